Background: an optimization exercise with open tools, aiming at small area and a short achievable clock period. Do not read the settings as production practice. Only simulation tests tie the RTL to the original design; equivalence was not proved. Runs are listed by start time; runs that overlapped did not see each other's results, and the first one shown may already differ from the original design. Some runs may be left out. An edit can pass the tests and still lose a function that they never use.

## design/flow/run.sh

```bash
#!/bin/bash
# synth_recipe.tcl (not shown) runs the flow's synth.tcl, then flattens the netlist and writes it again
# the make line also repeats each setting of config.mk as NAME=value (left out here)
make -C /OpenROAD-flow-scripts/flow DESIGN_CONFIG=/design/flow/config.mk WORK_HOME=/design/flow/orfs CLKGATE_MAP_FILE= SYNTH_SCRIPT=/design/flow/synth_recipe.tcl finish
```

## design/flow/config.mk

```make
export PLATFORM = sky130hd
export DESIGN_NAME = processor_arm
export DESIGN_NICKNAME = processor_arm
export VERILOG_FILES = /design/flow/design.v
export SDC_FILE = /design/flow/constraint.sdc
export NUM_CORES = 4
export LEC_CHECK = 0
export CAP_MARGIN = 20
export CORE_MARGIN = 2
export CORE_UTILIZATION = 45
export PLACE_DENSITY = 0.6
export SLEW_MARGIN = 20
```

## design/flow/constraint.sdc

```tcl
create_clock -name core_clock -period 9.0 [get_ports {CLOCK_50}]
set_input_delay 1.8000 -clock core_clock [delete_from_list [all_inputs] [get_ports {CLOCK_50}]]
set_output_delay 1.8000 -clock core_clock [all_outputs]
set_load 0.01 [all_outputs]
```

## design/flow/design.v

```verilog
module flopr #(parameter N = 64)
              (input logic clk, reset,
		input logic [N-1:0] d,
		output logic [N-1:0] q);
	always_ff @(posedge clk, posedge reset)
		if (reset) q <= 'b0;
		else q <= d;
endmodule
module mux2 #(parameter N = 64)
				(input logic [N-1:0] d0, d1,
				input logic s,
				output logic [N-1:0] y);
	assign y = s ? d1 : d0;
endmodule
module adder #(parameter N = 64)
					(input logic [N-1:0] a, b,
					output logic [N-1:0] y);
	assign y = a + b;
endmodule
module sl2 #(parameter N = 64)
				(input logic [N-1:0] a,					
				output logic [N-1:0] y);
	assign y[0] = 1'b0;
	assign y[1] = 1'b0;
	assign y[63:2] = a[61:0];
endmodule
module signext (input logic [31:0] a,
					 output logic [63:0] y);
	always_comb
		casez(a[31:21])
		    11'b111_1100_00?0: y = {{55{a[20]}}, a[20:12]};
		    11'b101_1010_0???: y = {{45{a[23]}}, a[23:5]};
		    11'b110_1001_01??: y = {48'b0, a[20:5]};
		    default : y = '0;
		endcase
endmodule 
module alu (input logic [63:0] a, b,
			input logic [3:0] ALUControl,
			input logic [1:0] LSL,
			output logic [63:0] result,
			output logic zero);
	always_comb
		begin
			casez(ALUControl)
				4'b0000: result = a & b;
				4'b0001: result = a | b;
				4'b0010: result = a + b;
				4'b0110: result = a - b;
				4'b0111: result = b;
				4'b0100: result = b << (LSL * 16);
				default: result = '1;
			endcase
			zero = (result == '0) ? '1 : '0;
		end
endmodule
module regfile #(parameter N=64)
					(input logic clk, we3,
					 input logic [4:0] ra1, ra2, wa3,
					 input logic [N-1:0] wd3,
					 output logic [N-1:0] rd1, rd2);
		logic [N-1:0] registers [0:31];
		always_ff @(posedge clk)
			begin
				if(we3) begin
					registers[wa3] <= wd3;
				end
			end
	always_comb begin
		rd1 = (ra1 == 5'b11111) ? 64'b0 : ((we3 && (ra1 == wa3)) ? wd3 : registers[ra1]);
		rd2 = (ra2 == 5'b11111) ? 64'b0 : ((we3 && (ra2 == wa3)) ? wd3 : registers[ra2]);
	end
endmodule
module maindec (input logic [10:0] Op,
					 output logic Reg2Loc, ALUSrc, MemtoReg, RegWrite, MemRead, MemWrite, Branch,
					 output logic  [1:0] ALUOp);
		logic [0:8] results;
		always_comb
		casez(Op)
			11'b111_1100_0010 : results = 9'b011110000;
			11'b111_1100_0000 : results = 9'b110001000;
			11'b101_1010_0??? : results = 9'b100000101;
			11'b100_0101_1000 : results = 9'b000100010;
			11'b110_0101_1000 : results = 9'b000100010;
			11'b100_0101_0000 : results = 9'b000100010;
			11'b101_0101_0000 : results = 9'b000100010;
			11'b110_1001_01?? : results = 9'b010100011;  
			default : results = 9'b000000000;
		endcase 
		assign Reg2Loc = results[0];
		assign ALUSrc = results[1];
		assign MemtoReg = results[2];
		assign RegWrite = results[3];
		assign MemRead = results[4];
		assign MemWrite = results[5];
		assign Branch = results[6];
		assign ALUOp = results[7:8];
endmodule 
module aludec (input  logic [10:0] funct,  
					input  logic [1:0]  aluop,  
					output logic [3:0] alucontrol);  				
	always_comb
		if (aluop == 2'b00) alucontrol = 4'b0010;										 
		else if (aluop == 2'b01) alucontrol = 4'b0111; 									 
		else if((aluop == 2'b10)  & (funct == 11'b10001011000)) alucontrol = 4'b0010;	 
		else if((aluop == 2'b10)  & (funct == 11'b11001011000)) alucontrol = 4'b0110;	 
		else if((aluop == 2'b10)  & (funct == 11'b10001010000)) alucontrol = 4'b0000;	 
		else if((aluop == 2'b10)  & (funct == 11'b10101010000)) alucontrol = 4'b0001;	 
		else if(aluop == 2'b11)  alucontrol = 4'b0100; 									 
		else alucontrol = 4'b0000;
endmodule
module controller(input logic [10:0] instr,
						output logic [3:0] AluControl,						
						output logic reg2loc, regWrite, AluSrc, Branch,
											memtoReg, memRead, memWrite);
	logic [1:0] AluOp_s;
	maindec 	decPpal 	(.Op(instr), 
							.Reg2Loc(reg2loc), 
							.ALUSrc(AluSrc), 
							.MemtoReg(memtoReg), 
							.RegWrite(regWrite), 
							.MemRead(memRead), 
							.MemWrite(memWrite), 
							.Branch(Branch), 
							.ALUOp(AluOp_s));	
	aludec 	decAlu 	(.funct(instr), 
							.aluop(AluOp_s), 
							.alucontrol(AluControl));
endmodule
module fetch #(parameter N=64)
				 (input logic PCSrc_F, clk, reset,
				  input logic [N-1:0] PCBranch_F,
				  output logic [N-1:0] imem_addr_F);
		logic [N-1:0] adder_output, mux_output;
		mux2 Mux (adder_output, PCBranch_F, PCSrc_F, mux_output);
		flopr PC (clk, reset, mux_output, imem_addr_F);
		adder Add (imem_addr_F, 64'd4, adder_output);
endmodule 
module decode #(parameter N = 64)
					(input logic regWrite_D, reg2loc_D, clk,
					input logic [N-1:0] writeData3_D,
					input logic [31:0] instr_D,
					output logic [N-1:0] signImm_D, readData1_D, readData2_D, 
					input logic [4:0] wa3_D);  
	logic [4:0] ra2;			
	mux2 	#(5) 	ra2mux	(.d0(instr_D[20:16]), .d1(instr_D[4:0]), .s(reg2loc_D), .y(ra2));
	regfile 		registers(.clk(clk), .we3(regWrite_D), .ra1(instr_D[9:5]), .ra2(ra2), .wa3(wa3_D), 
								 .wd3(writeData3_D), .rd1(readData1_D), .rd2(readData2_D));
	signext 		ext		(.a(instr_D), .y(signImm_D));	
endmodule
module execute #(parameter N = 64)
					(input logic AluSrc,
					 input logic [3:0] AluControl,
					 input logic [1:0] LSL,
					 input logic [N-1:0] PC_E, signImm_E, readData1_E, readData2_E,
					 output logic [N-1:0] PCBranch_E, aluResult_E, writeData_E, 
					 output logic zero_E);
		logic [N-1:0] sl2_output, mux_output;
		sl2 SL2 (signImm_E, sl2_output);
		mux2 Mux (readData2_E, signImm_E, AluSrc, mux_output);
		alu ALU (readData1_E,  mux_output, AluControl, LSL, aluResult_E, zero_E);
		adder Add (PC_E, sl2_output, PCBranch_E);
		assign writeData_E = readData2_E;
endmodule 
module memory 	(input logic Branch_M, zero_M,					
					output logic PCSrc_M);
	assign PCSrc_M = Branch_M & zero_M;
endmodule
module writeback #(parameter N = 64)
					(input logic [N-1:0] aluResult_W, DM_readData_W,
					input logic memtoReg,
					output logic [N-1:0] writeData3_W);					
	mux2 #(64) MtoRmux (.d0(aluResult_W), .d1(DM_readData_W), .s(memtoReg), .y(writeData3_W));
endmodule
module datapath #(parameter N = 64)
					(input logic reset, clk,
					input logic reg2loc,									
					input logic AluSrc,
					input logic [3:0] AluControl,
					input logic	Branch,
					input logic memRead,
					input logic memWrite,
					input logic regWrite,	
					input logic memtoReg,									
					input logic [31:0] IM_readData,
					input logic [N-1:0] DM_readData,
					output logic [N-1:0] IM_addr, DM_addr, DM_writeData,
					output logic DM_writeEnable, DM_readEnable );					
	logic PCSrc;
	logic [N-1:0] PCBranch_E, aluResult_E, writeData_E, writeData3; 
	logic [N-1:0] signImm_D, readData1_D, readData2_D;
	logic zero_E;
	logic [95:0] qIF_ID;
	logic [270:0] qID_EX;
	logic [202:0] qEX_MEM;
	logic [134:0] qMEM_WB;
	fetch 	#(64) 	FETCH 	(.PCSrc_F(PCSrc),
										.clk(clk),
										.reset(reset),
										.PCBranch_F(qEX_MEM[197:134]),
										.imem_addr_F(IM_addr));								
	flopr 	#(96)		IF_ID 	(.clk(clk),
										.reset(reset), 
										.d({IM_addr, IM_readData}),
										.q(qIF_ID));
	decode 	#(64) 	DECODE 	(.regWrite_D(qMEM_WB[134]),
										.reg2loc_D(reg2loc), 
										.clk(clk),
										.writeData3_D(writeData3),
										.instr_D(qIF_ID[31:0]), 
										.signImm_D(signImm_D), 
										.readData1_D(readData1_D),
										.readData2_D(readData2_D),
										.wa3_D(qMEM_WB[4:0]));				
	flopr 	#(271)	ID_EX 	(.clk(clk),
										.reset(reset), 
										.d({AluSrc, AluControl, Branch, memRead, memWrite, regWrite, memtoReg,	
											qIF_ID[95:32], signImm_D, readData1_D, readData2_D, qIF_ID[4:0]}),
										.q(qID_EX));
	logic [1:0] LSL_reg;
	always_ff @(posedge clk) begin
			LSL_reg <= qIF_ID[22:21];
		end
	execute 	#(64) 	EXECUTE 	(.AluSrc(qID_EX[270]),
										.AluControl(qID_EX[269:266]),
										.LSL(LSL_reg),
										.PC_E(qID_EX[260:197]), 
										.signImm_E(qID_EX[196:133]), 
										.readData1_E(qID_EX[132:69]), 
										.readData2_E(qID_EX[68:5]), 
										.PCBranch_E(PCBranch_E), 
										.aluResult_E(aluResult_E), 
										.writeData_E(writeData_E), 
										.zero_E(zero_E));											
	flopr 	#(203)	EX_MEM 	(.clk(clk),
										.reset(reset), 
										.d({qID_EX[265:261], PCBranch_E, zero_E, aluResult_E, writeData_E, qID_EX[4:0]}),
										.q(qEX_MEM));	
	memory				MEMORY	(.Branch_M(qEX_MEM[202]), 
										.zero_M(qEX_MEM[133]), 
										.PCSrc_M(PCSrc));
	assign DM_writeData = qEX_MEM[68:5];
	assign DM_addr = qEX_MEM[132:69];
	assign DM_writeEnable = qEX_MEM[200];
	assign DM_readEnable = qEX_MEM[201];
	flopr 	#(135)	MEM_WB 	(.clk(clk),
										.reset(reset), 
										.d({qEX_MEM[199:198], qEX_MEM[132:69],	DM_readData, qEX_MEM[4:0]}),
										.q(qMEM_WB));
	writeback #(64) 	WRITEBACK (.aluResult_W(qMEM_WB[132:69]), 
										.DM_readData_W(qMEM_WB[68:5]), 
										.memtoReg(qMEM_WB[133]), 
										.writeData3_W(writeData3));		
endmodule
module processor_arm #(parameter N = 64)
							(input logic CLOCK_50, reset,
							output logic [N-1:0] IM_addr,
							input  logic [31:0] IM_readData,
							output logic [N-1:0] DM_writeData, DM_addr,
							output logic DM_writeEnable, DM_readEnable,
							input  logic [N-1:0] DM_readData);
	logic [3:0] AluControl;
	logic reg2loc, regWrite, AluSrc, Branch, memtoReg, memRead, memWrite;
	logic [10:0] instr;
	controller 		c 			(.instr(instr), 
									.AluControl(AluControl), 
									.reg2loc(reg2loc), 
									.regWrite(regWrite), 
									.AluSrc(AluSrc), 
									.Branch(Branch),
									.memtoReg(memtoReg), 
									.memRead(memRead), 
									.memWrite(memWrite));
	datapath #(64) dp 		(.reset(reset), 
									.clk(CLOCK_50), 
									.reg2loc(reg2loc), 
									.AluSrc(AluSrc), 
									.AluControl(AluControl), 
									.Branch(Branch), 
									.memRead(memRead),
									.memWrite(memWrite), 
									.regWrite(regWrite), 
									.memtoReg(memtoReg), 
									.IM_readData(IM_readData), 
									.DM_readData(DM_readData), 
									.IM_addr(IM_addr), 
									.DM_addr(DM_addr), 
									.DM_writeData(DM_writeData), 
									.DM_writeEnable(DM_writeEnable), 
									.DM_readEnable(DM_readEnable));				
	flopr #(11)		IF_ID_TOP(.clk(CLOCK_50),
									.reset(reset), 
									.d(IM_readData[31:21]), 
									.q(instr));
endmodule
```

==> flow_summary.json, run 1 <==
{
  "status": "no timing/DRC/antenna violations",
  "setup_viol": 0,
  "hold_viol": 0,
  "fin_skew_ns": 0.0406,
  "synth_fp_nets": 10800,
  "reg_top3": "dp.DECODE.registers.registers: 2048 flops, dp.ID_EX.q: 224 flops, dp.EX_MEM.q: 202 flops",
  "die-area_sq_mm": 0.300,
  "yosys.area_share.simple_pct": 12.8,
  "area_growth_pct": 12.1,
  "min_to": "dp.ID_EX.q[246]",
  "grt_pass1_vias": 92900,
  "placed_area_sq_mm": 0.140,
  "min_path_cells": 0,
  "cts_tree": "yes",
  "synth_compound_area_share_pct": 9.01,
  "clockBufferDepth": 4,
  "track_usage_pct": 31.7,
  "drcViolationCount": 0,
  "grt_pass1_wl_microns": 688000,
  "core_sq_mm": 0.294,
  "die_w_microns": 548,
  "final_cell_mix": "nand2_1 (2333), edfxtp_1 (2048), dfrtp_1 (712), mux4_2 (644), nand3_1 (609)",
  "cpMaxStageDelayCell": "nor4_1",
  "synth-edff-count": 2048,
  "synth_fa_ha_area_share_pct": 1.23,
  "drive_above_1_share_pct": 14.0,
  "num-nets-final": 10700,
  "synth_seq_area_share_pct": 59.7,
  "place_congestion": 1.02,
  "crit_fanout": 16,
  "ios": 292,
  "antenna_found_initial": 27,
  "wl_microns": 487000,
  "htree_levels": 5,
  "synthDistinctLibCells": 104,
  "syn_area_sq_mm": 0.133,
  "period_minus_slack_ns": 8.57,
  "via_per_inst": 6.54,
  "ys_warn_count": 12,
  "rrSetupSlack_ns": 0.43,
  "die_h_microns": 548,
  "largest_reg_flops": 2048,
  "fill_cells": 24800,
  "synth_area_leaders": "edfxtp_1 (46%), dfrtp_1 (14%), mux4_2 (11%)",
  "insertion_delay_ns": 0.95,
  "rsz0062_at_grt": "false",
  "slew-limit-headroom_pct": 15.0,
  "tns_ns": 0,
  "ant_nets": 0,
  "postCtsSetupRepairBufs": 0,
  "maxSlewViolCount": 0,
  "finalInstanceArea_sq_mm": 0.149,
  "synth_ff_type": "edfxtp_1",
  "vias": 96000,
  "wire_per_inst_microns": 33.2,
  "cts.clk_slew.worst_paths_ns": 0.06,
  "cts_sinks": 2771,
  "dp.cells": 14100,
  "maxCapViolCount": 0,
  "cts_made_buffers": 298,
  "grt_max_degree": 168,
  "endpoint_kind": "register",
  "synth-seq-cells": 2771,
  "yosysTopAreaCellShare_pct": 46.2,
  "critical_path_class": "register to register",
  "worst_slew_pin_slew_ns": 1.27,
  "async_flop_share_pct": 26.0,
  "drt-initial-drc-count": 13800,
  "cp-start-kind": "register",
  "fin_cells": 14700,
  "synth_xor_area_share_pct": 1.54,
  "hold_buffers": 0,
  "rows": 199,
  "worstReg2RegStart": "dp.ID_EX.q[270]",
  "final_common_cell": "nand2_1",
  "initial_core_util_pct": 45.3,
  "critical_path_required_ns": 9.82,
  "drt-pass1-iter-count": 9,
  "min_from": "dp.IF_ID.q[81]",
  "hpwlAfterDp_microns": 301000,
  "cts_root_buf": "clkbuf_16",
  "finalCritPeriodShare_pct": 95.2,
  "gr-total-overflow": 0,
  "worstPathArrival_ns": 9.39,
  "ff2ff_path_depth": 23,
  "top_register": "dp.DECODE.registers.registers",
  "cts_resized": 0,
  "synth_top_family_by_area": "simple AND/OR/NAND/NOR gates",
  "crit_chain": "mux2i_1, ha_1, o211ai_1, nor3_1, nand3_1, or3b_2, or3_1, o21ai_2, nand2_1, xor2_1, ha_1, nand4_1, nor4_1, nand3_1, o211ai_1, nor3_2, a31oi_1, xor2_1, a211o_1, or4b_1, or4_1, or4_1, nor4_2",
  "fmax_mhz": 117,
  "reg2reg_to": "dp.EX_MEM.q[133]",
  "port-buffer-count": 291,
  "hp-class": "register to register",
  "whs_ns": 0.339,
  "synth_largest_area_cell": "edfxtp_1",
  "synthMuxAreaShare_pct": 12.3,
  "cpPeakStageDelay_ns": 0.62,
  "syn_area_per_cell_sq_um": 12.5,
  "postSynthCellCount": 10600
}
layer usage:
metal	global-route usage, %	up-vias	routed length, microns
met4	11.6	8	19900
met2	48.9	6117	221000
met5	0	-	56
met1	43.7	49000	191000
met3	7.84	1054	55400
li1	-	39800	-
worst max path at each step:
stage | startpoint | endpoint | slack (ns) | cells past startpoint
global route | dp.ID_EX.q[270] | dp.EX_MEM.q[133] | 0.02 | 25
finish | dp.ID_EX.q[270] | dp.EX_MEM.q[133] | 0.43 | 23
CTS | dp.ID_EX.q[270] | dp.EX_MEM.q[133] | 0.35 | 23
detailed placement | dp.ID_EX.q[270] | dp.EX_MEM.q[133] | 0.39 | 23
floorplan | reset | IF_ID_TOP.q[0] | -2.68 | 1
global placement | dp.ID_EX.q[270] | dp.EX_MEM.q[133] | 0.38 | 23
critical path: cells and delay by family, from the launching register on:
kind | cells | cell delay, ns
simple gates | 13 | 4.93
xor+xnor | 2 | 0.30
mux | 1 | 0.46
flops | 1 | 0.60
compound gates | 5 | 1.35
fa+ha+maj | 2 | 0.81
cell families (layout without fill, tap and decap cells):
group           count (synthesis)  in the layout
compound gates               1745           1745
xor+xnor                      234            234
fa+ha+maj                     130            130
buf+inv                      1028           1156
flops                        2771           2771
mux                           815            815
other cells                     0              8
simple gates                 3897           3897
metrics by stage:
stage / worst slack, ns / util (%)
after global placement: 0.376 / 47.4
after global routing: 0.0183 / 50.8
after CTS: 0.352 / 50.7
final: 0.433 / 50.8
after detailed placement: 0.392 / 47.4
after floorplan: -2.68 / -
layout make-up:
type / instances / area [sq um] / share of cell area [%]
Clock inverter: 154 / 1560 / 1.04
Antenna cell: 8 / 20.0 / 0.0134
Sequential cell: 2771 / 79600 / 53.3
Tap cell: 3919 / 4900 / 3.28
Clock buffer: 390 / 8170 / 5.47
Multi-Input combinational cell: 6821 / 49600 / 33.2
Inverter: 101 / 385 / 0.258
Timing Repair Buffer: 511 / 5160 / 3.46
synth_stat cells (13+ instances only):
cell      count
o21ai_1      22
buf_2        95
and3_1      274
and2_1       16
buf_1        78
nand2b_1     33
a311oi_1    363
mux4_2      644
xor2_1      110
mux2_2       70
o21bai_1     26
nor4_1       38
a21oi_1     367
or3b_2       13
dfrtp_1     721
nor3_1       76
o22ai_1      64
edfxtp_1   2048
o211ai_1     32
o221ai_1     39
clkbuf_1    609
buf_4       135
o31ai_1      16
nor2b_1      35
or3_1        16
nor2_1      325
o21a_1       21
a31oi_1     153
nand4_1      45
inv_1       100
a211oi_1    150
a221oi_1     14
nand2_1    2333
or4_1        15
nand3_1     610
a21o_1       83
o21ai_0     258
xnor2_1     124
ha_1        128
mux2i_1      98
Power of run 1 is not shown: the default activity estimate is doubtful for this run.
==> run 2: changes to the inputs <==
==> design/flow/design.v (replaced) <==
module regfile #(parameter N=64)
					(input  logic clk, we,
					 input  logic [4:0] wa,
					 input  logic [N-1:0] wd,
					 input  logic [4:0] ra1, ra2,
					 input  logic byp1, byp2,
					 output logic [N-1:0] rd1, rd2);
	logic [N-1:0] registers [0:30];
	genvar k;
	generate
		for (k = 0; k < 31; k++) begin : g_reg
			always_ff @(posedge clk)
				if (we && wa == k) registers[k] <= wd;
		end
	endgenerate
	always_comb begin
		rd1 = {N{byp1}} & wd;
		rd2 = {N{byp2}} & wd;
		for (int i = 0; i < 31; i++) begin
			rd1 = rd1 | ({N{ra1 == i}} & registers[i]);
			rd2 = rd2 | ({N{ra2 == i}} & registers[i]);
		end
	end
endmodule
module processor_arm #(parameter N = 64)
							(input logic CLOCK_50, reset,
							output logic [N-1:0] IM_addr,
							input  logic [31:0] IM_readData,
							output logic [N-1:0] DM_writeData, DM_addr,
							output logic DM_writeEnable, DM_readEnable,
							input  logic [N-1:0] DM_readData);
	logic clk;
	assign clk = CLOCK_50;
	logic [63:0] pc_q;
	logic        d_ldur, d_stur, d_cbz, d_add, d_sub, d_and, d_orr, d_movz;
	logic [4:0]  d_ra1, d_ra2;
	logic        d_byp1, d_byp2;
	logic [23:0] d_ins;       
	logic [63:0] d_pc;
	logic        e_memRead, e_memWrite, e_branch, e_regWrite, e_memtoReg;
	logic        e_and, e_orr, e_cin;
	logic [63:0] e_a, e_b, e_s;
	logic [4:0]  e_rd;
	logic        m_memRead, m_memWrite, m_branch, m_regWrite, m_memtoReg;
	logic        m_zero;
	logic [63:0] m_res, m_s;
	logic [4:0]  m_rd;
	logic        w_regWrite;
	logic [4:0]  w_rd;
	logic [63:0] w_wd;
	logic        pcsrc;
	logic [63:0] pc_next;
	assign pcsrc   = m_branch & m_zero;
	assign pc_next = pcsrc ? m_res : pc_q + 64'd4;
	always_ff @(posedge clk, posedge reset)
		if (reset) pc_q <= '0;
		else       pc_q <= pc_next;
	assign IM_addr = pc_q;
	logic [10:0] op;
	logic f_ldur, f_stur, f_cbz, f_add, f_sub, f_and, f_orr, f_movz;
	assign op     = IM_readData[31:21];
	assign f_ldur = (op == 11'b111_1100_0010);
	assign f_stur = (op == 11'b111_1100_0000);
	assign f_cbz  = (op[10:3] == 8'b101_1010_0);
	assign f_add  = (op == 11'b100_0101_1000);
	assign f_sub  = (op == 11'b110_0101_1000);
	assign f_and  = (op == 11'b100_0101_0000);
	assign f_orr  = (op == 11'b101_0101_0000);
	assign f_movz = (op[10:2] == 9'b110_1001_01);
	logic [4:0] f_rn, f_rm2;
	logic       f_hit1, f_hit2, f_noa;
	assign f_rn   = IM_readData[9:5];
	assign f_rm2  = IM_readData[28] ? IM_readData[4:0] : IM_readData[20:16];
	assign f_hit1 = m_regWrite & (f_rn  == m_rd) & (f_rn  != 5'd31);
	assign f_hit2 = m_regWrite & (f_rm2 == m_rd) & (f_rm2 != 5'd31);
	assign f_noa  = f_cbz | f_movz;
	always_ff @(posedge clk, posedge reset)
		if (reset) begin
			d_ldur <= 1'b0; d_stur <= 1'b0; d_cbz <= 1'b0; d_add <= 1'b0;
			d_sub  <= 1'b0; d_and  <= 1'b0; d_orr <= 1'b0; d_movz <= 1'b0;
		end else begin
			d_ldur <= f_ldur; d_stur <= f_stur; d_cbz <= f_cbz; d_add <= f_add;
			d_sub  <= f_sub;  d_and  <= f_and;  d_orr <= f_orr; d_movz <= f_movz;
		end
	always_ff @(posedge clk) begin
		d_ra1  <= (f_noa | f_hit1) ? 5'd31 : f_rn;
		d_byp1 <= f_hit1 & ~f_noa;
		d_ra2  <= f_hit2 ? 5'd31 : f_rm2;
		d_byp2 <= f_hit2;
		d_ins  <= IM_readData[23:0];
		d_pc   <= pc_q;
	end
	logic [63:0] rd1, rd2;
	logic [63:0] target;
	logic        d_we;
	regfile RF (.clk(clk), .we(w_regWrite), .wa(w_rd), .wd(w_wd),
	            .ra1(d_ra1), .byp1(d_byp1), .ra2(d_ra2), .byp2(d_byp2),
	            .rd1(rd1), .rd2(rd2));
	assign target = d_pc + {{43{d_ins[23]}}, d_ins[23:5], 2'b00};
	logic [63:0] imm9, immz, a_d, b_d;
	assign imm9 = {{55{d_ins[20]}}, d_ins[20:12]};
	assign immz = {48'b0, d_ins[20:5]} << {d_ins[22:21], 4'b0000};
	assign a_d = rd1 | ({64{d_cbz}} & target);
	assign b_d = ({64{d_add | d_and | d_orr}} & rd2) |
	             ({64{d_sub}} & ~rd2) |
	             ({64{d_ldur | d_stur}} & imm9) |
	             ({64{d_movz}} & immz);
	assign d_we = d_ldur | d_add | d_sub | d_and | d_orr | d_movz;
	always_ff @(posedge clk, posedge reset)
		if (reset) begin
			e_memRead <= 1'b0; e_memWrite <= 1'b0; e_branch <= 1'b0;
			e_regWrite <= 1'b0; e_memtoReg <= 1'b0;
		end else begin
			e_memRead <= d_ldur; e_memWrite <= d_stur; e_branch <= d_cbz;
			e_regWrite <= d_we; e_memtoReg <= d_ldur;
		end
	always_ff @(posedge clk) begin
		e_and <= d_and;
		e_orr <= d_orr;
		e_cin <= d_sub;
		e_a   <= a_d;
		e_b   <= b_d;
		e_s   <= rd2;
		e_rd  <= d_ins[4:0];
	end
	logic [64:0] sum;
	logic [63:0] res;
	assign sum = {e_a, 1'b1} + {e_b, e_cin};
	always_comb
		if (e_and)      res = e_a & e_b;
		else if (e_orr) res = e_a | e_b;
		else            res = sum[64:1];
	always_ff @(posedge clk, posedge reset)
		if (reset) begin
			m_memRead <= 1'b0; m_memWrite <= 1'b0; m_branch <= 1'b0;
			m_regWrite <= 1'b0; m_memtoReg <= 1'b0;
		end else begin
			m_memRead <= e_memRead; m_memWrite <= e_memWrite; m_branch <= e_branch;
			m_regWrite <= e_regWrite; m_memtoReg <= e_memtoReg;
		end
	always_ff @(posedge clk) begin
		m_zero <= (e_s == 64'd0);
		m_res  <= res;
		m_s    <= e_s;
		m_rd   <= e_rd;
	end
	assign DM_addr        = m_res;
	assign DM_writeData   = m_s;
	assign DM_writeEnable = m_memWrite;
	assign DM_readEnable  = m_memRead;
	always_ff @(posedge clk, posedge reset)
		if (reset) w_regWrite <= 1'b0;
		else       w_regWrite <= m_regWrite;
	always_ff @(posedge clk) begin
		w_rd <= m_rd;
		w_wd <= m_memtoReg ? DM_readData : m_res;
	end
endmodule
==> run 2 against run 1 <==
Effect of this change:
- die area shrank 19%
- area after synthesis shrank 19%
- largest cell class unchanged
- count of clock-buffer cells in the layout shrank 31
- critical endpoint is now e_a[62]
- register-to-register slack improved by 3.7 ns
- via count shrank 5.4%
- setup slack improved by 3.7 ns
- still clean
==> flow_summary.json, run 2 <==
{
  "crit_fanout": 5,
  "tns_ns": 0,
  "place_congestion": 0.998,
  "num-nets-final": 8622,
  "ios": 292,
  "fin_skew_ns": 0.0579,
  "postCtsSetupRepairBufs": 0,
  "top_register": "RF.registers",
  "port-buffer-count": 291,
  "rsz0062_at_grt": "false",
  "vias": 90800,
  "grt_max_degree": 75,
  "synth_area_leaders": "edfxtp_1 (55%), dfxtp_1 (9.3%), a22oi_1 (7.4%)",
  "hpwlAfterDp_microns": 303000,
  "hold_buffers": 0,
  "wl_microns": 543000,
  "insertion_delay_ns": 0.99,
  "syn_area_sq_mm": 0.108,
  "slew-limit-headroom_pct": 7.47,
  "async_flop_share_pct": 3.15,
  "cts_root_buf": "clkbuf_16",
  "htree_levels": 5,
  "status": "no timing/DRC/antenna violations",
  "setup_viol": 0,
  "ant_nets": 0,
  "final_common_cell": "edfxtp_1",
  "grt_pass1_vias": 83900,
  "drt-initial-drc-count": 18800,
  "drt-pass1-iter-count": 10,
  "via_per_inst": 7.70,
  "synth_fa_ha_area_share_pct": 2.23,
  "synth_fp_nets": 8329,
  "synthDistinctLibCells": 81,
  "clockBufferDepth": 4,
  "worst_slew_pin_slew_ns": 1.39,
  "cts_sinks": 2568,
  "core_sq_mm": 0.240,
  "yosys.area_share.simple_pct": 7.01,
  "synth_xor_area_share_pct": 1.40,
  "critical_path_class": "register to register",
  "cts_resized": 0,
  "gr-total-overflow": 0,
  "grt_pass1_wl_microns": 719000,
  "wire_per_inst_microns": 46.0,
  "synth-seq-cells": 2568,
  "initial_core_util_pct": 45.1,
  "die-area_sq_mm": 0.245,
  "drive_above_1_share_pct": 10.6,
  "cp-start-kind": "register",
  "synthMuxAreaShare_pct": 1.45,
  "rows": 180,
  "endpoint_kind": "register",
  "antenna_found_initial": 54,
  "postSynthCellCount": 8039,
  "track_usage_pct": 43.0,
  "synth-edff-count": 1984,
  "area_growth_pct": 16.0,
  "hold_viol": 0,
  "cts.clk_slew.worst_paths_ns": 0.06,
  "cts_made_buffers": 279,
  "maxSlewViolCount": 0,
  "synth_top_family_by_area": "compound AO/OA/AOI/OAI gates",
  "synthTopCellsByCount": "edfxtp_1 (1984), a22oi_1 (1061), dfxtp_1 (503), a221oi_1 (500), a22o_1 (494)",
  "cts_tree": "yes",
  "synth_compound_area_share_pct": 19.2,
  "yosysTopAreaCellShare_pct": 55.0,
  "worstPathArrival_ns": 5.66,
  "largest_reg_flops": 1984,
  "maxCapViolCount": 0,
  "whs_ns": 0.326,
  "final_cell_mix": "edfxtp_1 (1984), a22oi_1 (1061), a221oi_1 (500), dfxtp_1 (496), a22o_1 (494)",
  "syn_area_per_cell_sq_um": 13.5,
  "yosysMostFrequentCell": "edfxtp_1",
  "synth_ff_type": "edfxtp_1",
  "synth_largest_area_cell": "edfxtp_1",
  "critical_path_required_ns": 9.77,
  "die_h_microns": 495,
  "finalCritPeriodShare_pct": 54.2,
  "period_minus_slack_ns": 4.88,
  "synth_seq_area_share_pct": 66.2,
  "hp-class": "register to register",
  "fmax_mhz": 205,
  "drcViolationCount": 0,
  "fill_cells": 19800,
  "ys_warn_count": 3,
  "die_w_microns": 495
}
## run 2: cell count changes in the layout (fill, tap and decap cells not counted), sizes merged, moves of 141 or more
| cell | delta |
|---|---|
| nand4 | +141 |
| and3 | -247 |
| dfrtp | -640 |
| nand2 | -2008 |
| nand3 | -142 |
| dfxtp | +501 |
| a221oi | +486 |
| a22o | +484 |
| mux4 | -644 |
| a22oi | +1052 |
| a21oi | -192 |
| a311oi | -358 |
## run 2: layer usage
metal | GRT usage, % | wire length [microns]
met5 | 1.14 | 396
met4 | 29.0 | 50100
met3 | 23.8 | 105000
met2 | 59.2 | 212000
met1 | 50.9 | 175000
## run 2: final cells by class
class                      count  area (sq um)  area share, %
multi-input combinational   4761         34800           27.7
timing repair buffer         546          5180           4.12
inverter                     176           664          0.529
tap                         3185          3990           3.17
sequential                  2568         71700           57.1
antenna                       78           195          0.155
clock inverter               122          1420           1.13
clock buffer                 359          7690           6.12
## run 2: cells by family after synthesis
family / count (synthesis)
simple gates: 1517
mux: 147
flops: 2568
fa+ha+maj: 192
compound gates: 2732
xor+xnor: 173
buf+inv: 710
## run 2: stage by stage
stage	worst slack, ns	utilization [%]	instance area (sq um)	instances
after floorplan	5.04	-	108000	8039
after global placement	4.10	48.4	116000	11200
after detailed placement	4.23	48.5	116000	11200
after CTS	4.21	52.3	125000	11700
after global routing	4.01	52.3	125000	11700
final	4.12	52.4	126000	11800
## run 2: final timing paths
path                                  to     start  cells past startpoint  slack [ns]
worst max-delay path             e_a[62]  d_ins[5]                     12        4.12
worst min-delay path             m_rd[1]   e_rd[1]                      0        0.33
worst max register to register   e_a[62]  d_ins[5]                     12        4.12
worst min register to register   m_rd[1]   e_rd[1]                      0        0.33
max in group asynchronous       pc_q[52]     reset                      3        6.66
min in group asynchronous       pc_q[10]     reset                      2        1.20
## run 2: critical path, cell delays in order, from the launching register on
cell and delay, ns:
dfxtp_1 0.34, ha_1 0.25, fa_1 0.43, a211oi_1 0.40, o21ai_0 0.29, a211oi_1 0.65
o211ai_1 0.38, o2111ai_1 0.63, a31oi_1 0.27, a31oi_1 0.51, o21bai_1 0.21, a31oi_1 0.19
o21ai_0 0.11
Power of run 2 is not shown: the default activity estimate is doubtful for this run.
==> run 3: changes to the inputs <==
--- a/design/flow/design.v
+++ b/design/flow/design.v
@@ -4,3 +4,3 @@
 					 input  logic [N-1:0] wd,
-					 input  logic [4:0] ra1, ra2,
+					 input  logic [30:0] sel1, sel2,
 					 input  logic byp1, byp2,
@@ -19,4 +19,4 @@
 		for (int i = 0; i < 31; i++) begin
-			rd1 = rd1 | ({N{ra1 == i}} & registers[i]);
-			rd2 = rd2 | ({N{ra2 == i}} & registers[i]);
+			rd1 = rd1 | ({N{sel1[i]}} & registers[i]);
+			rd2 = rd2 | ({N{sel2[i]}} & registers[i]);
 		end
@@ -35,3 +35,3 @@
 	logic        d_ldur, d_stur, d_cbz, d_add, d_sub, d_and, d_orr, d_movz;
-	logic [4:0]  d_ra1, d_ra2;
+	logic [30:0] d_sel1, d_sel2;
 	logic        d_byp1, d_byp2;
@@ -84,6 +84,12 @@
 		end
+	logic [30:0] f_sel1, f_sel2;
+	always_comb
+		for (int k = 0; k < 31; k++) begin
+			f_sel1[k] = (f_rn  == k) & ~f_hit1 & ~f_noa;
+			f_sel2[k] = (f_rm2 == k) & ~f_hit2;
+		end
 	always_ff @(posedge clk) begin
-		d_ra1  <= (f_noa | f_hit1) ? 5'd31 : f_rn;
+		d_sel1 <= f_sel1;
 		d_byp1 <= f_hit1 & ~f_noa;
-		d_ra2  <= f_hit2 ? 5'd31 : f_rm2;
+		d_sel2 <= f_sel2;
 		d_byp2 <= f_hit2;
@@ -93,16 +99,15 @@
 	logic [63:0] rd1, rd2;
-	logic [63:0] target;
 	logic        d_we;
 	regfile RF (.clk(clk), .we(w_regWrite), .wa(w_rd), .wd(w_wd),
-	            .ra1(d_ra1), .byp1(d_byp1), .ra2(d_ra2), .byp2(d_byp2),
+	            .sel1(d_sel1), .byp1(d_byp1), .sel2(d_sel2), .byp2(d_byp2),
 	            .rd1(rd1), .rd2(rd2));
-	assign target = d_pc + {{43{d_ins[23]}}, d_ins[23:5], 2'b00};
-	logic [63:0] imm9, immz, a_d, b_d;
-	assign imm9 = {{55{d_ins[20]}}, d_ins[20:12]};
-	assign immz = {48'b0, d_ins[20:5]} << {d_ins[22:21], 4'b0000};
-	assign a_d = rd1 | ({64{d_cbz}} & target);
-	assign b_d = ({64{d_add | d_and | d_orr}} & rd2) |
-	             ({64{d_sub}} & ~rd2) |
-	             ({64{d_ldur | d_stur}} & imm9) |
-	             ({64{d_movz}} & immz);
+	logic [63:0] imm9, imm19, immz, immb, a_d, b_d;
+	assign imm9  = {{55{d_ins[20]}}, d_ins[20:12]};
+	assign imm19 = {{43{d_ins[23]}}, d_ins[23:5], 2'b00};
+	assign immz  = {48'b0, d_ins[20:5]} << {d_ins[22:21], 4'b0000};
+	assign immb  = ({64{d_ldur | d_stur}} & imm9) |
+	               ({64{d_cbz}} & imm19) |
+	               ({64{d_movz}} & immz);
+	assign a_d = rd1 | ({64{d_cbz}} & d_pc);
+	assign b_d = ((rd2 ^ {64{d_sub}}) & {64{d_add | d_sub | d_and | d_orr}}) | immb;
 	assign d_we = d_ldur | d_add | d_sub | d_and | d_orr | d_movz;
--- a/design/flow/config.mk
+++ b/design/flow/config.mk
@@ -11,2 +11,3 @@
 export PLACE_DENSITY = 0.6
+export SETUP_SLACK_MARGIN = 5
 export SLEW_MARGIN = 20
==> run 3 against run 2 <==
Effect of this change:
- hold slack got worse by 0.0051 ns
- maximum frequency increased by 23%
- core utilization decreased by 0.39 points
- count of clock-buffer cells in the layout decreased by 7
- setup slack improved by 0.92 ns
- sequential share of layout area increased by 2.7 points
- critical endpoint is now RF.registers[5][52]
==> flow_summary.json, run 3 <==
{
  "grt_pass1_vias": 80300,
  "final_common_cell": "edfxtp_1",
  "largest_reg_flops": 1984,
  "die_w_microns": 489,
  "hold_buffers": 0,
  "fin_cells": 11200,
  "ant_nets": 0,
  "endpoint_kind": "register",
  "reg2reg_to": "RF.registers[5][52]",
  "synth_area_leaders": "edfxtp_1 (56%), dfxtp_1 (10%), a22oi_1 (8.6%)",
  "rsz0062_at_grt": "false",
  "startpoint": "w_regWrite",
  "hold_viol": 0,
  "initial_core_util_pct": 45.2,
  "die-area_sq_mm": 0.239,
  "met2_usage_pct": 59.6,
  "hp-class": "register to register",
  "cts_tree": "yes",
  "grt_util_met3_pct": 27.0,
  "finalCritPeriodShare_pct": 44.1,
  "place_congestion": 0.991,
  "grtUsageMet1_pct": 51.1,
  "grt_pass1_wl_microns": 706000,
  "htree_levels": 5,
  "critical_path_class": "register to register",
  "synth-edff-count": 1984,
  "gr-total-overflow": 0,
  "synth_ff_type": "edfxtp_1",
  "area_growth_pct": 15.1,
  "clockBufferDepth": 4,
  "cts_sinks": 2620,
  "synth_seq_area_share_pct": 68.6,
  "hpwlAfterDp_microns": 303000,
  "top_register": "RF.registers",
  "cts_root_buf": "clkbuf_16",
  "maxSlewViolCount": 0,
  "drt-pass1-iter-count": 15,
  "dp.cells": 10700,
  "slew-limit-headroom_pct": 8.76,
  "critical_path_required_ns": 9.60,
  "rows": 178,
  "syn_area_sq_mm": 0.106,
  "synthTopCellsByCount": "edfxtp_1 (1984), a22oi_1 (1218), dfxtp_1 (555), a221oi_1 (396), a22o_1 (384)",
  "wl_microns": 541000,
  "vias": 87900,
  "ff2ff_path_depth": 5,
  "yosysMostFrequentCell": "edfxtp_1",
  "async_flop_share_pct": 3.09,
  "core_sq_mm": 0.235,
  "die_h_microns": 489,
  "worstReg2RegStart": "w_regWrite",
  "cp-endpoint": "RF.registers[5][52]",
  "fin_util_pct": 52.0,
  "final_cell_mix": "edfxtp_1 (1984), a22oi_1 (1218), dfxtp_1 (486), a221oi_1 (396), a22o_1 (384)",
  "worst_slew_pin_slew_ns": 1.37,
  "worstPathArrival_ns": 4.57,
  "fmax_mhz": 252,
  "synth_largest_area_cell": "edfxtp_1",
  "synth-seq-cells": 2620,
  "setup_viol": 0,
  "wire_per_inst_microns": 48.3,
  "yosysTopAreaCellShare_pct": 56.2,
  "maxCapViolCount": 0,
  "busiest_layer": "met2",
  "status": "no timing/DRC/antenna violations",
  "track_usage_pct": 43.7,
  "whs_ns": 0.321,
  "drcViolationCount": 0,
  "ys_warn_count": 3,
  "via_per_inst": 7.85,
  "synth_fp_nets": 7797,
  "antenna_found_initial": 65,
  "grt_max_degree": 83,
  "rrSetupSlack_ns": 5.04,
  "fin_skew_ns": 0.0522,
  "tns_ns": 0,
  "num-nets-final": 8028,
  "cts_made_buffers": 279,
  "drive_above_1_share_pct": 10.7,
  "cp-start-kind": "register",
  "port-buffer-count": 291,
  "drt-initial-drc-count": 19800,
  "postSynthCellCount": 7569,
  "synthDistinctLibCells": 75,
  "cts.clk_slew.worst_paths_ns": 0.06,
  "period_minus_slack_ns": 3.96,
  "ios": 292,
  "insertion_delay_ns": 0.99,
  "crit_fanout": 26,
  "syn_area_per_cell_sq_um": 14.0
}
-- run 3: cell types whose count changed after synthesis, sizes merged, moves of 103 or more --
cell	before	now
a221oi	501	398
a22o	494	384
a22oi	1061	1218
buf	62	180
nand3	468	237
nand4	187	294
-- run 3: how the worst min path moves through the flow --
stage / start / endpoint / slack [ns] / cells after the start
after floorplan: d_ins[0] / e_rd[0] / 0.31 / 0
after global placement: e_rd[1] / m_rd[1] / 0.31 / 0
after detailed placement: d_ins[0] / e_rd[0] / 0.31 / 0
after CTS: d_ins[3] / e_rd[3] / 0.31 / 0
after global routing: d_ins[3] / e_rd[3] / 0.32 / 0
final: d_ins[3] / e_rd[3] / 0.32 / 0
-- run 3: kinds of logic (layout without fill, tap and decap cells) --
kind of cell | count (synthesis) | in the layout | synth area share, %
flip-flops | 2620 | 2620 | 68.6
multiplexers | 131 | 131 | 1.36
other | 0 | 57 | 0
XOR/XNOR | 187 | 187 | 1.54
adder cells (fa/ha/maj) | 130 | 130 | 1.54
AO/OA/AOI/OAI | 2539 | 2539 | 18.4
buffers and inverters | 716 | 1145 | 2.55
AND/OR/NAND/NOR | 1246 | 1246 | 6.05
-- run 3: area by class of cell --
type                    count  area [sq um]
fillers                 19400        113000
diodes                     57           143
inverters                 157           594
multi-input cells        4233         30900
repair buffers            509          4770
well taps                3150          3940
clock inverters           127          1230
flip-flops and latches   2620         73000
clock buffers             352          7490
-- run 3: what timing repair did --
| action | 4_1_cts | 5_1_grt |
|---|---|---|
| resized for setup | 4 | 6 |
| setup buffers | 1 | 2 |
| endpoints found under the setup margin | 5 | 8 |
-- run 3: stage by stage --
stage	cell area [sq um]	setup slack (ns)
2_1_floorplan	106000	5.04
3_3_place_gp	113000	4.60
3_5_place_dp	113000	4.76
4_1_cts	122000	5.01
5_1_grt	122000	5.00
6_report	122000	5.04
-- run 3: per-layer routing --
metal / wire length, microns / vias up
li1: - / 31500
met1: 171000 / 42600
met2: 209000 / 10500
met3: 111000 / 3284
met4: 48900 / 82
met5: 1240 / -
-- run 3: critical path, stage by stage (launching register included) --
cell and delay [ns]:
dfrtp_1 0.42, nor2b_1 0.32, nand2_1 0.32, nor2_4 0.94, buf_4 0.80, buf_4 0.71
Power of run 3 is not shown: the default activity estimate is doubtful for this run.
==> run 4: changes to the inputs <==
--- a/design/flow/design.v
+++ b/design/flow/design.v
@@ -1 +1,32 @@
+module add64 (input  logic [63:0] a, b,
+              input  logic cin,
+              output logic [63:0] y);
+	logic [63:0] x;
+	logic [63:0] g0, p0, g1, p1, g2, p2, g3, p3, g4, p4, g5, p5, g6, p6;
+	add_pg  PG (.a(a), .b(b), .cin(cin), .g(g0), .p(p0), .x(x));
+	add_lvl #(1)  L1 (.gi(g0), .pi(p0), .go(g1), .po(p1));
+	add_lvl #(2)  L2 (.gi(g1), .pi(p1), .go(g2), .po(p2));
+	add_lvl #(4)  L3 (.gi(g2), .pi(p2), .go(g3), .po(p3));
+	add_lvl #(8)  L4 (.gi(g3), .pi(p3), .go(g4), .po(p4));
+	add_lvl #(16) L5 (.gi(g4), .pi(p4), .go(g5), .po(p5));
+	add_lvl #(32) L6 (.gi(g5), .pi(p5), .go(g6), .po(p6));
+	add_sum SUM (.x(x), .c({g6[62:0], cin}), .y(y));
+endmodule
+module add_pg (input  logic [63:0] a, b,
+               input  logic cin,
+               output logic [63:0] g, p, x);
+	assign x = a ^ b;
+	assign p = a | b;
+	assign g = {a[63:1] & b[63:1], (a[0] & b[0]) | ((a[0] | b[0]) & cin)};
+endmodule
+module add_lvl #(parameter D = 1)
+               (input  logic [63:0] gi, pi,
+                output logic [63:0] go, po);
+	assign go = {gi[63:D] | (pi[63:D] & gi[63-D:0]), gi[D-1:0]};
+	assign po = {pi[63:D] & pi[63-D:0], pi[D-1:0]};
+endmodule
+module add_sum (input  logic [63:0] x, c,
+                output logic [63:0] y);
+	assign y = x ^ c;
+endmodule
 module regfile #(parameter N=64)
@@ -40,3 +71,3 @@
 	logic        e_memRead, e_memWrite, e_branch, e_regWrite, e_memtoReg;
-	logic        e_and, e_orr, e_cin;
+	logic        e_cin;
 	logic [63:0] e_a, e_b, e_s;
@@ -110,4 +141,6 @@
 	               ({64{d_movz}} & immz);
-	assign a_d = rd1 | ({64{d_cbz}} & d_pc);
-	assign b_d = ((rd2 ^ {64{d_sub}}) & {64{d_add | d_sub | d_and | d_orr}}) | immb;
+	assign a_d = ({64{~(d_and | d_orr)}} & rd1) | ({64{d_cbz}} & d_pc);
+	assign b_d = ((rd2 ^ {64{d_sub}}) & {64{d_add | d_sub}}) |
+	             ({64{d_and}} & rd1 & rd2) |
+	             ({64{d_orr}} & (rd1 | rd2)) | immb;
 	assign d_we = d_ldur | d_add | d_sub | d_and | d_orr | d_movz;
@@ -122,4 +155,2 @@
 	always_ff @(posedge clk) begin
-		e_and <= d_and;
-		e_orr <= d_orr;
 		e_cin <= d_sub;
@@ -130,9 +161,4 @@
 	end
-	logic [64:0] sum;
 	logic [63:0] res;
-	assign sum = {e_a, 1'b1} + {e_b, e_cin};
-	always_comb
-		if (e_and)      res = e_a & e_b;
-		else if (e_orr) res = e_a | e_b;
-		else            res = sum[64:1];
+	add64 ALU (.a(e_a), .b(e_b), .cin(e_cin), .y(res));
 	always_ff @(posedge clk, posedge reset)
==> design/flow/flow/run.sh (new file) <==
#!/bin/bash
# Layout flow: the standard flow (standard.sh, unchanged synthesis), with
# setup repair aimed below the clock period so that the layout's achieved
# period is as short as the design allows. make's full output goes to
# flow_make.log; ORFS keeps each step's log under orfs/logs/.
set -euo pipefail
bash standard.sh SETUP_SLACK_MARGIN=5.8 finish > flow_make.log 2>&1
==> design/flow/standard.sh (new file) <==
#!/bin/bash
# synth_recipe.tcl (not shown) runs the flow's synth.tcl, then flattens the netlist and writes it again
# the make line also repeats each setting of config.mk as NAME=value (left out here)
make -C /OpenROAD-flow-scripts/flow DESIGN_CONFIG=/design/flow/config.mk WORK_HOME=/design/flow/orfs CLKGATE_MAP_FILE= SYNTH_SCRIPT=/design/flow/synth_recipe.tcl "${@:-finish}"
--- a/design/flow/config.mk
+++ b/design/flow/config.mk
@@ -10,4 +10,6 @@
 export CORE_UTILIZATION = 45
+export CTS_CLUSTER_DIAMETER = 100
+export CTS_CLUSTER_SIZE = 25
 export PLACE_DENSITY = 0.6
-export SETUP_SLACK_MARGIN = 5
 export SLEW_MARGIN = 20
+export SYNTH_HIERARCHICAL = 1
removed: design/flow/run.sh
==> run 4 against run 3 <==
Effect of this change:
- via count shrank 6.8%
- register-to-register slack better by 0.57 ns
- area after synthesis up 3.2%
- still clean
- design area decreased by 2.5%
- synthesized cell count is 5.3% higher
- maximum frequency increased by 17%
==> flow_summary.json, run 4 <==
{
  "status": "no timing/DRC/antenna violations",
  "crit_fanout": 37,
  "track_usage_pct": 36.5,
  "fmax_mhz": 295,
  "port-buffer-count": 291,
  "gr-total-overflow": 0,
  "hp-class": "register to register",
  "ant_nets": 0,
  "top_register": "RF.registers",
  "rsz0062_at_grt": "true",
  "rrSetupSlack_ns": 5.61,
  "period_minus_slack_ns": 3.39,
  "area_growth_pct": 8.72,
  "ios": 292,
  "maxCapViolCount": 0,
  "preCtsSetupSlack_ns": 4.01,
  "grt_max_degree": 85,
  "rows": 181,
  "cts_tree": "yes",
  "slew-limit-headroom_pct": 17.8,
  "hold_buffers": 0,
  "finalCritPeriodShare_pct": 37.7,
  "fin_ws_ns": 5.61,
  "min_from": "e_rd[3]",
  "fin_skew_ns": 0.0592,
  "drcViolationCount": 0,
  "worstReg2RegStart": "d_sel2[11]",
  "synth_fp_nets": 8197,
  "reg2reg_to": "e_b[60]",
  "die_w_microns": 497,
  "core_sq_mm": 0.243,
  "maxSlewViolCount": 0,
  "worstPathArrival_ns": 4.13,
  "regArea_sq_mm": 0.0732,
  "die-area_sq_mm": 0.247,
  "min_to": "m_rd[3]",
  "cpMaxStageDelayCell": "dfxtp_4",
  "min_path_cells": 0,
  "critical_path_required_ns": 9.74,
  "vias": 81900,
  "via_per_inst": 7.16,
  "die_h_microns": 497,
  "startpoint": "d_sel2[11]",
  "cts_sinks": 2618,
  "setup_viol": 0,
  "cpPeakStageDelay_ns": 0.87,
  "whs_ns": 0.336,
  "endpoint_kind": "register",
  "syn_area_per_cell_sq_um": 13.7,
  "clockBufferDepth": 3,
  "antenna_found_initial": 57,
  "largest_reg_flops": 1984,
  "hold_viol": 0,
  "drive_above_1_share_pct": 12.0,
  "multi_input_area_sq_mm": 0.0326,
  "cts_root_buf": "clkbuf_16",
  "drt-initial-drc-count": 13500,
  "syn_area_sq_mm": 0.109,
  "fill_cells": 20900,
  "insertion_delay_ns": 0.87,
  "initial_core_util_pct": 45.1,
  "place_congestion": 1.02,
  "grt_pass1_wl_microns": 629000,
  "crit_buf_inv": 1,
  "wl_microns": 467000,
  "critical_path_class": "register to register",
  "final_cell_mix": "a22oi_1 (2058), edfxtp_1 (1984), nand4_1 (552), dfxtp_1 (378), a21o_1 (335)",
  "postSynthCellCount": 7971,
  "cts_made_buffers": 116,
  "hpwlAfterDp_microns": 291000,
  "ff2ff_path_depth": 7,
  "cp-start-kind": "register",
  "htree_levels": 3,
  "worst_slew_pin_slew_ns": 1.23,
  "num-nets-final": 8299,
  "crit_chain": "buf_4, a22oi_1, nand4_1, or4_1, nand2_1, o21ai_0, nand3_1",
  "cts.clk_slew.worst_paths_ns": 0.10,
  "tns_ns": 0,
  "grt_pass1_vias": 78400,
  "drt-pass1-iter-count": 9,
  "cp_top_family": "simple AND/OR/NAND/NOR gates",
  "final_common_cell": "a22oi_1",
  "ys_warn_count": 9,
  "fin_util_pct": 49.1,
  "wire_per_inst_microns": 40.8
}
[run 4: what timing repair did]
item | in CTS | in global routing
setup buffers | 114 | 15
cloned | 0 | 1
resized for setup | 1097 | 16
endpoints found under the hold margin | 0 | 0
pin swaps | 2 | 5
endpoints found under the setup margin | 442 | 260
[run 4: layout make-up]
cell class	count	area share (%)
clock inverter	16	0.185
clock buffer	204	2.73
sequential	2618	61.5
timing repair buffer	586	4.03
multi-input combinational	4551	27.4
tap	3202	3.37
antenna	57	0.120
inverter	200	0.634
[run 4: per-stage QoR]
stage | area [sq um] | std cells
floorplan | 109000 | 7971
global placement | 114000 | 11000
detailed placement | 114000 | 11000
CTS | 119000 | 11400
global route | 119000 | 11400
finish | 119000 | 11400
[run 4: layer usage]
metal	wire [microns]	track usage, %
met2	202000	55.0
met4	36100	23.7
met5	632	0
met1	162000	44.5
met3	66400	12.8
[run 4: worst max path at each step]
stage	end	slack [ns]	cells after the start
3_5_place_dp	d_sel2[8]	4.01	6
3_3_place_gp	d_sel2[12]	4.01	6
4_1_cts	DM_readEnable	5.64	1
2_1_floorplan	RF.registers[11][0]	5.04	3
6_report	e_b[60]	5.61	7
5_1_grt	DM_readEnable	5.68	1
[run 4: worst reg2reg max path, cell delays in order (launching register included)]
cell and delay (ns):
dfxtp_4 0.87, buf_4 0.89, a22oi_1 0.26, nand4_1 0.16, or4_1 0.75, nand2_1 0.12
o21ai_0 0.12, nand3_1 0.11
Power of run 4 is not shown: the default activity estimate is doubtful for this run.
==> run 5: changes to the inputs <==
--- a/design/flow/design.v
+++ b/design/flow/design.v
@@ -3,12 +3,48 @@
               output logic [63:0] y);
-	logic [63:0] x;
-	logic [63:0] g0, p0, g1, p1, g2, p2, g3, p3, g4, p4, g5, p5, g6, p6;
-	add_pg  PG (.a(a), .b(b), .cin(cin), .g(g0), .p(p0), .x(x));
-	add_lvl #(1)  L1 (.gi(g0), .pi(p0), .go(g1), .po(p1));
-	add_lvl #(2)  L2 (.gi(g1), .pi(p1), .go(g2), .po(p2));
-	add_lvl #(4)  L3 (.gi(g2), .pi(p2), .go(g3), .po(p3));
-	add_lvl #(8)  L4 (.gi(g3), .pi(p3), .go(g4), .po(p4));
-	add_lvl #(16) L5 (.gi(g4), .pi(p4), .go(g5), .po(p5));
-	add_lvl #(32) L6 (.gi(g5), .pi(p5), .go(g6), .po(p6));
-	add_sum SUM (.x(x), .c({g6[62:0], cin}), .y(y));
+	logic [63:0] x, g0;
+	logic [6:0][63:0] G, P;    
+	logic [63:0] c;
+	add_pg PG (.a(a), .b(b), .cin(cin), .g(g0), .x(x));
+	genvar l, i;
+	generate
+		for (i = 0; i < 64; i++) begin : g_l1
+			if (i % 2 == 1) begin : g_odd
+				if (i >= 3) begin : g_gp
+					add_gp C (.g(g0[i]), .p(x[i]), .gl(g0[i-1]), .pl(x[i-1]), .go(G[1][i]), .po(P[1][i]));
+				end else begin : g_g
+					add_g  C (.g(g0[i]), .p(x[i]), .gl(g0[i-1]), .go(G[1][i]));
+					assign P[1][i] = 1'b0;
+				end
+			end else begin : g_even
+				assign G[1][i] = 1'b0;
+				assign P[1][i] = 1'b0;
+			end
+		end
+		for (l = 2; l <= 6; l++) begin : g_lvl
+			for (i = 0; i < 64; i++) begin : g_bit
+				if (i % 2 == 1 && i >= (1 << (l-1))) begin : g_op
+					if (i - (1 << l) + 1 > 0) begin : g_gp
+						add_gp C (.g(G[l-1][i]), .p(P[l-1][i]), .gl(G[l-1][i-(1 << (l-1))]),
+						          .pl(P[l-1][i-(1 << (l-1))]), .go(G[l][i]), .po(P[l][i]));
+					end else begin : g_g
+						add_g  C (.g(G[l-1][i]), .p(P[l-1][i]), .gl(G[l-1][i-(1 << (l-1))]), .go(G[l][i]));
+						assign P[l][i] = 1'b0;
+					end
+				end else begin : g_pass
+					assign G[l][i] = G[l-1][i];
+					assign P[l][i] = P[l-1][i];
+				end
+			end
+		end
+		assign c[0] = cin;
+		assign c[1] = g0[0];
+		for (i = 1; i < 63; i++) begin : g_l7
+			if (i % 2 == 0) begin : g_even
+				add_g C (.g(g0[i]), .p(x[i]), .gl(G[6][i-1]), .go(c[i+1]));
+			end else begin : g_odd
+				assign c[i+1] = G[6][i];
+			end
+		end
+	endgenerate
+	add_sum SUM (.x(x), .c(c), .y(y));
 endmodule
@@ -16,12 +52,12 @@
                input  logic cin,
-               output logic [63:0] g, p, x);
+               output logic [63:0] g, x);
 	assign x = a ^ b;
-	assign p = a | b;
-	assign g = {a[63:1] & b[63:1], (a[0] & b[0]) | ((a[0] | b[0]) & cin)};
-endmodule
-module add_lvl #(parameter D = 1)
-               (input  logic [63:0] gi, pi,
-                output logic [63:0] go, po);
-	assign go = {gi[63:D] | (pi[63:D] & gi[63-D:0]), gi[D-1:0]};
-	assign po = {pi[63:D] & pi[63-D:0], pi[D-1:0]};
+	assign g = {a[63:1] & b[63:1], (a[0] & b[0]) | ((a[0] ^ b[0]) & cin)};
+endmodule
+module add_gp (input logic g, p, gl, pl, output logic go, po);
+	assign go = g | (p & gl);
+	assign po = p & pl;
+endmodule
+module add_g (input logic g, p, gl, output logic go);
+	assign go = g | (p & gl);
 endmodule
@@ -32,4 +68,4 @@
 module regfile #(parameter N=64)
-					(input  logic clk, we,
-					 input  logic [4:0] wa,
+					(input  logic clk,
+					 input  logic [30:0] we,
 					 input  logic [N-1:0] wd,
@@ -39,17 +75,51 @@
 	logic [N-1:0] registers [0:30];
-	genvar k;
+	logic [63:0]  sq [0:1];        
+	rf_selreg SA (.clk(clk), .d({byp2, sel2, byp1, sel1}), .q(sq[0]));
+	rf_selreg SB (.clk(clk), .d({byp2, sel2, byp1, sel1}), .q(sq[1]));
+	genvar k, b;
 	generate
 		for (k = 0; k < 31; k++) begin : g_reg
+			logic          wen;
+			logic [N-1:0]  d;
+			assign wen = ~we[k];
+			for (b = 0; b < N; b++) begin : g_bit
+				rf_hold H (.we(we[k]), .wen(wen), .wd(wd[b]), .q(registers[k][b]), .d(d[b]));
+			end
 			always_ff @(posedge clk)
-				if (we && wa == k) registers[k] <= wd;
+				registers[k] <= d;
+		end
+		for (b = 0; b < N; b++) begin : g_bit
+			logic [31:0] d;
+			for (k = 0; k < 31; k++) begin : g_d
+				assign d[k] = registers[k][b];
+			end
+			assign d[31] = wd[b];
+			rf_read P1 (.s(sq[b / 32][31:0]),  .d(d), .y(rd1[b]));
+			rf_read P2 (.s(sq[b / 32][63:32]), .d(d), .y(rd2[b]));
 		end
 	endgenerate
-	always_comb begin
-		rd1 = {N{byp1}} & wd;
-		rd2 = {N{byp2}} & wd;
-		for (int i = 0; i < 31; i++) begin
-			rd1 = rd1 | ({N{sel1[i]}} & registers[i]);
-			rd2 = rd2 | ({N{sel2[i]}} & registers[i]);
-		end
-	end
+endmodule
+module rf_read (input  logic [31:0] s, d,
+                output logic y);
+	logic [10:0] t;
+	genvar j;
+	generate
+		for (j = 0; j < 10; j++) begin : g_t
+			rf_aoi222 A (.a1(s[3*j]),   .a2(d[3*j]),
+			             .b1(s[3*j+1]), .b2(d[3*j+1]),
+			             .c1(s[3*j+2]), .c2(d[3*j+2]), .y(t[j]));
+		end
+	endgenerate
+	assign t[10] = ~((s[30] & d[30]) | (s[31] & d[31]));
+	assign y = ~&t;
+endmodule
+module rf_selreg (input logic clk, input logic [63:0] d, output logic [63:0] q);
+	always_ff @(posedge clk)
+		q <= d;
+endmodule
+module rf_hold (input logic we, wen, wd, q, output logic d);
+	assign d = (we & wd) | (wen & q);
+endmodule
+module rf_aoi222 (input logic a1, a2, b1, b2, c1, c2, output logic y);
+	assign y = ~((a1 & a2) | (b1 & b2) | (c1 & c2));
 endmodule
@@ -66,7 +136,5 @@
 	logic        d_ldur, d_stur, d_cbz, d_add, d_sub, d_and, d_orr, d_movz;
-	logic [30:0] d_sel1, d_sel2;
-	logic        d_byp1, d_byp2;
 	logic [23:0] d_ins;       
 	logic [63:0] d_pc;
-	logic        e_memRead, e_memWrite, e_branch, e_regWrite, e_memtoReg;
+	logic        e_memRead, e_memWrite, e_branch, e_regWrite;
 	logic        e_cin;
@@ -74,3 +142,3 @@
 	logic [4:0]  e_rd;
-	logic        m_memRead, m_memWrite, m_branch, m_regWrite, m_memtoReg;
+	logic        m_memRead, m_memWrite, m_branch, m_regWrite;
 	logic        m_zero;
@@ -78,4 +146,3 @@
 	logic [4:0]  m_rd;
-	logic        w_regWrite;
-	logic [4:0]  w_rd;
+	logic [30:0] w_we;        
 	logic [63:0] w_wd;
@@ -122,6 +189,2 @@
 	always_ff @(posedge clk) begin
-		d_sel1 <= f_sel1;
-		d_byp1 <= f_hit1 & ~f_noa;
-		d_sel2 <= f_sel2;
-		d_byp2 <= f_hit2;
 		d_ins  <= IM_readData[23:0];
@@ -131,4 +194,4 @@
 	logic        d_we;
-	regfile RF (.clk(clk), .we(w_regWrite), .wa(w_rd), .wd(w_wd),
-	            .sel1(d_sel1), .byp1(d_byp1), .sel2(d_sel2), .byp2(d_byp2),
+	regfile RF (.clk(clk), .we(w_we), .wd(w_wd),
+	            .sel1(f_sel1), .byp1(f_hit1 & ~f_noa), .sel2(f_sel2), .byp2(f_hit2),
 	            .rd1(rd1), .rd2(rd2));
@@ -149,6 +212,6 @@
 			e_memRead <= 1'b0; e_memWrite <= 1'b0; e_branch <= 1'b0;
-			e_regWrite <= 1'b0; e_memtoReg <= 1'b0;
+			e_regWrite <= 1'b0;
 		end else begin
 			e_memRead <= d_ldur; e_memWrite <= d_stur; e_branch <= d_cbz;
-			e_regWrite <= d_we; e_memtoReg <= d_ldur;
+			e_regWrite <= d_we;
 		end
@@ -166,6 +229,6 @@
 			m_memRead <= 1'b0; m_memWrite <= 1'b0; m_branch <= 1'b0;
-			m_regWrite <= 1'b0; m_memtoReg <= 1'b0;
+			m_regWrite <= 1'b0;
 		end else begin
 			m_memRead <= e_memRead; m_memWrite <= e_memWrite; m_branch <= e_branch;
-			m_regWrite <= e_regWrite; m_memtoReg <= e_memtoReg;
+			m_regWrite <= e_regWrite;
 		end
@@ -181,9 +244,16 @@
 	assign DM_readEnable  = m_memRead;
-	always_ff @(posedge clk, posedge reset)
-		if (reset) w_regWrite <= 1'b0;
-		else       w_regWrite <= m_regWrite;
-	always_ff @(posedge clk) begin
-		w_rd <= m_rd;
-		w_wd <= m_memtoReg ? DM_readData : m_res;
-	end
-endmodule
+	logic [30:0] m_we;
+	always_comb
+		for (int k = 0; k < 31; k++)
+			m_we[k] = m_regWrite & (m_rd == k);
+	always_ff @(posedge clk, posedge reset)
+		if (reset) w_we <= '0;
+		else       w_we <= m_we;
+	logic e_ld, m_ld;
+	always_ff @(posedge clk) begin
+		e_ld <= d_ldur;
+		m_ld <= e_ld;
+	end
+	always_ff @(posedge clk)
+		w_wd <= m_ld ? DM_readData : m_res;
+endmodule
==> design/flow/flow/run.sh (replaced) <==
#!/bin/bash
# Layout flow: the standard flow (standard.sh, unchanged synthesis) with
#  - setup repair aimed below the clock period, so that the layout's achieved
#    period is as short as the design allows;
#  - every input and output port buffered by a buf_2 (resized later as
#    timing needs) instead of the default port buffer.
# make's full output goes to flow_make.log; ORFS keeps each step's log under
# orfs/logs/.
set -euo pipefail
bash standard.sh SETUP_SLACK_MARGIN=5.8 \
	"BUFFER_PORTS_ARGS=-buffer_cell sky130_fd_sc_hd__buf_2" \
	finish > flow_make.log 2>&1
--- a/design/flow/config.mk
+++ b/design/flow/config.mk
@@ -9,6 +9,6 @@
 export CORE_MARGIN = 2
-export CORE_UTILIZATION = 45
+export CORE_UTILIZATION = 60
 export CTS_CLUSTER_DIAMETER = 100
 export CTS_CLUSTER_SIZE = 25
-export PLACE_DENSITY = 0.6
+export PLACE_DENSITY = 0.7
 export SLEW_MARGIN = 20
==> run 5 against run 4 <==
Effect of this change:
- still clean
- clock skew decreased by 0.024 ns
- count of clock-buffer cells in the layout shrank 69
- routed wire length shrank 2.1%
- register-to-register slack better by 0.11 ns
- maximum frequency rose by 3.1%
- sequential cell count grew 91
- setup slack better by 0.10 ns
- critical path depth decreased by 6
- global-route usage grew 14 points
- final cell count is 2.2% lower
- non-clock buffer count rose by 53
- area after synthesis decreased by 8.3%
- critical path type is now register to output pin
==> flow_summary.json, run 5 <==
{
  "status": "no timing/DRC/antenna violations",
  "cts_made_buffers": 118,
  "fin_util_pct": 66.4,
  "cp-start-kind": "register",
  "track_usage_pct": 50.8,
  "dp.cells": 11000,
  "synth-seq-cells": 2709,
  "top_register": "RF.registers",
  "port-buffer-count": 291,
  "cp_top_family": "flip-flops",
  "final_cell_mix": "dfxtp_1 (2542), a22o_1 (2176), a222oi_1 (1288), buf_4 (339), nand2_1 (307)",
  "cts_tree": "yes",
  "drcViolationCount": 0,
  "fill_cells": 12700,
  "place_congestion": 1.01,
  "gr-total-overflow": 0,
  "finalInstanceArea_sq_mm": 0.111,
  "endpoint_kind": "output pin",
  "htree_levels": 3,
  "insertion_delay_ns": 0.85,
  "synth_compound_area_share_pct": 35.1,
  "critical_path_required_ns": 7.20,
  "cpMaxStageDelayCell": "dfrtp_2",
  "synth_ff_type": "dfxtp_1",
  "synthDistinctLibCells": 67,
  "maxSlewViolCount": 0,
  "synth_xor_area_share_pct": 0.969,
  "largest_reg_flops": 1984,
  "ant_nets": 0,
  "grt_pass1_vias": 89800,
  "fin_cells": 11200,
  "cts_root_buf": "clkbuf_16",
  "synth_fa_ha_area_share_pct": 0.811,
  "initial_core_util_pct": 60.2,
  "critical_path_class": "register to output pin",
  "placed_area_sq_mm": 0.106,
  "via_per_inst": 8.49,
  "drt-pass1-iter-count": 17,
  "wl_microns": 457000,
  "synth_area_leaders": "dfxtp_1 (52%), a22o_1 (19%), a222oi_1 (13%)",
  "period_minus_slack_ns": 3.29,
  "antenna_found_initial": 29,
  "hold_viol": 0,
  "slew-limit-headroom_pct": 15.3,
  "drive_above_1_share_pct": 13.1,
  "synthMuxAreaShare_pct": 0.821,
  "hpwlAfterDp_microns": 274000,
  "rsz0062_at_grt": "true",
  "worstPathArrival_ns": 1.49,
  "final_common_cell": "dfxtp_1",
  "cts.clk_slew.worst_paths_ns": 0.10,
  "fin_skew_ns": 0.0351,
  "synth_fp_nets": 8446,
  "ys_warn_count": 12,
  "cts_sinks": 2709,
  "synth-edff-count": 0,
  "die_h_microns": 413,
  "yosysMostFrequentCell": "dfxtp_1",
  "drt-initial-drc-count": 22500,
  "hold_buffers": 0,
  "async_flop_share_pct": 4.10,
  "core_sq_mm": 0.167,
  "crit_fanout": 2,
  "grt_pass1_wl_microns": 633000,
  "cpPeakStageDelay_ns": 0.50,
  "postSynthCellCount": 8283,
  "fmax_mhz": 304,
  "maxCapViolCount": 0,
  "die_w_microns": 413,
  "synthTopCellsByCount": "dfxtp_1 (2598), a22o_1 (2176), a222oi_1 (1288), nand2_1 (307), nand4_1 (305)",
  "area_growth_pct": 10.3,
  "ios": 292,
  "wire_per_inst_microns": 40.9,
  "syn_area_sq_mm": 0.100,
  "setup_viol": 0,
  "crit_chain": "buf_6",
  "synth_top_family_by_area": "compound AO/OA/AOI/OAI gates",
  "tns_ns": 0,
  "rows": 150,
  "die-area_sq_mm": 0.170,
  "yosys.area_share.simple_pct": 7.11,
  "hp-class": "register to register",
  "finalCritPeriodShare_pct": 36.6,
  "grt_max_degree": 85,
  "worst_slew_pin_slew_ns": 1.27,
  "num-nets-final": 9109,
  "syn_area_per_cell_sq_um": 12.1,
  "yosysTopAreaCellShare_pct": 51.8,
  "crit_buf_inv": 1,
  "synth_largest_area_cell": "dfxtp_1",
  "vias": 94900,
  "clockBufferDepth": 3,
  "synth_seq_area_share_pct": 54.6
}
-- run 5: cell types whose count changed in the layout (fill, tap and decap cells not counted), moves of 247 or more --
cell,change
a222oi_1,+1280
a22o_1,+2111
a22oi_1,-2050
dfxtp_1,+2164
edfxtp_1,-1984
nand4_1,-247
-- run 5: per-stage QoR --
stage | worst slack [ns] | hold slack, ns
floorplan | 5.74 | 0.310
global placement | 4.66 | 0.311
detailed placement | 4.57 | 0.312
CTS | 5.72 | 0.328
global route | 5.70 | 0.338
finish | 5.71 | 0.331
-- run 5: final cells by class --
| type | count | area, sq um | share of cell area (%) |
|---|---|---|---|
| Antenna cell | 11 | 27.5 | 0.0249 |
| Clock buffer | 135 | 3040 | 2.74 |
| Inverter | 45 | 173 | 0.156 |
| Sequential cell | 2709 | 55000 | 49.7 |
| Clock inverter | 5 | 66.3 | 0.0599 |
| Timing Repair Buffer | 639 | 4460 | 4.03 |
| Tap cell | 2204 | 2760 | 2.49 |
| Multi-Input combinational cell | 5433 | 45200 | 40.8 |
-- run 5: final timing paths --
path	start	endpoint	slack (ns)	cells after the start
max	pc_q[58]	IM_addr[58]	5.71	1
min	e_rd[1]	m_rd[1]	0.33	0
max reg2reg	RF.SA.q[54]	e_b[4]	5.72	7
min reg2reg	e_rd[1]	m_rd[1]	0.33	0
max in group asynchronous	reset	w_we[27]	6.55	3
min in group asynchronous	reset	pc_q[40]	1.11	2
-- run 5: per-module statistics from Yosys, one instance, submodules excluded, a selection --
module | cells inside | times used | flops+latches
add_sum | 64 | 1 | 0
rf_hold | 1 | 1984 | 0
rf_selreg | 64 | 2 | 64
rf_read | 5 | 128 | 0
add_g | 1 | 62 | 0
add_pg | 65 | 1 | 0
rf_aoi222 | 1 | 1280 | 0
processor_arm | 1797 | 1 | 597
add_gp | 2 | 124 | 0
regfile | 2015 | 1 | 1984
-- run 5: per-layer routing --
layer | vias up | part of all wire (%) | GRT usage, %
met5 | - | 0.29 | 1.44
met4 | 42 | 7.0 | 29.2
met3 | 2360 | 19 | 28.3
met2 | 9155 | 39 | 69.3
met1 | 45700 | 35 | 62.2
li1 | 37700 | - | -
-- run 5: kinds of logic (layout without fill, tap and decap cells) --
logic type / after synthesis / in the layout
compound gates: 3982 / 3982
mux: 73 / 73
fa+ha+maj: 65 / 65
other cells: 0 / 11
simple gates: 1202 / 1202
flops: 2709 / 2709
xor+xnor: 111 / 111
buf+inv: 141 / 824
-- run 5: repair_timing --
action,in CTS,in global routing
pin swaps,1,5
hold endpoints to repair,0,0
gates cloned,0,0
buffers inserted,70,1
setup endpoints to repair,135,113
resized for setup,154,37
Power of run 5 is not shown: the default activity estimate is doubtful for this run.
==> run 6: changes to the inputs <==
--- a/design/flow/design.v
+++ b/design/flow/design.v
@@ -146,2 +146,3 @@
 	logic [4:0]  m_rd;
+	logic [30:0] m_we;        
 	logic [30:0] w_we;        
@@ -167,9 +168,20 @@
 	assign f_movz = (op[10:2] == 9'b110_1001_01);
-	logic [4:0] f_rn, f_rm2;
-	logic       f_hit1, f_hit2, f_noa;
-	assign f_rn   = IM_readData[9:5];
-	assign f_rm2  = IM_readData[28] ? IM_readData[4:0] : IM_readData[20:16];
-	assign f_hit1 = m_regWrite & (f_rn  == m_rd) & (f_rn  != 5'd31);
-	assign f_hit2 = m_regWrite & (f_rm2 == m_rd) & (f_rm2 != 5'd31);
+	logic [31:0] f_dn, f_dm, f_dt;
+	logic [30:0] f_sel1, f_sel2;
+	logic        f_hit1, f_hit2, f_noa;
+	always_comb
+		for (int k = 0; k < 32; k++) begin
+			f_dn[k] = (IM_readData[9:5]   == k);
+			f_dm[k] = (IM_readData[20:16] == k);
+			f_dt[k] = (IM_readData[4:0]   == k);
+		end
 	assign f_noa  = f_cbz | f_movz;
+	always_comb begin
+		for (int k = 0; k < 31; k++) begin
+			f_sel1[k] = f_dn[k] & ~m_we[k] & ~f_noa;
+			f_sel2[k] = (IM_readData[28] ? f_dt[k] : f_dm[k]) & ~m_we[k];
+		end
+		f_hit1 = |(f_dn[30:0] & m_we) & ~f_noa;
+		f_hit2 = |((IM_readData[28] ? f_dt[30:0] : f_dm[30:0]) & m_we);
+	end
 	always_ff @(posedge clk, posedge reset)
@@ -182,8 +194,2 @@
 		end
-	logic [30:0] f_sel1, f_sel2;
-	always_comb
-		for (int k = 0; k < 31; k++) begin
-			f_sel1[k] = (f_rn  == k) & ~f_hit1 & ~f_noa;
-			f_sel2[k] = (f_rm2 == k) & ~f_hit2;
-		end
 	always_ff @(posedge clk) begin
@@ -195,3 +201,3 @@
 	regfile RF (.clk(clk), .we(w_we), .wd(w_wd),
-	            .sel1(f_sel1), .byp1(f_hit1 & ~f_noa), .sel2(f_sel2), .byp2(f_hit2),
+	            .sel1(f_sel1), .byp1(f_hit1), .sel2(f_sel2), .byp2(f_hit2),
 	            .rd1(rd1), .rd2(rd2));
@@ -244,3 +250,2 @@
 	assign DM_readEnable  = m_memRead;
-	logic [30:0] m_we;
 	always_comb
==> run 6 against run 5 <==
Effect of this change:
- first-iteration DRC count is 8.7% higher
- routed wire length is 1.7% higher
- still clean on timing, DRC and antenna
- largest cell class unchanged
- sequential cell count stayed put
- core utilization up 0.26 points
- setup slack better by 0.030 ns
- die area up 0.57%
- via count increased by 2.5%
==> flow_summary.json, run 6 <==
{
  "fill_cells": 12800,
  "cp-start-kind": "register",
  "rows": 150,
  "die_h_microns": 414,
  "cts_sinks": 2709,
  "grt_pass1_wl_microns": 646000,
  "finalInstanceArea_sq_mm": 0.111,
  "finalCritPeriodShare_pct": 36.3,
  "critical_path_class": "register to register",
  "cpPeakStageDelay_ns": 0.78,
  "syn_area_per_cell_sq_um": 12.1,
  "grt_max_degree": 84,
  "placed_area_sq_mm": 0.107,
  "period_minus_slack_ns": 3.26,
  "cts_made_buffers": 118,
  "die_w_microns": 414,
  "status": "no timing/DRC/antenna violations",
  "ff2ff_path_depth": 7,
  "critical_path_required_ns": 9.70,
  "synth_fp_nets": 8526,
  "final_cell_mix": "dfxtp_1 (2548), a22o_1 (2176), a222oi_1 (1288), buf_4 (336), nand4_1 (294)",
  "ys_warn_count": 12,
  "synth-edff-count": 0,
  "maxCapViolCount": 0,
  "tns_ns": 0,
  "top_register": "RF.registers",
  "cts_tree": "yes",
  "regArea_sq_mm": 0.0550,
  "crit_fanout": 24,
  "gr-total-overflow": 0,
  "fmax_mhz": 306,
  "largest_reg_flops": 1984,
  "synth_seq_area_share_pct": 54.3,
  "endpoint_kind": "register",
  "track_usage_pct": 50.7,
  "syn_area_sq_mm": 0.101,
  "clockBufferDepth": 3,
  "crit_chain": "buf_6, a222oi_1, nand4_1, or4_4, a21o_1, a222oi_1, nand3_1",
  "synth_ff_type": "dfxtp_1",
  "initial_core_util_pct": 60.4,
  "num-nets-final": 9174,
  "rrSetupSlack_ns": 5.74,
  "worst_slew_pin_slew_ns": 1.34,
  "core_sq_mm": 0.167,
  "min_path_cells": 0,
  "async_flop_share_pct": 4.10,
  "synthDistinctLibCells": 63,
  "slew-limit-headroom_pct": 10.3,
  "wl_microns": 464000,
  "multi_input_area_sq_mm": 0.0455,
  "ios": 292,
  "synth_area_leaders": "dfxtp_1 (52%), a22o_1 (19%), a222oi_1 (13%)",
  "antenna_found_initial": 28,
  "yosysMostFrequentCell": "dfxtp_1",
  "drt-initial-drc-count": 24500,
  "fin_skew_ns": 0.0611,
  "hp-class": "register to register",
  "cpMaxStageDelayCell": "or4_4",
  "setup_viol": 0,
  "ant_nets": 0,
  "area_growth_pct": 10.4,
  "yosysTopAreaCellShare_pct": 51.5,
  "via_per_inst": 8.63,
  "place_congestion": 1.00,
  "vias": 97300,
  "synth-seq-cells": 2709,
  "worstPathArrival_ns": 3.96,
  "die-area_sq_mm": 0.171,
  "insertion_delay_ns": 0.86,
  "drt-pass1-iter-count": 15,
  "hold_buffers": 0,
  "final_common_cell": "dfxtp_1",
  "grt_pass1_vias": 92100,
  "postSynthCellCount": 8363,
  "wire_per_inst_microns": 41.2,
  "htree_levels": 3,
  "drive_above_1_share_pct": 12.8,
  "port-buffer-count": 291,
  "synth_largest_area_cell": "dfxtp_1",
  "synthTopCellsByCount": "dfxtp_1 (2598), a22o_1 (2176), a222oi_1 (1288), nand4_1 (294), nand2_1 (245)",
  "maxSlewViolCount": 0,
  "cp_common_cell": "a222oi_1",
  "cts_root_buf": "clkbuf_16",
  "cts.clk_slew.worst_paths_ns": 0.11,
  "drcViolationCount": 0,
  "hpwlAfterDp_microns": 277000,
  "rsz0062_at_grt": "true",
  "hold_viol": 0
}
-- run 6: changes by cell type in the layout (fill, tap and decap cells not counted), sizes merged, moves of 10 or more --
cell,delta
and4,+10
nand2,-61
a31oi,+11
nand3,-18
a21oi,+31
xor2,-16
o32ai,+14
nand4,-12
o21ai,-33
a22oi,+31
nor2,+33
inv,+17
-- run 6: metrics by stage --
| step | setup WS [ns] | hold slack [ns] | utilization [%] | instances |
|---|---|---|---|---|
| global route | 5.72 | 0.317 | 66.7 | 11300 |
| finish | 5.74 | 0.323 | 66.7 | 11300 |
| CTS | 5.76 | 0.320 | 66.4 | 11200 |
| global placement | 4.82 | 0.312 | 64.0 | 11000 |
| detailed placement | 4.73 | 0.312 | 64.0 | 11000 |
| floorplan | 5.80 | 0.310 | - | 8363 |
-- run 6: area by class of cell --
type | instances | area share, %
inverters | 62 | 0.212
clock buffers | 146 | 2.79
multi-input cells | 5477 | 40.9
well taps | 2204 | 2.48
flip-flops and latches | 2709 | 49.4
repair buffers | 643 | 4.10
diodes | 20 | 0.0449
clock inverters | 7 | 0.117
-- run 6: worst paths after layout --
path / from / end
worst max-delay path: RF.SA.q[50] / e_b[19]
worst min register to register: e_ld / m_ld
worst min-delay path: e_ld / m_ld
min in group asynchronous: reset / pc_q[20]
worst max register to register: RF.SA.q[50] / e_b[19]
max in group asynchronous: reset / w_we[29]
-- run 6: metal layers --
metal	track usage (%)	wire length (microns)
met5	1.08	481
met4	27.7	33400
met3	29.3	92200
met2	68.8	179000
met1	62.6	159000
-- run 6: what timing repair did --
item	in CTS	in global routing
resized for setup	123	78
setup buffers	64	8
gates cloned	0	1
setup endpoints to repair	141	83
pin swaps	0	11
-- run 6: modules after synthesis, one instance, submodules excluded, excerpt --
module | cell area [sq um] | copies in the design
add_g | 7.51 | 62
rf_hold | 8.76 | 1984
rf_selreg | 1280 | 2
rf_read | 36.3 | 128
add_sum | 561 | 1
add_gp | 13.8 | 124
rf_aoi222 | 10.0 | 1280
add_pg | 808 | 1
regfile | 39800 | 1
processor_arm | 20100 | 1
-- run 6: worst max-delay path, delay by kind of cell (launching register included) --
family                 cells  cell delay, ns
AND/OR/NAND/NOR            3            1.48
flip-flops                 1            0.42
buffers and inverters      1            0.25
AO/OA/AOI/OAI              3            0.91
-- run 6: cell families after synthesis --
| logic type | share of synthesized area, % |
|---|---|
| compound gates | 35.4 |
| xor+xnor | 0.868 |
| fa+ha+maj | 0.806 |
| buf+inv | 0.698 |
| flops | 54.3 |
| mux | 0.748 |
| simple gates | 7.21 |
Power of run 6 is not shown: the default activity estimate is doubtful for this run.
==> run 7: changes to the inputs <==
--- a/design/flow/flow/run.sh
+++ b/design/flow/flow/run.sh
@@ -9,3 +9,3 @@
 set -euo pipefail
-bash standard.sh SETUP_SLACK_MARGIN=5.8 \
+bash standard.sh SETUP_SLACK_MARGIN=6.0 \
 	"BUFFER_PORTS_ARGS=-buffer_cell sky130_fd_sc_hd__buf_2" \
==> run 7 against run 6 <==
Effect of this change:
- hold slack gained 0.0024 ns
- register-to-register slack improved by 0.16 ns
- final cell count is 0.58% higher
- core utilization rose by 1.3 points
- highest routed layer unchanged
==> flow_summary.json, run 7 <==
{
  "maxSlewViolCount": 0,
  "gr-total-overflow": 0,
  "cts.clk_slew.worst_paths_ns": 0.10,
  "hold_buffers": 0,
  "fill_cells": 12400,
  "slew-limit-headroom_pct": 10.0,
  "crit_fanout": 2,
  "synthDistinctLibCells": 63,
  "cp_top_family": "flip-flops",
  "hpwlAfterDp_microns": 276000,
  "antenna_found_initial": 35,
  "syn_area_per_cell_sq_um": 12.1,
  "syn_area_sq_mm": 0.101,
  "yosysTopAreaCellShare_pct": 51.5,
  "endpoint_kind": "output pin",
  "grt_pass1_wl_microns": 644000,
  "die-area_sq_mm": 0.171,
  "final_common_cell": "dfxtp_1",
  "cp-start-kind": "register",
  "grt_max_degree": 85,
  "htree_levels": 3,
  "die_w_microns": 414,
  "hp-class": "register to register",
  "synth_ff_type": "dfxtp_1",
  "maxCapViolCount": 0,
  "insertion_delay_ns": 0.83,
  "synth_fp_nets": 8526,
  "tns_ns": 0,
  "track_usage_pct": 50.6,
  "grt_pass1_vias": 92400,
  "drt-initial-drc-count": 24000,
  "period_minus_slack_ns": 3.19,
  "hold_viol": 0,
  "yosysMostFrequentCell": "dfxtp_1",
  "setup_viol": 0,
  "rsz0062_at_grt": "true",
  "critical_path_class": "register to output pin",
  "cts_sinks": 2709,
  "drcViolationCount": 0,
  "wl_microns": 467000,
  "synth_largest_area_cell": "dfxtp_1",
  "core_sq_mm": 0.167,
  "finalCritPeriodShare_pct": 35.4,
  "crit_chain": "buf_6",
  "place_congestion": 1.02,
  "ys_warn_count": 12,
  "synth-edff-count": 0,
  "area_growth_pct": 12.5,
  "crit_buf_inv": 1,
  "port-buffer-count": 291,
  "cpMaxStageDelayCell": "dfrtp_2",
  "worstPathArrival_ns": 1.39,
  "cts_made_buffers": 118,
  "status": "no timing/DRC/antenna violations",
  "postSynthCellCount": 8363,
  "num-nets-final": 9255,
  "via_per_inst": 8.59,
  "initial_core_util_pct": 60.4,
  "drive_above_1_share_pct": 14.9,
  "worst_slew_pin_slew_ns": 1.35,
  "drt-pass1-iter-count": 15,
  "largest_reg_flops": 1984,
  "synth_area_leaders": "dfxtp_1 (52%), a22o_1 (19%), a222oi_1 (13%)",
  "synthTopCellsByCount": "dfxtp_1 (2598), a22o_1 (2176), a222oi_1 (1288), nand4_1 (294), nand2_1 (245)",
  "synth-seq-cells": 2709,
  "ios": 292,
  "cts_tree": "yes",
  "synth_seq_area_share_pct": 54.3,
  "ant_nets": 0,
  "top_register": "RF.registers",
  "rows": 150,
  "wire_per_inst_microns": 41.2,
  "clockBufferDepth": 3,
  "fmax_mhz": 313,
  "async_flop_share_pct": 4.10,
  "final_cell_mix": "dfxtp_1 (2470), a22o_1 (2176), a222oi_1 (1288), buf_4 (366), nand4_1 (294)",
  "vias": 97400,
  "critical_path_required_ns": 7.20,
  "cts_root_buf": "clkbuf_16",
  "die_h_microns": 414,
  "cpPeakStageDelay_ns": 0.45,
  "fin_skew_ns": 0.0376
}
==> run 7: changes by cell type in the layout (fill, tap and decap cells not counted), moves of 12 or more <==
cell     change
buf_4       +30
dfxtp_1     -78
nor3_1      -22
diode_2     -12
dfxtp_4     +32
nor3_2      +22
buf_6      +126
buf_2      -113
buf_12      +23
dfxtp_2     +46
==> run 7: logic make-up after synthesis <==
group           share of synthesized area, %
xor+xnor                               0.868
compound gates                          35.4
flops                                   54.3
buf+inv                                0.698
mux                                    0.748
simple gates                            7.21
fa+ha+maj                              0.806
==> run 7: layout make-up <==
type,count,area (sq um),area share (%)
Inverter,62,236,0.208
Tap cell,2204,2760,2.43
Multi-Input combinational cell,5477,45800,40.3
Clock buffer,144,3090,2.72
Clock inverter,5,57.6,0.0507
Sequential cell,2709,55200,48.6
Antenna cell,8,20.0,0.0176
Timing Repair Buffer,724,6420,5.66
==> run 7: final timing paths <==
| path | start | to | slack (ns) | cells after the start |
|---|---|---|---|---|
| min in group asynchronous | reset | pc_q[17] | 1.12 | 2 |
| worst min-delay path | e_rd[1] | m_rd[1] | 0.33 | 0 |
| worst max-delay path | pc_q[57] | IM_addr[57] | 5.81 | 1 |
| worst min register to register | e_rd[1] | m_rd[1] | 0.33 | 0 |
| worst max register to register | RF.SA.q[46] | e_b[26] | 5.90 | 8 |
| max in group asynchronous | reset | w_we[27] | 6.30 | 4 |
==> run 7: timing repair <==
item	CTS	global route
cloned	0	12
pin swaps	0	31
setup buffers	105	46
setup endpoints to repair	212	318
gates resized for setup	313	199
==> run 7: metal layers <==
layer	track usage [%]	wire length [microns]	vias to the layer above
met5	2.78	709	-
met3	27.8	92100	2528
li1	-	-	38200
met1	63.2	161000	46600
met4	27.9	33600	42
met2	68.4	179000	9922
==> run 7: Yosys stat by module (local to each module, per instance), a selection <==
module,cells inside,copies in the design
regfile,2015,1
add_gp,2,124
processor_arm,1877,1
rf_hold,1,1984
add_g,1,62
rf_read,5,128
add_pg,65,1
rf_aoi222,1,1280
rf_selreg,64,2
==> run 7: per-stage QoR <==
step	setup WS [ns]	utilization, %	hold WS (ns)	cells	cell area [sq um]
floorplan	5.86	-	0.310	8363	101000
global placement	4.95	64.1	0.311	11000	107000
detailed placement	5.01	64.1	0.312	11000	107000
CTS	5.79	67.1	0.327	11300	112000
global route	5.80	68.0	0.331	11300	114000
finish	5.81	68.0	0.325	11300	114000
Power of run 7 is not shown: the default activity estimate is doubtful for this run.
==> run 8: changes to the inputs <==
--- a/design/flow/design.v
+++ b/design/flow/design.v
@@ -146,3 +146,2 @@
 	logic [4:0]  m_rd;
-	logic [30:0] m_we;        
 	logic [30:0] w_we;        
@@ -168,20 +167,9 @@
 	assign f_movz = (op[10:2] == 9'b110_1001_01);
-	logic [31:0] f_dn, f_dm, f_dt;
-	logic [30:0] f_sel1, f_sel2;
-	logic        f_hit1, f_hit2, f_noa;
-	always_comb
-		for (int k = 0; k < 32; k++) begin
-			f_dn[k] = (IM_readData[9:5]   == k);
-			f_dm[k] = (IM_readData[20:16] == k);
-			f_dt[k] = (IM_readData[4:0]   == k);
-		end
+	logic [4:0] f_rn, f_rm2;
+	logic       f_hit1, f_hit2, f_noa;
+	assign f_rn   = IM_readData[9:5];
+	assign f_rm2  = IM_readData[28] ? IM_readData[4:0] : IM_readData[20:16];
+	assign f_hit1 = m_regWrite & (f_rn  == m_rd) & (f_rn  != 5'd31);
+	assign f_hit2 = m_regWrite & (f_rm2 == m_rd) & (f_rm2 != 5'd31);
 	assign f_noa  = f_cbz | f_movz;
-	always_comb begin
-		for (int k = 0; k < 31; k++) begin
-			f_sel1[k] = f_dn[k] & ~m_we[k] & ~f_noa;
-			f_sel2[k] = (IM_readData[28] ? f_dt[k] : f_dm[k]) & ~m_we[k];
-		end
-		f_hit1 = |(f_dn[30:0] & m_we) & ~f_noa;
-		f_hit2 = |((IM_readData[28] ? f_dt[30:0] : f_dm[30:0]) & m_we);
-	end
 	always_ff @(posedge clk, posedge reset)
@@ -194,2 +182,8 @@
 		end
+	logic [30:0] f_sel1, f_sel2;
+	always_comb
+		for (int k = 0; k < 31; k++) begin
+			f_sel1[k] = (f_rn  == k) & ~f_hit1 & ~f_noa;
+			f_sel2[k] = (f_rm2 == k) & ~f_hit2;
+		end
 	always_ff @(posedge clk) begin
@@ -201,3 +195,3 @@
 	regfile RF (.clk(clk), .we(w_we), .wd(w_wd),
-	            .sel1(f_sel1), .byp1(f_hit1), .sel2(f_sel2), .byp2(f_hit2),
+	            .sel1(f_sel1), .byp1(f_hit1 & ~f_noa), .sel2(f_sel2), .byp2(f_hit2),
 	            .rd1(rd1), .rd2(rd2));
@@ -250,2 +244,3 @@
 	assign DM_readEnable  = m_memRead;
+	logic [30:0] m_we;
 	always_comb
==> run 8 against run 7 <==
Effect of this change:
- still clean on timing, DRC and antenna
- global-route usage rose by 0.82 points
- design area fell by 0.71%
- sequential share of layout area rose by 0.37 points
==> flow_summary.json, run 8 <==
{
  "initial_core_util_pct": 60.2,
  "crit_fanout": 2,
  "cp_top_family": "flip-flops",
  "die-area_sq_mm": 0.170,
  "gr-total-overflow": 0,
  "maxCapViolCount": 0,
  "num-nets-final": 9189,
  "whs_ns": 0.335,
  "ios": 292,
  "worst_slew_pin_slew_ns": 1.32,
  "worstReg2RegStart": "RF.SA.q[45]",
  "setup_viol": 0,
  "cpMaxStageDelayCell": "dfrtp_2",
  "min_to": "m_rd[4]",
  "drt-initial-drc-count": 24300,
  "wire_per_inst_microns": 41.4,
  "syn_area_per_cell_sq_um": 12.1,
  "port-buffer-count": 291,
  "grtUsageMet1_pct": 62.7,
  "maxSlewViolCount": 0,
  "cts_sinks": 2709,
  "wl_microns": 467000,
  "preCtsSetupSlack_ns": 4.81,
  "synth_largest_area_cell": "dfxtp_1",
  "critical_path_required_ns": 7.20,
  "synth_area_leaders": "dfxtp_1 (52%), a22o_1 (19%), a222oi_1 (13%)",
  "reg2reg_to": "e_b[4]",
  "ant_nets": 0,
  "cts_tree": "yes",
  "hp-class": "register to register",
  "synthTopCellsByCount": "dfxtp_1 (2598), a22o_1 (2176), a222oi_1 (1288), nand2_1 (307), nand4_1 (305)",
  "min_from": "e_rd[4]",
  "crit_buf_inv": 1,
  "syn_area_sq_mm": 0.100,
  "vias": 96300,
  "synthDistinctLibCells": 67,
  "antenna_found_initial": 26,
  "grt_max_degree": 87,
  "drive_above_1_share_pct": 14.6,
  "rrSetupSlack_ns": 5.84,
  "crit_chain": "buf_6",
  "synth_top_family_by_area": "compound AO/OA/AOI/OAI gates",
  "drcViolationCount": 0,
  "tns_ns": 0,
  "rows": 150,
  "slew-limit-headroom_pct": 12.3,
  "fmax_mhz": 306,
  "rsz0062_at_grt": "true",
  "endpoint_kind": "output pin",
  "cp-start-kind": "register",
  "hold_buffers": 0,
  "track_usage_pct": 51.4,
  "ys_warn_count": 12,
  "yosysMostFrequentCell": "dfxtp_1",
  "insertion_delay_ns": 0.83,
  "status": "no timing/DRC/antenna violations",
  "synth_xor_area_share_pct": 0.969,
  "htree_levels": 3,
  "synth-edff-count": 0,
  "min_path_cells": 0,
  "fin_ws_ns": 5.73,
  "die_h_microns": 413,
  "fin_skew_ns": 0.0288,
  "async_flop_share_pct": 4.10,
  "place_congestion": 1.02,
  "clockBufferDepth": 3,
  "final_cell_mix": "dfxtp_1 (2469), a22o_1 (2176), a222oi_1 (1288), buf_4 (376), nand2_1 (307)",
  "synth-seq-cells": 2709,
  "yosys.area_share.simple_pct": 7.11,
  "cts_made_buffers": 118,
  "cts_root_buf": "clkbuf_16",
  "synth_compound_area_share_pct": 35.1,
  "postSynthCellCount": 8283,
  "cts.clk_slew.worst_paths_ns": 0.10,
  "synthMuxAreaShare_pct": 0.821,
  "hpwlAfterDp_microns": 273000,
  "synth_seq_area_share_pct": 54.6,
  "largest_reg_flops": 1984,
  "synth_fp_nets": 8446,
  "hold_viol": 0,
  "synth_fa_ha_area_share_pct": 0.811,
  "busiest_layer": "met2",
  "grt_util_met3_pct": 29.2,
  "synth_ff_type": "dfxtp_1",
  "critical_path_class": "register to output pin",
  "grt_pass1_vias": 90700,
  "fin_util_pct": 67.6,
  "final_common_cell": "dfxtp_1",
  "period_minus_slack_ns": 3.27,
  "die_w_microns": 413,
  "top_register": "RF.registers",
  "grt_pass1_wl_microns": 640000,
  "cpPeakStageDelay_ns": 0.49,
  "area_growth_pct": 12.4,
  "met2_usage_pct": 69.5,
  "worstPathArrival_ns": 1.47,
  "via_per_inst": 8.55,
  "finalCritPeriodShare_pct": 36.3,
  "ff2ff_path_depth": 7,
  "core_sq_mm": 0.167,
  "yosysTopAreaCellShare_pct": 51.8,
  "drt-pass1-iter-count": 14
}
==> run 8: area by class of cell <==
type,instances,area [sq um]
diodes,15,37.5
clock inverters,4,57.6
repair buffers,719,6310
flip-flops and latches,2709,55200
multi-input cells,5433,45100
fillers,12400,53900
well taps,2204,2760
inverters,45,173
clock buffers,137,3090
==> run 8: what timing repair did <==
| action | 4_1_cts | 5_1_grt |
|---|---|---|
| hold endpoints to repair | 0 | 0 |
| setup endpoints to repair | 266 | 253 |
| setup buffers | 103 | 40 |
| pin swaps | 1 | 24 |
| resized for setup | 349 | 173 |
| cloned | 0 | 10 |
==> run 8: through the flow <==
stage | std cells | area, sq um
after global routing | 11300 | 113000
after CTS | 11200 | 112000
after detailed placement | 11000 | 106000
after global placement | 11000 | 106000
after floorplan | 8283 | 100000
final | 11300 | 113000
==> run 8: per-module statistics from Yosys (local to each module, per instance), excerpt <==
module / area (sq um) / times used
add_g: 7.51 / 62
processor_arm: 19600 / 1
add_sum: 561 / 1
add_gp: 13.8 / 124
rf_read: 36.3 / 128
add_pg: 808 / 1
==> run 8: cell families (layout without fill, tap and decap cells) <==
group           Yosys count  count (layout)
compound gates         3982            3982
xor+xnor                111             111
fa+ha+maj                65              65
buf+inv                 141             905
flops                  2709            2709
mux                      73              73
other cells               0              15
simple gates           1202            1202
==> run 8: metal layers <==
metal  part of all wire (%)  wire [microns]
met1                     34          158000
met2                     38          179000
met3                     20           93300
met4                    7.6           35400
met5                   0.25            1180
==> run 8: how the worst max path moves through the flow <==
stage / startpoint / to / slack (ns) / cells past startpoint
2_1_floorplan: IM_readData[28] / RF.SA.q[37] / 5.77 / 7
3_3_place_gp: IM_readData[28] / RF.SA.q[41] / 4.88 / 6
3_5_place_dp: IM_readData[28] / RF.SA.q[41] / 4.81 / 6
4_1_cts: pc_q[27] / IM_addr[27] / 5.75 / 1
5_1_grt: pc_q[22] / IM_addr[22] / 5.69 / 1
6_report: pc_q[55] / IM_addr[55] / 5.73 / 1
Power of run 8 is not shown: the default activity estimate is doubtful for this run.

[port drivers added, routing unchanged]
The flow's constraints put no driver on any port. The routed layouts listed below were extracted and timed again, unchanged, in two steps. Step 1: set_driving_cell puts a clkbuf_16 on CLOCK_50 and a buf_2 on each other input, an assumption about the parent block. Step 2 also shifts input and output timing later by t, the mid clock arrival at the registers, as if the neighbouring blocks saw the same clock. Three values: ideal, step 1, step 2; two values: the first two.
run	t (ns)	slack for setup (ns)	worst setup path at the end	worst register clock-pin slew, ns
run 1	1.018	0.433 / 0.433 / 0.433	register to register	0.07 / 0.07
run 2	1.051	4.118 / 4.118 / 4.118	register to register	0.07 / 0.07
run 3	1.063	5.035 / 4.942 / 4.697	input to register	0.07 / 0.07
run 4	0.956	5.605 / 5.569 / 5.056	input to register	0.11 / 0.11
run 5	0.925	5.706 / 5.616 / 5.164	input to register	0.11 / 0.11
run 6	0.930	5.737 / 5.688 / 5.002	input to register	0.11 / 0.11
run 7	0.911	5.810 / 5.718 / 5.073	input to register	0.11 / 0.11
run 8	0.917	5.729 / 5.632 / 5.243	input to register	0.11 / 0.11
After both steps every run listed still meets setup and hold. The setup slack of run 7, which loses most, moves by -0.092 ns with the drivers and by -0.737 ns with both steps.
